This is an optimization exercise on Yosys and OpenROAD, whose aim is small area, not a production implementation.
Only simulation tests tie the RTL to the original design; equivalence was not proved.
Order is by start time. A run may have started before the one above it ended, and the first run may already hold edits.
Not every run is shown, and edits may drop behaviour that the tests do not exercise.
No activity file was given, so power comes from the tool's default toggle rates.

===== flow/run.sh =====
#!/bin/bash
# synth_recipe.tcl (not shown) runs the flow's synth.tcl, then flattens the netlist and writes it again
# the make line also repeats each setting of config.mk as NAME=value (left out here)
make -C /OpenROAD-flow-scripts/flow DESIGN_CONFIG=/design/flow/config.mk WORK_HOME=/design/flow/orfs CLKGATE_MAP_FILE= SYNTH_SCRIPT=/design/flow/synth_recipe.tcl finish

===== flow/design.v =====
module CIPU(
    input clk,
    input rst,
    input [7:0] people_thing_in,
    input ready_fifo,
    input ready_lifo,
    input [7:0] thing_in,
    input [3:0] thing_num,
    output reg valid_fifo,
    output reg valid_lifo,
    output reg valid_fifo2,
    output reg [7:0] people_thing_out,
    output reg [7:0] thing_out,
    output reg done_thing,
    output reg done_fifo,
    output reg done_lifo,
    output reg done_fifo2
);
reg [2:0] state, next_state;
parameter IDLE = 3'd0,
          READ = 3'd1,
          FIFO_OUT = 3'd2,
          LIFO_OUT = 3'd3,
          FINISH = 3'd4;
reg [7:0] passenger_fifo[0:15];
reg [7:0] baggage_lifo[0:15];
reg [4:0] fifo_head, fifo_tail, lifo_top, lifo_tail;
reg [3:0] thing_num_buf;
reg done_flag, read_done_flag, flag;
always @(posedge clk or posedge rst) begin
    if (rst) state <= IDLE;
    else state <= next_state;
end
always @(*) begin
    if (rst) next_state = IDLE;
    else begin
        case (state)
            IDLE:
                if (ready_fifo) next_state = READ;
                else next_state = IDLE;
            READ:
                if (done_lifo) next_state = FIFO_OUT;
                else next_state = READ;
            FIFO_OUT:
                if (fifo_tail < fifo_head ) next_state = LIFO_OUT;
                else next_state = FIFO_OUT;
            LIFO_OUT:
                if (done_fifo2) next_state = FINISH;
                else next_state = LIFO_OUT;
            FINISH:
                next_state = FINISH;
            default:
                next_state = IDLE;
        endcase
    end
end
always @(posedge clk or posedge rst) begin
    if (rst) begin
        fifo_head <= 0;
        fifo_tail <= 0;
        lifo_top <= 0;
        lifo_tail <= 0;
        valid_fifo <= 0;
        done_fifo <= 0;
        valid_lifo <= 0;
        valid_fifo2 <= 0;
        done_thing <= 0;
        thing_num_buf <= 0;
        done_flag <= 1;
        read_done_flag <= 0;
        flag <= 0;
        done_lifo <= 0;
        done_fifo2 <= 0;
    end else begin
        case (state)
            READ: begin
                if (people_thing_in >= "A" && people_thing_in <= "Z") begin
                    passenger_fifo[fifo_tail] <= people_thing_in;
                    fifo_tail <= fifo_tail + 1;
                end 
                if (thing_in != ";" && thing_in != "$") begin
                    if (lifo_top < 15) begin   
                        lifo_top <= lifo_top + 1;
                        baggage_lifo[lifo_top] <= thing_in;
                    end
                end
                else if (thing_in == ";" && thing_num_buf == 0 && !valid_lifo && !done_thing) begin
                    if(thing_num)
                        thing_num_buf <= thing_num; 
                    else if(flag == 0)
                    begin
                        flag <= 1;
                    end
                end
                else if (thing_in == "$" ) begin
                    read_done_flag <= 1;
                    done_lifo <= 1;
                end
                if (thing_num_buf > 0) begin
                    thing_out <= baggage_lifo[lifo_top -1];
                    lifo_top <= lifo_top - 1;
                    thing_num_buf <= thing_num_buf - 1;  
                    valid_lifo <= 1;  
                    done_flag <= 0;
                end 
                else if(flag)begin
                    thing_out <= "0";
                    valid_lifo <= 1;
                    done_flag <= 0;
                    flag <= 0;
                end
                else if(thing_num_buf == 0 && !done_flag) begin
                    valid_lifo <= 0;
                    done_thing <= 1;
                    done_flag <= 1;
                end
                else begin
                    valid_lifo <= 0;
                    done_thing <= 0;
                end
            end
            FIFO_OUT: begin
                if (fifo_head < fifo_tail) begin
                    people_thing_out <= passenger_fifo[fifo_head];
                    valid_fifo <= 1;
                    done_fifo <= 0;
                end
                else if (fifo_head == fifo_tail)begin
                    valid_fifo <= 0;
                    done_fifo <= 1;
                end
                fifo_head <= fifo_head + 1;
            end
            LIFO_OUT:
            begin
                if (lifo_top > lifo_tail) begin
                    thing_out <= baggage_lifo[lifo_tail];
                    lifo_tail <= lifo_tail + 1;
                    valid_fifo2 <= 1;  
                end 
                else  begin
                    valid_fifo2 <= 0;
                    done_fifo2 <= 1;
                end
            end
            FINISH: begin
            end
        endcase
    end
end
endmodule

===== flow/constraint.sdc =====
create_clock -name core_clock -period 5.0 [get_ports {clk}]
set_input_delay 1.0000 -clock core_clock [delete_from_list [all_inputs] [get_ports {clk}]]
set_output_delay 1.0000 -clock core_clock [all_outputs]
set_load 0.01 [all_outputs]

===== flow/config.mk =====
export PLATFORM = sky130hd
export DESIGN_NAME = CIPU
export DESIGN_NICKNAME = CIPU
export VERILOG_FILES = /design/flow/design.v
export SDC_FILE = /design/flow/constraint.sdc
export NUM_CORES = 4
export LEC_CHECK = 0
export CAP_MARGIN = 20
export CORE_MARGIN = 2
export CORE_UTILIZATION = 40
export SLEW_MARGIN = 20

==> results.txt, run 1 <==
outcome=complete, no violations; post-synth top area cell=edfxtp_1; worst path cell trace=buf_4 > inv_1 > ha_2 > buf_4 > nor2b_1 > nand2_1 > a21boi_0 > a31o_2 > a221o_1 > a221oi_1 > a31oi_1; clk buf depth=3; drt total wl=roughly 47000 microns; CP top delay family=compound AO/OA/AOI/OAI gates; gr usage total=around 24%; Crit. End Element=flip-flop; post-synthesis xor/xnor area fraction=1.38%; WHS Path Cells=1; dpl hpwl=31200 microns; mapped cell area=0.0147 sq mm; PostCTS Resize Cnt=0; worst min-delay path class=reg2reg; RR Startpoint=lifo_top[1]; # hold bufs at CTS=0; Final Skew=around 24 ps; Overflow after GRT=0; utilization after layout=between 40% and 50%; Worst Hold Launch=lifo_tail[4]; drt wl/cell=26.8 microns; Seq/Total Area, Yosys=61.6%; TritonCTS clock tree=built; upper clock frequency limit=roughly 270 MHz; Levels on crit path=11; DRT Pass-1 Iters=8; # clock sinks=308; Iter 0 DRT Violations=1593; Compound-Gate Fraction of Synth Area=16.2%; Die Area=0.0384 sq mm; Synth Area in Simple Gates=a little under an eighth; Die X=196 microns; Mean Syn Cell Area=between 10 and 15 sq um; Yosys cell types=80; clock-pin slew on the worst setup and hold paths=60 ps; placed insts=1688; number of routed nets with antenna violations=0; Max Slew Vio Count=0; Critical R2R Capture=thing_out[4]; hold endpoint=lifo_tail[4]; Req. time, crit path=around 5300 ps; largest family of logic cells by synthesized area=compound AO/OA/AOI/OAI gates; Critical path buffers and inverters=3; area share of the leading cell type in the synthesized netlist=55.5%; Area contributors post-synth=edfxtp_1, dfrtp_1, a22oi_1, ha_1, nand2_1; Core Area=between 0.03 and 0.04 sq mm; Final GP Congestion=~0.99; initial antenna violation count=3; crit-path max FO=20; Initial Util=40.4%; overall power consumption=9.71 mW; setup TNS=0 ps; synthesized flop and latch total=308; Post-CTS Setup Inserts=0; layout cells sized above 1=14.7%; PortBufs=45; die height=between 150 and 200 microns; Worst R2R Setup Slack=between 1000 and 1500 ps; P per Cell Area=564 mW/mm^2; asr flop ratio synth=11.7%; Post-Synthesis Cells=1157; CP max stage delay=500 ps; row count=70; Most used DFF post-synth=edfxtp_1; WS Path Type=reg2reg; Final period util=75.5%; CP arrival=~4000 ps; P&R area growth vs syn=16.8%; H-tree depth=2; Min Clock Period, post-route=3770 ps; fillcell total=3237; Skew-Pair Late Insertion Delay=550 ps; setup violators final=0; Reg area=0.00907 sq mm; Post-Layout Inst Area=0.0172 sq mm; Worst path slowest cell=ha_2; via count=11200; Vias/cell=6.36; mux share of post-synthesis cell area=under 10%; Worst-Margin Slew=986 ps; Worst slew margin=between 30 and 40%; vias in the first global route=10800; wire length of the first global-routing pass=69600 microns; Post-synth EDFFs=272; Lkg Pwr=5.80 nW; setup repair after global routing missed its margin=no; multi-input logic area=approximately 0.0052 sq mm; clk root buf=clkbuf_16; Hold Vio Cnt, Final=0; Adder-Cell Fraction of Synth Area=2.46%; TritonCTS Buffers=35; final cell count without fillers=1753; Layout Nets=1310; max-cap violations=0; r2r worst-path depth=11; most used cell, CP=buf_4; I/O Pins=between 40 and 50; Max VDD drop=0.230 mV; Syn. warnings=3; type of origin of the critical path=flip-flop; pin count of the biggest net entering global routing=37; DR DRC count=0; placed cell area=0.0161 sq mm
[worst reg2reg max path, cell delays in order, from the launching register on]
cell and delay (ps):
dfrtp_1 370, buf_4 200, inv_1 120, ha_2 500, buf_4 370, nor2b_1 440, nand2_1 170, a21boi_0 350
a31o_2 260, a221o_1 170, a221oi_1 40, a31oi_1 500
[cells by family (layout without fill, tap and decap cells)]
kind of cell    count (synthesis)  after routing
compound gates                324            324
xor+xnor                       19             19
fa+ha+maj                      29             29
buf+inv                        98            223
flops                         308            308
mux                            48             48
other cells                     0              3
simple gates                  331            331
[sequential cells by signal (all words and copies together) (netlist names), 3 cells and up]
name / flops
baggage_lifo: 128
fifo_head: 5
fifo_tail: 5
lifo_tail: 5
lifo_top: 5
passenger_fifo: 128
people_thing_out: 8
state: 3
thing_num_buf: 4
thing_out: 8
[layout by cell type, fill, tap and decap left out, types with 7 or more instances in the layout]
cell type,Yosys,layout
edfxtp_1,272,272
buf_4,3,92
nand2_1,86,86
nor2_1,74,74
a22oi_1,57,57
nand3_1,47,47
clkdlybuf4s50_1,0,45
o21ai_0,43,43
a21oi_1,38,38
clkbuf_16,0,35
dfrtp_1,35,34
ha_1,29,28
a222oi_1,25,25
mux2i_1,25,25
a22o_1,23,23
inv_1,22,22
nor3_1,21,21
a31oi_1,21,21
a221oi_1,19,19
nand4_1,18,18
a32oi_1,18,18
nor2b_1,14,14
xnor2_1,14,14
mux2_2,14,14
nand2b_1,12,12
and3_1,12,12
clkbuf_1,41,12
o22ai_1,9,9
and2_1,8,8
mux4_2,8,8
a211oi_1,7,7
[cells in the mapped netlist, types with 4 or more instances]
master     number
a21o_1          5
dfrtp_1        35
nand4_1        18
mux2i_1        25
a221oi_1       19
or4_1           4
nand3_1        47
buf_6           7
o211ai_1        5
nor4_1          4
a31o_2          5
a31oi_1        21
and3_1         12
nand2b_1       12
a311oi_1        4
o21ai_1         5
o21a_1          5
clkbuf_1       41
a22o_1         23
a222oi_1       25
mux4_2          8
a211oi_1        7
nor2b_1        14
edfxtp_1      272
a22oi_1        57
a21oi_1        38
o2111ai_1       4
buf_1          11
and2_1          8
inv_1          22
xnor2_1        14
o21ai_0        43
o22ai_1         9
nor3_1         21
nand2_1        86
nor2_1         74
a32oi_1        18
mux2_2         14
or3_1           5
ha_1           29
buf_2          12
[report_power, final]
part	leakage [nW]	internal, mW	total, mW	switching, mW
Sequential	2.89	3.00	3.19	0.189
Combinational	2.39	1.44	4.06	2.62
Clock	0.524	1.43	2.47	1.04
[per-layer routing]
metal	vias up	share of wire (%)	track usage, %	routed length, microns
met1	5421	40	34.1	19000
met4	2	5.5	11.7	2560
li1	4822	-	-	-
met5	-	0.053	0	25
met2	725	43	35.7	20100
met3	182	11	6.33	5340
[through the flow]
step | setup slack, ps | hold WS (ps)
2_1_floorplan | 2070 | 445
4_1_cts | 1310 | 480
3_3_place_gp | 887 | 465
6_report | 1230 | 475
3_5_place_dp | 877 | 468
5_1_grt | 1110 | 496
[layout make-up]
| type | count | area share [%] |
|---|---|---|
| Antenna cell | 3 | 0.0436 |
| Clock buffer | 48 | 5.43 |
| Clock inverter | 14 | 0.938 |
| Inverter | 24 | 0.524 |
| Multi-Input combinational cell | 751 | 30.3 |
| Sequential cell | 308 | 52.7 |
| Tap cell | 468 | 3.40 |
| Timing Repair Buffer | 137 | 6.63 |
[worst max path at each step]
stage                     slack, ps        start                    to
after global placement          890  thing_in[5]   baggage_lifo[11][7]
after floorplan                2070          rst  passenger_fifo[0][0]
after detailed placement        880  thing_in[5]   baggage_lifo[11][7]
after global routing           1110  lifo_top[1]          thing_out[4]
final                          1230  lifo_top[1]          thing_out[4]
after CTS                      1310  lifo_top[1]          thing_out[4]
==> run 2: changes to the inputs <==
==> flow/design.v (replaced) <==
module CIPU(
    input clk,
    input rst,
    input [7:0] people_thing_in,
    input ready_fifo,
    input ready_lifo,
    input [7:0] thing_in,
    input [3:0] thing_num,
    output reg valid_fifo,
    output reg valid_lifo,
    output reg valid_fifo2,
    output [7:0] people_thing_out,
    output reg [7:0] thing_out,
    output reg done_thing,
    output reg done_fifo,
    output reg done_lifo,
    output reg done_fifo2
);
reg [1:0] st;
wire s_read = (st == 2'b01);
wire s_fout = (st == 2'b10);
wire s_lout = (st == 2'b11);
reg [4:0] pq [0:15];
reg [4:0] qi;           
reg [4:0] pout;
assign people_thing_out = {3'b010, pout};
reg [7:0] stk [0:14];
reg [3:0] top;
reg [3:0] cnt;
reg       zflag;
wire letter  = s_read && (people_thing_in[7:5] == 3'b010) && (people_thing_in[4:0] != 5'd0) &&
               (people_thing_in[4:0] <= 5'd26);
wire is_semi = (thing_in == 8'h3B);
wire is_end  = (thing_in == 8'h24);
wire push    = s_read && !is_semi && !is_end && (top != 4'd15);
wire load    = is_semi && (cnt == 4'd0) && !valid_lifo && !done_thing;
wire popping = (cnt != 4'd0);
wire [3:0] topm1 = top - 4'd1;
wire [3:0] raddr = s_lout ? qi[3:0] : topm1;
wire lout_go = (top != 4'd0);
wire q_more  = !qi[4];
integer i;
always @(posedge clk) begin
    if (letter) begin
        pq[0] <= people_thing_in[4:0];
        for (i = 1; i < 16; i = i + 1) pq[i] <= pq[i-1];
    end
    if (push) stk[top] <= thing_in;
    pout <= pq[qi[3:0]];
    thing_out <= (s_read && !popping) ? 8'h30 : stk[raddr];
end
always @(posedge clk or posedge rst) begin
    if (rst) begin
        st <= 2'b00;
        qi <= 5'h1f;
        top <= 4'd0;
        cnt <= 4'd0;
        zflag <= 1'b0;
        valid_fifo <= 1'b0;
        valid_lifo <= 1'b0;
        valid_fifo2 <= 1'b0;
        done_thing <= 1'b0;
        done_fifo <= 1'b0;
        done_lifo <= 1'b0;
        done_fifo2 <= 1'b0;
    end else begin
        case (st)
            2'b00: if (ready_fifo) st <= 2'b01;
            2'b01: begin
                if (done_lifo) st <= 2'b10;
                if (letter) qi <= qi + 5'd1;
                if (push) top <= top + 4'd1;
                if (load && thing_num != 4'd0) cnt <= thing_num;
                if (is_end) done_lifo <= 1'b1;
                if (popping) begin
                    top <= topm1;
                    cnt <= cnt - 4'd1;
                end
                zflag <= !zflag && load && (thing_num == 4'd0);
                valid_lifo <= popping || zflag;
                done_thing <= !popping && !zflag && valid_lifo;
            end
            2'b10: begin
                if (done_fifo) begin
                    st <= 2'b11;
                    qi <= qi + 5'd1;
                end else begin
                    valid_fifo <= q_more;
                    done_fifo <= !q_more;
                    if (q_more) qi <= qi - 5'd1;
                end
            end
            2'b11: begin
                valid_fifo2 <= lout_go;
                done_fifo2 <= !lout_go;
                if (lout_go) begin
                    top <= topm1;
                    qi <= qi + 5'd1;
                end
            end
        endcase
    end
end
endmodule
==> results.txt, run 2 <==
outcome=complete, no violations (unchanged); mapped cell area=0.0101 sq mm (was 0.0147 sq mm); # clock sinks=236 (was 308); layout cells sized above 1=10.8% (was 14.7%); Hold Vio Cnt, Final=0 (unchanged); Yosys cell types=83 (was 80); Worst R2R Setup Slack=1760 ps (was 1230 ps); Die X=163 microns (was 196 microns); worst path cell trace=clkinv_1 > ha_1 > a22o_1 > a211oi_1 > o22ai_1 > a221oi_1 > a21oi_1 (was buf_4 > inv_1 > ha_2 > buf_4 > nor2b_1 > nand2_1 > a21boi_0 > a31o_2 > a221o_1 > a221oi_1 > a31oi_1); CP max stage delay=870 ps (was 500 ps); H-tree depth=1 (was 2); Vias/cell=5.75 (was 6.36); drt total wl=23200 microns (was 47000 microns); Iter 0 DRT Violations=621 (was 1593); hold endpoint=pq[10][4] (was lifo_tail[4]); synthesized flop and latch total=236 (was 308); Critical R2R Capture=pout[4] (was thing_out[4]); worst setup margin=1760 ps (was 1230 ps); flip-flop count of the largest register after layout=120; Min Clock Period, post-route=3240 ps (was 3770 ps); drt wl/cell=20.9 microns (was 26.8 microns); Fin Hold WS=443 ps (was 475 ps); Skew-Pair Late Insertion Delay=530 ps (was 550 ps); max-cap violations=0 (unchanged); PortBufs=42 (was 45); Final GP Congestion=0.808 (was 0.994); multi-input logic area=0.00304 sq mm (was 0.00522 sq mm); Crit. End Element=flip-flop (unchanged); met3 WL post-DR=1450 microns (was 5340 microns); setup TNS=0 ps (unchanged); clk buf depth=3 (unchanged); met2 WL post-DR=11400 microns (was 20100 microns); initial antenna violation count=0 (was 3); RR Startpoint=qi[0] (was lifo_top[1]); Core Area=0.0250 sq mm (was 0.0364 sq mm); DRT Pass-1 Iters=5 (was 8); dpl hpwl=14800 microns (was 31200 microns); Max VDD drop=0.297 mV (was 0.230 mV); Largest regs=stk: 120 flops, pq: 80 flops, thing_out: 8 flops (was baggage_lifo: 128 flops, passenger_fifo: 128 flops); via count=6380 (was 11200); n_diodes=0 (was 3); r2r worst-path depth=7 (was 11); Post-synth EDFFs=200 (was 272); Initial Util=40.5% (was 40.4%); DR DRC count=0 (unchanged); WHS Path Cells=0 (was 1); Worst path slowest cell=dfstp_2 (was ha_2); row count=58 (was 70); Die Area=0.0266 sq mm (was 0.0384 sq mm); clock-pin slew on the worst setup and hold paths=60 ps (about the same); overall power consumption=7.59 mW (was 9.71 mW); Post-Synthesis Cells=718 (was 1157); Most used DFF post-synth=edfxtp_1 (unchanged); wire length of the first global-routing pass=36700 microns (was 69600 microns); Final period util=64.7% (was 75.5%); die height=163 microns (was 196 microns); Lkg Pwr=3.89 nW (was 5.80 nW); Syn. warnings=2 (was 3); I/O Pins=47 (unchanged); Final Skew=16.6 ps (was 24.0 ps); type of origin of the critical path=flip-flop (unchanged); gr usage total=17.7% (was 24.5%); Req. time, crit path=5400 ps (was 5270 ps); most frequent cell after synthesis=edfxtp_1 (unchanged); number of routed nets with antenna violations=0 (unchanged); Worst Hold Launch=pq[9][4] (was lifo_tail[4]); asr flop ratio synth=9.75% (was 11.7%); Worst-Margin Slew=1080 ps (was 986 ps); Mean Syn Cell Area=14.1 sq um (was 12.7 sq um); # hold bufs at CTS=0 (unchanged); TritonCTS Buffers=25 (was 35); most frequent cells in the layout=edfxtp_1, nand2_1, nor2_1 (was edfxtp_1, buf_4, nand2_1); upper clock frequency limit=309 MHz (was 265 MHz); clk root buf=clkbuf_16 (unchanged); P&R area growth vs syn=15.1% (was 16.8%); Layout Nets=802 (was 1310); leading cell type in the layout, fill and taps excluded=edfxtp_1 (unchanged); crit-path max FO=27 (was 20); P per Cell Area=650 mW/mm^2 (was 564 mW/mm^2); Reg with most FFs=stk; Max Slew Vio Count=0 (unchanged); pin count of the biggest net entering global routing=81 (was 37); Overflow after GRT=0 (unchanged); vias in the first global route=6468 (was 10800); Area contributors post-synth=edfxtp_1, dfrtp_1, mux4_2, dfxtp_1, ha_1 (was edfxtp_1, dfrtp_1, a22oi_1, ha_1, nand2_1); synth cell count leaders=edfxtp_1, nand2_1, nor2_1 (unchanged); TritonCTS clock tree=built (unchanged); setup violators final=0 (unchanged); CP arrival=3630 ps (was 4050 ps); PostCTS Resize Cnt=0 (unchanged); WS Path Type=reg2reg (unchanged); Reg area=0.00685 sq mm (was 0.00907 sq mm); fillcell total=2203 (was 3237); post-synth top area cell=edfxtp_1 (unchanged); Top Metal Used=met4 (was met5); M1 WL=9680 microns (was 19000 microns); area share of the leading cell type in the synthesized netlist=59.2% (was 55.5%); Worst slew margin=27.8% (was 33.3%); setup repair after global routing missed its margin=no (unchanged); Post-CTS Setup Inserts=0 (unchanged); dpl ws=1230 ps (was 877 ps); worst min-delay path class=reg2reg (unchanged); Seq/Total Area, Yosys=67.5% (was 61.6%)
## run 2: cell types whose count changed in the layout (fill, tap and decap cells not counted), moves of 22 or more
cell / before / now
edfxtp_1: 272 / 200
a22oi_1: 57 / 11
nor2_1: 74 / 44
buf_4: 92 / 15
nand3_1: 47 / 17
nand2_1: 86 / 45
mux2i_1: 25 / 3
## run 2: per-layer routing
metal,global-route usage [%],up-vias
li1,-,2893
met1,23.4,3206
met2,29.7,244
met3,2.87,37
met4,6.15,0
met5,0,-
## run 2: cell type report
type	count	share of cell area [%]
Clock buffer	39	6.16
Clock inverter	7	0.525
Inverter	16	0.515
Multi-Input combinational cell	425	26.0
Sequential cell	236	58.7
Tap cell	330	3.54
Timing Repair Buffer	57	4.57
## run 2: kinds of logic after synthesis
kind of cell               count (synthesis)  share of synthesized area (%)
other                                      2                         0.0741
muxes                                     21                           3.85
AOI/OAI and AO/OA                        169                           11.9
and+or+nand+nor                          209                           11.3
buffers and inverters                     58                           2.73
DFF                                      236                           67.5
adders and majority gates                 17                           2.10
xor gates and xnor gates                   6                          0.518
## run 2: worst max-delay path by stage
stage	start	to	slack [ps]	cells after the start
3_5_place_dp	thing_in[4]	stk[10][2]	1230	6
3_3_place_gp	thing_in[4]	stk[10][2]	1320	6
4_1_cts	st[0]	thing_out[4]	1740	6
6_report	qi[0]	pout[4]	1760	7
5_1_grt	st[0]	thing_out[4]	1530	6
2_1_floorplan	people_thing_in[7]	pq[0][0]	150	2
## run 2: per-stage QoR
| stage | area [sq um] | std cells | util (%) |
|---|---|---|---|
| final | 11700 | 1110 | 46.6 |
| after global routing | 11700 | 1110 | 46.6 |
| after CTS | 11700 | 1110 | 46.6 |
| after detailed placement | 10900 | 1064 | 43.5 |
| after global placement | 10900 | 1064 | 43.5 |
| after floorplan | 10100 | 719 | - |
## run 2: power breakdown
group          switching [mW]  internal (mW)  total, mW
clock network           0.726           1.04       1.76
logic                    1.84           1.27       3.10
registers               0.265           2.46       2.72
total                    2.83           4.76       7.59
## run 2: worst max-delay path: cells and delay by family, from the launching register on
family	cells	cell delay, ps
AO/OA/AOI/OAI	5	1060
flip-flops	1	870
adder cells (fa/ha/maj)	1	680
buffers and inverters	1	490
==> run 3: changes to the inputs <==
==> flow/flow/run.sh (new file) <==
#!/bin/bash
# Standard ORFS layout with smaller port buffers, smaller clock buffers and no CTS dummy loads.
set -euo pipefail
export BUFFER_PORTS_ARGS="-buffer_cell sky130_fd_sc_hd__buf_1"
export CTS_ARGS="-sink_clustering_enable -repair_clock_nets -dont_use_dummy_load -buf_list {sky130_fd_sc_hd__clkbuf_2 sky130_fd_sc_hd__clkbuf_4}"
bash standard.sh > standard.log 2>&1
==> flow/standard.sh (new file) <==
#!/bin/bash
# synth_recipe.tcl (not shown) runs the flow's synth.tcl, then flattens the netlist and writes it again
# the make line also repeats each setting of config.mk as NAME=value (left out here)
make -C /OpenROAD-flow-scripts/flow DESIGN_CONFIG=/design/flow/config.mk WORK_HOME=/design/flow/orfs CLKGATE_MAP_FILE= SYNTH_SCRIPT=/design/flow/synth_recipe.tcl "${@:-finish}"
removed: flow/run.sh
==> results.txt, run 3 <==
vias in the first global route=6398 (was 6468); fillcell total=2293 (was 2203); drt total wl=22800 microns (was 23200 microns); max-cap violations=0 (unchanged); P per Cell Area=621 mW/mm^2 (was 650 mW/mm^2); setup TNS=0 ps (unchanged); worst path cell trace=clkinv_1 > ha_1 > a22o_1 > a211oi_1 > o22ai_1 > a221oi_1 > a21oi_1 (unchanged); TritonCTS clock tree=built (unchanged); NetSw=2.74 mW (was 2.83 mW); Worst path slowest cell=dfstp_2 (unchanged); clk root buf=clkbuf_4 (was clkbuf_16); layout cells sized above 1=15.2% (was 10.8%); upper clock frequency limit=297 MHz (was 309 MHz); TritonCTS Buffers=61 (was 25); Crit. End Element=flip-flop (unchanged); Final Skew=152 ps (was 16.6 ps); asr flop ratio synth=9.75% (unchanged); gr usage total=17.3% (was 17.7%); Worst-Margin Slew=976 ps (was 1080 ps); Max Slew Vio Count=0 (unchanged); P&R area growth vs syn=9.94% (was 15.1%); Die X=163 microns (unchanged); Area contributors post-synth=edfxtp_1, dfrtp_1, mux4_2, dfxtp_1, ha_1 (unchanged); Mean Syn Cell Area=14.1 sq um (unchanged); dpl hpwl=14300 microns (was 14800 microns); busiest layer in global routing=met2 (unchanged); met3 usage in global routing=4.29% (was 2.87%); CP max stage delay=890 ps (was 870 ps); WHS Path Cells=0 (unchanged); PortBufs=42 (unchanged); most frequent cell after synthesis=edfxtp_1 (unchanged); Lkg Pwr=3.70 nW (was 3.89 nW); flip-flop count of the largest register after layout=120 (unchanged); Reg power frac=39.4% (was 35.9%); mapped cell area=0.0101 sq mm (unchanged); Final period util=67.4% (was 64.7%); Initial Util=40.5% (unchanged); Yosys cell types=83 (unchanged); Seq/Total Area, Yosys=67.5% (unchanged); WS Path Type=reg2reg (unchanged); Largest regs=stk: 120 flops, pq: 80 flops, thing_out: 8 flops (unchanged); initial antenna violation count=1 (was 0); Most used DFF post-synth=edfxtp_1 (unchanged); area share of the leading cell type in the synthesized netlist=59.2% (unchanged); Min Clock Period, post-route=3370 ps (was 3240 ps); met2 GRT Util=27.7% (was 29.7%); I/O Pins=47 (unchanged); placed cell area=0.0107 sq mm (was 0.0109 sq mm); synth cell count leaders=edfxtp_1, nand2_1, nor2_1 (unchanged); Layout Nets=841 (was 802); Worst slew margin=34.9% (was 27.8%); Die Area=0.0266 sq mm (unchanged); Comb power frac=43.2% (was 40.9%); post-synth top area cell=edfxtp_1 (unchanged); Int Power=4.18 mW (was 4.76 mW); # hold bufs at CTS=0 (unchanged); PostCTS Resize Cnt=0 (unchanged); Overflow after GRT=0 (unchanged); Skew-Pair Late Insertion Delay=730 ps (was 530 ps); synthesized flop and latch total=236 (unchanged); Req. time, crit path=5460 ps (was 5400 ps); worst min-delay path class=reg2reg (unchanged); r2r worst-path depth=7 (unchanged); pin count of the biggest net entering global routing=81 (unchanged); wire length of the first global-routing pass=35600 microns (was 36700 microns); Post-Synthesis Cells=718 (unchanged); Final GP Congestion=0.820 (was 0.808); clock-pin slew on the worst setup and hold paths=60 ps (about the same); Reg with most FFs=stk (unchanged); Hold Vio Cnt, Final=0 (unchanged); leading cell type in the layout, fill and taps excluded=edfxtp_1 (unchanged); DR DRC count=0 (unchanged); clk buf depth=3 (unchanged); Clk pwr share=17.4% (was 23.2%); type of origin of the critical path=flip-flop (unchanged); DRT Pass-1 Iters=5 (unchanged); Post-synth EDFFs=200 (unchanged); crit-path max FO=27 (unchanged); row count=58 (unchanged); Net Sw Frac=39.6% (was 37.3%); drt wl/cell=20.2 microns (was 20.9 microns); # clock sinks=236 (unchanged); Post-CTS Setup Inserts=0 (unchanged); Iter 0 DRT Violations=571 (was 621); setup repair after global routing missed its margin=no (unchanged); Vias/cell=5.67 (was 5.75); Syn. warnings=2 (unchanged); die height=163 microns (unchanged); CP arrival=3830 ps (was 3630 ps); Core Area=0.0250 sq mm (unchanged); setup violators final=0 (unchanged); Max VDD drop=0.275 mV (was 0.297 mV); via count=6405 (was 6380); most frequent cells in the layout=edfxtp_1, clkbuf_4, nand2_1 (was edfxtp_1, nand2_1, nor2_1); met1 usage=22.8% (was 23.4%); H-tree depth=2 (was 1); outcome=complete, no violations (unchanged); Post-Layout Inst Area=0.0111 sq mm (was 0.0117 sq mm); number of routed nets with antenna violations=0 (unchanged)
[run 3: layer usage]
metal  vias to the layer above  routed length, microns
met2                       222                   10800
met5                         -                       0
li1                       2981                       -
met3                        53                    1430
met4                         0                     604
met1                      3149                    9950
[run 3: path summary, 6_finish.rpt]
| kind | slack [ps] | endpoint | startpoint |
|---|---|---|---|
| max | 1630 | pout[4] | qi[0] |
| min | 390 | pq[12][1] | pq[11][1] |
| max reg2reg | 1630 | pout[4] | qi[0] |
| min reg2reg | 390 | pq[12][1] | pq[11][1] |
| max in group asynchronous | 3920 | top[0] | rst |
| min in group asynchronous | 490 | cnt[0] | rst |
[run 3: cell type report]
cell class,instances,area [sq um],area share (%)
antenna,1,2.50,0.0224
clock buffer,61,458,4.11
sequential,236,6850,61.4
timing repair buffer,60,293,2.63
tap,330,413,3.70
inverter,16,60.1,0.539
multi-input combinational,425,3080,27.6
[run 3: per-stage QoR]
stage	hold slack (ps)	worst slack (ps)	util [%]	instances	power (mW)
after global placement	428	1590	42.7	1067	5.73
after CTS	334	1640	44.5	1128	6.97
after floorplan	426	146	-	719	4.90
after global routing	380	1390	44.5	1129	7.39
final	393	1630	44.5	1129	6.92
after detailed placement	435	1510	42.7	1067	5.75
[run 3: logic make-up after synthesis]
logic type / synth area share, %
other: 0.0741
muxes: 3.85
and+or+nand+nor: 11.3
buffers and inverters: 2.73
adders and majority gates: 2.10
AOI/OAI and AO/OA: 11.9
xor gates and xnor gates: 0.518
DFF: 67.5
[run 3: power groups by stage]
| stage | clock, mW | combinational [mW] | sequential (mW) |
|---|---|---|---|
| final | 1.20 | 2.99 | 2.73 |
| after global routing | 1.35 | 3.28 | 2.76 |
| after floorplan | 0 | 2.25 | 2.65 |
| after CTS | 1.25 | 2.99 | 2.73 |
| after global placement | 0 | 2.97 | 2.76 |
| after detailed placement | 0 | 2.98 | 2.77 |
[run 3: worst max-delay path: cells and delay by family (launching register included)]
family / cells / cell delay (ps)
fa+ha+maj: 1 / 700
buf+inv: 1 / 510
compound gates: 5 / 1080
flops: 1 / 890
==> run 4: changes to the inputs <==
==> flow/flow/run.sh (replaced) <==
#!/bin/bash
# Standard ORFS layout, with the combinational logic of the standard synthesis
# re-mapped for area (registers untouched), small port buffers, and a clock tree
# of small clock buffers without dummy loads.
set -euo pipefail
export RDIR=$PWD/orfs/results/sky130hd/CIPU/base
export BUFFER_PORTS_ARGS="-buffer_cell sky130_fd_sc_hd__buf_1"
export CTS_ARGS="-sink_clustering_enable -repair_clock_nets -dont_use_dummy_load -buf_list {sky130_fd_sc_hd__clkbuf_4 sky130_fd_sc_hd__clkbuf_8} -sink_clustering_size 16 -sink_clustering_max_diameter 60"
export ABC_SCRIPT="+strash;&get,-n;&deepsyn,-T,90;&dch,-f;&nf,-R,1000;&put"
bash standard.sh synth > synth.log 2>&1
cp $RDIR/1_2_yosys.v $RDIR/1_2_yosys_std.v
if yosys -c flow/resynth.tcl > resynth.log 2>&1 && yosys -c flow/equiv.tcl > equiv.log 2>&1; then
  cp $RDIR/1_2_yosys_rs.v $RDIR/1_2_yosys.v
  rm -f $RDIR/1_synth.odb $RDIR/1_synth.sdc
  echo "using the re-mapped netlist" > resynth_used.log
else
  echo "re-mapping failed; using the standard netlist" > resynth_used.log
fi
bash standard.sh > standard.log 2>&1
==> flow/flow/equiv.tcl (new file) <==
# Prove the re-mapped netlist equal to the standard one, register for register.
set lib $::env(FLOW_HOME)/platforms/sky130hd/lib/sky130_fd_sc_hd__tt_025C_1v80.lib
set rdir $::env(RDIR)
set top $::env(FLOW_TOP)
yosys read_liberty -ignore_miss_func $lib
yosys read_verilog $rdir/1_2_yosys_std.v
yosys rename $top gold
yosys read_verilog $rdir/1_2_yosys_rs.v
yosys rename $top gate
yosys flatten gold gate
yosys async2sync
yosys opt_clean
yosys equiv_make gold gate eq
yosys hierarchy -top eq
yosys equiv_simple -undef
yosys equiv_induct -undef
yosys equiv_status -assert
==> flow/flow/resynth.tcl (new file) <==
# Re-map the combinational logic of the standard synthesis netlist for area.
# Every register cell of the standard synthesis is kept as it is (same instance,
# name and cell type); only the logic between them is re-synthesized.
set lib $::env(FLOW_HOME)/platforms/sky130hd/lib/sky130_fd_sc_hd__tt_025C_1v80.lib
set rdir $::env(RDIR)
set top $::env(FLOW_TOP)
yosys read_liberty -ignore_miss_func $lib
yosys read_verilog $rdir/1_2_yosys_std.v
yosys hierarchy -top $top
yosys blackbox *df* *dlx* *dlr* *dlclkp* *sdlclkp*
yosys flatten
yosys opt -purge
yosys abc -liberty $lib -dont_use sky130_fd_sc_hd__probe_p_8 -dont_use sky130_fd_sc_hd__probec_p_8 \
  -dont_use sky130_fd_sc_hd__lpflow_* -script $::env(ABC_SCRIPT)
yosys opt_clean -purge
yosys setundef -zero
yosys hilomap -singleton -hicell sky130_fd_sc_hd__conb_1 HI -locell sky130_fd_sc_hd__conb_1 LO
yosys splitnets
yosys opt_clean -purge
yosys rename -hide w:*.*
# left out here: hide names made inside functions
yosys tee -o $rdir/resynth_stat.txt stat -liberty $lib
yosys write_verilog -noattr -noexpr -nohex -nodec $rdir/1_2_yosys_rs.v
==> results.txt, run 4 <==
Worst-Margin Slew=999 ps (was 976 ps); DRT Pass-1 Iters=5 (unchanged); CP max stage delay=510 ps (was 890 ps); drt wl/cell=20.4 microns (was 20.2 microns); r2r worst-path depth=9 (was 7); Post-Layout Inst Area=0.00971 sq mm (was 0.0111 sq mm); setup TNS=0 ps (unchanged); CP arrival=4020 ps (was 3830 ps); Vias/cell=5.64 (was 5.67); Max VDD drop=0.282 mV (was 0.275 mV); Initial Util=40.5% (about the same); Critical path buffers and inverters=0 (was 1); PostCTS Resize Cnt=0 (unchanged); Worst slew margin=32.7% (was 34.9%); Critical R2R Capture=thing_out[6] (was pout[4]); gr usage total=16.3% (was 17.3%); I/O Pins=47 (unchanged); Syn. warnings=2 (unchanged); type of origin of the critical path=flip-flop (unchanged); Min Clock Period, post-route=3590 ps (was 3370 ps); PortBufs=42 (unchanged); Final Skew=60.6 ps (was 152 ps); setup violators final=0 (unchanged); Max Slew Vio Count=0 (unchanged); worst path cell trace=nand2b_1 > or2_0 > nor4_1 > o21ai_0 > o21ai_0 > nand3_1 > o221ai_1 > a31oi_1 > o31ai_1 (was clkinv_1 > ha_1 > a22o_1 > a211oi_1 > o22ai_1 > a221oi_1 > a21oi_1); Mean Syn Cell Area=15.3 sq um (was 14.1 sq um); Layout Nets=678 (was 841); n_diodes=0 (was 1); upper clock frequency limit=278 MHz (was 297 MHz); max-cap violations=0 (unchanged); clk root buf=clkbuf_8 (was clkbuf_4); outcome=complete, no violations (unchanged); worst min-delay path class=reg2reg (unchanged); crit-path max FO=12 (was 27); Post-Synthesis Cells=575 (was 718); clk buf depth=3 (unchanged); Req. time, crit path=5430 ps (was 5460 ps); P per Cell Area=563 mW/mm^2 (was 621 mW/mm^2); H-tree depth=1 (was 2); Lkg Pwr=3.04 nW (was 3.70 nW); crit path from=st[1] (was qi[0]); most frequent cells in the layout=edfxtp_1, o22ai_1, nor2_1 (was edfxtp_1, clkbuf_4, nand2_1); layout cells sized above 1=6.29% (was 15.2%); RR Startpoint=st[1] (was qi[0]); setup repair after global routing missed its margin=no (unchanged); initial antenna violation count=1 (unchanged); row count=54 (was 58); Skew-Pair Late Insertion Delay=550 ps (was 730 ps); # hold bufs at CTS=0 (unchanged); DR DRC count=0 (unchanged); most used cell, CP=o21ai_0; mapped cell area=0.00879 sq mm (was 0.0101 sq mm); Worst R2R Setup Slack=1410 ps (was 1630 ps); leading cell type in the layout, fill and taps excluded=edfxtp_1 (unchanged); TritonCTS clock tree=built (unchanged); number of routed nets with antenna violations=0 (unchanged); Post-CTS Setup Inserts=0 (unchanged); Die X=152 microns (was 163 microns); Crit. End Element=flip-flop (unchanged); drt total wl=19000 microns (was 22800 microns); WS Path Type=reg2reg (unchanged); wire length of the first global-routing pass=29900 microns (was 35600 microns); Levels on crit path=9 (was 7); clock-pin slew on the worst setup and hold paths=100 ps (was 60 ps); Final period util=71.8% (was 67.4%); Final GP Congestion=0.805 (was 0.820); placed cell area=0.00941 sq mm (was 0.0107 sq mm); TritonCTS Buffers=21 (was 61); via count=5256 (was 6405); flip-flop count of the largest register after layout=120 (unchanged); # clock sinks=236 (unchanged); Reg with most FFs=stk (unchanged); Core Area=0.0217 sq mm (was 0.0250 sq mm); Worst path slowest cell=nand3_1 (was dfstp_2); Die Area=0.0232 sq mm (was 0.0266 sq mm); die height=152 microns (was 163 microns); dpl hpwl=12300 microns (was 14300 microns); Iter 0 DRT Violations=540 (was 571); vias in the first global route=5330 (was 6398); CP top delay family=simple AND/OR/NAND/NOR gates (was compound AO/OA/AOI/OAI gates); CP Capture Point=thing_out[6] (was pout[4]); Hold Vio Cnt, Final=0 (unchanged); P&R area growth vs syn=10.4% (was 9.94%); Overflow after GRT=0 (unchanged); pin count of the biggest net entering global routing=57 (was 81); Largest regs=stk: 120 flops, pq: 80 flops, thing_out: 8 flops (unchanged)
[run 4: final cells by class]
type / instances / area, sq um
tap: 280 / 350
clock buffer: 21 / 289
fill: 1893 / 12000
sequential: 236 / 6850
inverter: 4 / 15.0
timing repair buffer: 55 / 255
multi-input combinational: 336 / 1950
[run 4: worst min path at each step]
stage	start	to	cells after the start
after floorplan	pq[9][2]	pq[10][2]	0
after global placement	pq[12][2]	pq[13][2]	0
after detailed placement	pq[12][2]	pq[13][2]	0
after CTS	pq[12][2]	pq[13][2]	0
after global routing	pq[12][2]	pq[13][2]	0
final	pq[12][2]	pq[13][2]	0
[run 4: metal layers]
metal	vias to the layer above	GRT usage, %	part of all wire (%)	routed length, microns
li1	2449	-	-	-
met1	2610	22.3	44	8280
met2	162	27.0	49	9260
met3	35	2.39	5.1	968
met4	0	5.07	2.6	503
met5	-	0	0	0
[run 4: per-stage QoR]
step	utilization [%]	hold WS [ps]	setup WS (ps)	power [mW]	cells
5_1_grt	44.8	426	1020	5.81	932
6_report	44.8	423	1410	5.46	932
3_3_place_gp	43.4	425	1290	4.50	911
4_1_cts	44.7	426	1370	5.48	932
3_5_place_dp	43.4	429	1160	4.54	911
2_1_floorplan	-	421	179	3.82	576
[run 4: report_power, final]
part | switching [mW] | internal (mW) | total [mW] | leakage, nW
clock | 0.576 | 0.375 | 0.951 | 0.151
sequential | 0.167 | 2.35 | 2.52 | 2.18
combinational | 1.33 | 0.666 | 2.00 | 0.708
total | 2.07 | 3.39 | 5.46 | 3.04
[run 4: worst register-to-register path, delay by kind of cell, from the launching register on]
kind	cells	cell delay [ps]
AOI/OAI and AO/OA	5	1320
and+or+nand+nor	4	1640
DFF	1	500
==> run 5: changes to the inputs <==
--- a/flow/flow/run.sh
+++ b/flow/flow/run.sh
@@ -5,7 +5,7 @@
 set -euo pipefail
 export RDIR=$PWD/orfs/results/sky130hd/CIPU/base
 export BUFFER_PORTS_ARGS="-buffer_cell sky130_fd_sc_hd__buf_1"
-export CTS_ARGS="-sink_clustering_enable -repair_clock_nets -dont_use_dummy_load -buf_list {sky130_fd_sc_hd__clkbuf_4 sky130_fd_sc_hd__clkbuf_8} -sink_clustering_size 16 -sink_clustering_max_diameter 60"
+export CTS_ARGS="-sink_clustering_enable -repair_clock_nets -dont_use_dummy_load -buf_list {sky130_fd_sc_hd__clkbuf_8} -sink_clustering_size 20 -sink_clustering_max_diameter 60"
 export ABC_SCRIPT="+strash;&get,-n;&deepsyn,-T,90;&dch,-f;&nf,-R,1000;&put"
 bash standard.sh synth > synth.log 2>&1
 cp $RDIR/1_2_yosys.v $RDIR/1_2_yosys_std.v
--- a/flow/config.mk
+++ b/flow/config.mk
@@ -8,4 +8,5 @@
 export CAP_MARGIN = 20
 export CORE_MARGIN = 2
 export CORE_UTILIZATION = 40
+export GPL_TIMING_DRIVEN = 0
 export SLEW_MARGIN = 20
==> results.txt, run 5 <==
Largest regs=stk: 120 flops, pq: 80 flops, thing_out: 8 flops (unchanged); leading cell type in the layout, fill and taps excluded=edfxtp_1 (unchanged); Skew-Pair Late Insertion Delay=540 ps (was 550 ps); Die Area=0.0232 sq mm (unchanged); PostCTS Resize Cnt=0 (unchanged); layout cells sized above 1=5.30% (was 6.29%); type of origin of the critical path=flip-flop (unchanged); upper clock frequency limit=274 MHz (was 278 MHz); Layout Nets=667 (was 678); Iter 0 DRT Violations=439 (was 540); flip-flop count of the largest register after layout=120 (unchanged); Max Slew Vio Count=0 (unchanged); Min Clock Period, post-route=3650 ps (was 3590 ps); drt wl/cell=20.7 microns (was 20.4 microns); Final Skew=99.8 ps (was 60.6 ps); P&R area growth vs syn=10.2% (was 10.4%); Hold Vio Cnt, Final=0 (unchanged); TritonCTS Buffers=19 (was 21); Post-Layout Inst Area=0.00969 sq mm (was 0.00971 sq mm); placed insts=902 (was 911); pin count of the biggest net entering global routing=28 (was 57); initial antenna violation count=0 (was 1); DRT Pass-1 Iters=5 (unchanged); worst min-delay path class=reg2reg (unchanged); Initial Util=40.5% (unchanged); clk buf depth=3 (unchanged); Syn. warnings=2 (unchanged); Reg with most FFs=stk (unchanged); gr usage total=16.1% (was 16.3%); Overflow after GRT=0 (unchanged); placed cell area=0.00943 sq mm (was 0.00941 sq mm); max-cap violations=0 (unchanged); # clock sinks=236 (unchanged); Max VDD drop=0.299 mV (was 0.282 mV); n_diodes=0 (unchanged); Reg area=0.00685 sq mm (unchanged); mapped cell area=0.00879 sq mm (unchanged); fillcell total=1888 (was 1893); setup repair after global routing missed its margin=no (unchanged); H-tree depth=1 (unchanged); Post-CTS Setup Inserts=0 (unchanged); wire length of the first global-routing pass=29900 microns (about the same); Worst-Margin Slew=1050 ps (was 999 ps); Final GP Congestion=0.801 (was 0.805); Final period util=73.1% (was 71.8%); Lkg Pwr=3.00 nW (was 3.04 nW); via count=5280 (was 5256); # hold bufs at CTS=0 (unchanged); setup violators final=0 (unchanged); CP arrival=4080 ps (was 4020 ps); DR DRC count=0 (unchanged); Core Area=0.0217 sq mm (unchanged); PortBufs=42 (unchanged); die height=152 microns (unchanged); row count=54 (unchanged); Post-Synthesis Cells=575 (unchanged); multi-input logic area=0.00197 sq mm (was 0.00195 sq mm); Req. time, crit path=5430 ps (about the same); final cell count without fillers=921 (was 932); clk root buf=clkbuf_8 (unchanged); Die X=152 microns (unchanged); I/O Pins=47 (unchanged); most frequent cells in the layout=edfxtp_1, o22ai_1, nor2_1 (unchanged); Vias/cell=5.73 (was 5.64); Crit. End Element=flip-flop (unchanged); outcome=complete, no violations (unchanged); Mean Syn Cell Area=15.3 sq um (unchanged); TritonCTS clock tree=built (unchanged); dpl hpwl=12400 microns (was 12300 microns); drt total wl=19100 microns (was 19000 microns); crit-path max FO=17 (was 12); WS Path Type=reg2reg (unchanged); Worst slew margin=29.5% (was 32.7%); number of routed nets with antenna violations=0 (unchanged); clock-pin slew on the worst setup and hold paths=120 ps (was 100 ps); P per Cell Area=559 mW/mm^2 (was 563 mW/mm^2); vias in the first global route=5293 (was 5330)
[run 5: critical path: stages (launching register included)]
cell and delay (ps):
dfrtp_1 550, nand2_1 280, o21ai_0 740, nand2_1 740, nor3_1 780, a221oi_1 260
o31ai_1 170
[run 5: final cells by class]
| class | count | share of cell area [%] |
|---|---|---|
| inverters | 4 | 0.155 |
| repair buffers | 46 | 2.53 |
| flip-flops and latches | 236 | 70.7 |
| well taps | 280 | 3.62 |
| clock buffers | 19 | 2.70 |
| multi-input cells | 336 | 20.3 |
[run 5: path summary, 6_finish.rpt]
check,slack (ps),cells past startpoint,startpoint,end
max in group asynchronous,4090,2,rst,top[3]
worst max-delay path,1350,6,st[1],thing_out[6]
worst min-delay path,430,0,pq[3][2],pq[4][2]
worst min register to register,430,0,pq[3][2],pq[4][2]
min in group asynchronous,470,2,rst,valid_fifo
worst max register to register,1350,6,st[1],thing_out[6]
[run 5: where the power goes]
part,switching [mW],internal (mW)
Combinational,1.34,0.641
Sequential,0.173,2.35
Clock,0.571,0.342
[run 5: metal layers]
layer | share of wire, % | global-route usage (%) | vias up
li1 | - | - | 2430
met1 | 44 | 21.8 | 2669
met3 | 4.5 | 2.42 | 34
met4 | 2.7 | 4.54 | 0
met5 | 0 | 0 | -
met2 | 49 | 27.3 | 147
[run 5: through the flow]
step	utilization (%)	setup WS [ps]	hold WS, ps	setup TNS (ps)	power (mW)
after CTS	44.7	1380	441	0	5.42
final	44.7	1350	431	0	5.42
after global routing	44.7	1010	449	0	5.74
after floorplan	-	179	421	0	3.82
after detailed placement	43.5	1130	433	0	4.53
after global placement	42.9	-1010	427	-4250	4.49
==> run 6: changes to the inputs <==
--- a/flow/design.v
+++ b/flow/design.v
@@ -20,7 +20,7 @@
 wire s_read = (st == 2'b01);
 wire s_fout = (st == 2'b10);
 wire s_lout = (st == 2'b11);
-reg [4:0] pq [0:15];
+reg [4:0] pq [0:14];
 reg [4:0] qi;           
 reg [4:0] pout;
 assign people_thing_out = {3'b010, pout};
@@ -37,16 +37,18 @@
 wire popping = (cnt != 4'd0);
 wire [3:0] topm1 = top - 4'd1;
 wire [3:0] raddr = s_lout ? qi[3:0] : topm1;
+wire [3:0] pq_ra = s_read ? (letter ? 4'd14 : 4'd15) : qi[3:0];
+wire [4:0] pq_rd = (pq_ra == 4'd15) ? pout : pq[pq_ra];
 wire lout_go = (top != 4'd0);
 wire q_more  = !qi[4];
 integer i;
 always @(posedge clk) begin
     if (letter) begin
         pq[0] <= people_thing_in[4:0];
-        for (i = 1; i < 16; i = i + 1) pq[i] <= pq[i-1];
+        for (i = 1; i < 15; i = i + 1) pq[i] <= pq[i-1];
     end
     if (push) stk[top] <= thing_in;
-    pout <= pq[qi[3:0]];
+    pout <= pq_rd;
     thing_out <= (s_read && !popping) ? 8'h30 : stk[raddr];
 end
 always @(posedge clk or posedge rst) begin
--- a/flow/flow/run.sh
+++ b/flow/flow/run.sh
@@ -5,8 +5,8 @@
 set -euo pipefail
 export RDIR=$PWD/orfs/results/sky130hd/CIPU/base
 export BUFFER_PORTS_ARGS="-buffer_cell sky130_fd_sc_hd__buf_1"
-export CTS_ARGS="-sink_clustering_enable -repair_clock_nets -dont_use_dummy_load -buf_list {sky130_fd_sc_hd__clkbuf_8} -sink_clustering_size 20 -sink_clustering_max_diameter 60"
-export ABC_SCRIPT="+strash;&get,-n;&deepsyn,-T,90;&dch,-f;&nf,-R,1000;&put"
+export CTS_ARGS="-sink_clustering_enable -repair_clock_nets -dont_use_dummy_load -buf_list {sky130_fd_sc_hd__clkbuf_4 sky130_fd_sc_hd__clkbuf_8} -sink_clustering_size 16 -sink_clustering_max_diameter 60"
+export ABC_SCRIPT="+strash;&get,-n;&deepsyn,-T,240;&dch,-f;&nf,-R,1000;&put"
 bash standard.sh synth > synth.log 2>&1
 cp $RDIR/1_2_yosys.v $RDIR/1_2_yosys_std.v
 if yosys -c flow/resynth.tcl > resynth.log 2>&1 && yosys -c flow/equiv.tcl > equiv.log 2>&1; then
==> results.txt, run 6 <==
Reg with most FFs=stk (unchanged); layout cells sized above 1=7.11% (was 5.30%); overall power consumption=5.26 mW (was 5.42 mW); setup violators final=0 (unchanged); Worst path slowest cell=a21oi_4 (was nor3_1); placed insts=874 (was 902); setup TNS=0 ps (unchanged); fillcell total=1875 (was 1888); initial antenna violation count=0 (unchanged); Die X=151 microns (was 152 microns); Skew-Pair Late Insertion Delay=530 ps (was 540 ps); Min Clock Period, post-route=3990 ps (was 3650 ps); PostCTS Resize Cnt=0 (unchanged); Critical path buffers and inverters=2 (was 0); max-cap violations=0 (unchanged); Worst-Margin Slew=984 ps (was 1050 ps); outcome=complete, no violations (unchanged); vias in the first global route=5221 (was 5293); die height=151 microns (was 152 microns); drt total wl=19800 microns (was 19100 microns); Largest regs=stk: 120 flops, pq: 75 flops, thing_out: 8 flops (was stk: 120 flops, pq: 80 flops, thing_out: 8 flops); worst path cell trace=nand2b_1 > nor4b_1 > o21ai_0 > a21oi_4 > buf_16 > buf_16 > or2_0 > nand2_1 > nand2_1 > a41oi_1 > nor2_1 > xor2_1 (was nand2_1 > o21ai_0 > nand2_1 > nor3_1 > a221oi_1 > o31ai_1); multi-input logic area=0.00191 sq mm (was 0.00197 sq mm); CP max stage delay=620 ps (was 780 ps); clock-pin slew on the worst setup and hold paths=100 ps (was 120 ps); Mean Syn Cell Area=15.7 sq um (was 15.3 sq um); most frequent cells in the layout=edfxtp_1, nand2_1, buf_1 (was edfxtp_1, o22ai_1, nor2_1); final cell count without fillers=894 (was 921); Vias/cell=5.94 (was 5.73); Initial Util=40.8% (was 40.5%); DRT Pass-1 Iters=5 (unchanged); H-tree depth=1 (unchanged); dpl ws=959 ps (was 1130 ps); setup repair after global routing missed its margin=no (unchanged); DR DRC count=0 (unchanged); clk buf depth=3 (unchanged); clk root buf=clkbuf_8 (unchanged); mapped cell area=0.00860 sq mm (was 0.00879 sq mm); P&R area growth vs syn=11.1% (was 10.2%); # clock sinks=231 (was 236); row count=53 (was 54); # hold bufs at CTS=0 (unchanged); I/O Pins=47 (unchanged); worst min-delay path class=reg2reg (unchanged); Worst slew margin=34.2% (was 29.5%); pin count of the biggest net entering global routing=26 (was 28); via count=5306 (was 5280); Iter 0 DRT Violations=506 (was 439); Layout Nets=645 (was 667); Post-Synthesis Cells=549 (was 575); TritonCTS Buffers=20 (was 19); TritonCTS clock tree=built (unchanged); Final Skew=52.7 ps (was 99.8 ps); Final period util=79.8% (was 73.1%); leading cell type in the layout, fill and taps excluded=edfxtp_1 (unchanged); Hold Vio Cnt, Final=0 (unchanged); drt wl/cell=22.2 microns (was 20.7 microns); placed cell area=0.00929 sq mm (was 0.00943 sq mm); Final GP Congestion=0.812 (was 0.801); Req. time, crit path=5460 ps (was 5430 ps); Core Area=0.0211 sq mm (was 0.0217 sq mm); crit-path max FO=25 (was 17); CP arrival=4450 ps (was 4080 ps); P per Cell Area=551 mW/mm^2 (was 559 mW/mm^2); worst setup margin=1010 ps (was 1350 ps); dpl hpwl=13100 microns (was 12400 microns); type of origin of the critical path=flip-flop (unchanged); number of routed nets with antenna violations=0 (unchanged); gr usage total=17.6% (was 16.1%); Worst R2R Setup Slack=1010 ps (was 1350 ps); Max Slew Vio Count=0 (unchanged); Lkg Pwr=3.03 nW (was 3.00 nW); Overflow after GRT=0 (unchanged); CP top delay family=simple AND/OR/NAND/NOR gates (unchanged); Die Area=0.0227 sq mm (was 0.0232 sq mm); Max VDD drop=0.235 mV (was 0.299 mV); n_diodes=0 (unchanged); flip-flop count of the largest register after layout=120 (unchanged); Syn. warnings=2 (unchanged); Reg area=0.00675 sq mm (was 0.00685 sq mm); PortBufs=42 (unchanged); Post-CTS Setup Inserts=0 (unchanged); Crit. End Element=flip-flop (unchanged); upper clock frequency limit=251 MHz (was 274 MHz); Post-Layout Inst Area=0.00956 sq mm (was 0.00969 sq mm); wire length of the first global-routing pass=30000 microns (was 29900 microns); WS Path Type=reg2reg (unchanged)
## run 6: per-stage QoR
step                util (%)  hold slack [ps]
floorplan                  -              425
global placement        43.2              430
detailed placement      44.0              435
CTS                     45.3              415
global route            45.3              434
finish                  45.3              422
## run 6: layer usage
layer | track usage, % | wire length [microns] | vias up
met3 | 2.67 | 1330 | 33
met2 | 27.8 | 9420 | 220
li1 | - | - | 2371
met1 | 25.3 | 8700 | 2682
met5 | 0 | 0 | -
met4 | 5.19 | 358 | 0
## run 6: cell type report
class	instances	area share (%)
multi-input cells	313	20.0
well taps	275	3.60
repair buffers	49	2.75
flip-flops and latches	231	70.6
inverters	6	0.236
clock buffers	20	2.88
## run 6: path summary, 6_finish.rpt
path / start / end / cells past startpoint
worst min-delay path: pq[4][3] / pq[5][3] / 0
max in group asynchronous: rst / qi[2] / 2
min in group asynchronous: rst / done_fifo2 / 2
worst max register to register: st[1] / qi[4] / 12
worst min register to register: pq[4][3] / pq[5][3] / 0
worst max-delay path: st[1] / qi[4] / 12
## run 6: power breakdown
group | switching [mW] | internal, mW | leakage, nW
registers | 0.171 | 2.34 | 2.14
logic | 1.23 | 0.600 | 0.743
clock network | 0.571 | 0.359 | 0.144
==> run 7: changes to the inputs <==
--- a/flow/design.v
+++ b/flow/design.v
@@ -26,8 +26,7 @@
 assign people_thing_out = {3'b010, pout};
 reg [7:0] stk [0:14];
 reg [3:0] top;
-reg [3:0] cnt;
-reg       zflag;
+reg [3:0] cnt;          
 wire letter  = s_read && (people_thing_in[7:5] == 3'b010) && (people_thing_in[4:0] != 5'd0) &&
                (people_thing_in[4:0] <= 5'd26);
 wire is_semi = (thing_in == 8'h3B);
@@ -39,6 +38,7 @@
 wire [3:0] raddr = s_lout ? qi[3:0] : topm1;
 wire [3:0] pq_ra = s_read ? (letter ? 4'd14 : 4'd15) : qi[3:0];
 wire [4:0] pq_rd = (pq_ra == 4'd15) ? pout : pq[pq_ra];
+wire num0    = (thing_num == 4'd0);    
 wire lout_go = (top != 4'd0);
 wire q_more  = !qi[4];
 integer i;
@@ -49,7 +49,7 @@
     end
     if (push) stk[top] <= thing_in;
     pout <= pq_rd;
-    thing_out <= (s_read && !popping) ? 8'h30 : stk[raddr];
+    thing_out <= (s_read && num0) ? 8'h30 : stk[raddr];
 end
 always @(posedge clk or posedge rst) begin
     if (rst) begin
@@ -57,7 +57,6 @@
         qi <= 5'h1f;
         top <= 4'd0;
         cnt <= 4'd0;
-        zflag <= 1'b0;
         valid_fifo <= 1'b0;
         valid_lifo <= 1'b0;
         valid_fifo2 <= 1'b0;
@@ -72,15 +71,14 @@
                 if (done_lifo) st <= 2'b10;
                 if (letter) qi <= qi + 5'd1;
                 if (push) top <= top + 4'd1;
-                if (load && thing_num != 4'd0) cnt <= thing_num;
+                if (load) cnt <= num0 ? 4'd1 : thing_num;
                 if (is_end) done_lifo <= 1'b1;
                 if (popping) begin
-                    top <= topm1;
+                    if (!num0) top <= topm1;
                     cnt <= cnt - 4'd1;
                 end
-                zflag <= !zflag && load && (thing_num == 4'd0);
-                valid_lifo <= popping || zflag;
-                done_thing <= !popping && !zflag && valid_lifo;
+                valid_lifo <= popping;
+                done_thing <= !popping && valid_lifo;
             end
             2'b10: begin
                 if (done_fifo) begin
--- a/flow/config.mk
+++ b/flow/config.mk
@@ -7,6 +7,7 @@
 export LEC_CHECK = 0
 export CAP_MARGIN = 20
 export CORE_MARGIN = 2
-export CORE_UTILIZATION = 40
+export CORE_UTILIZATION = 65
 export GPL_TIMING_DRIVEN = 0
+export PLACE_DENSITY = 0.75
 export SLEW_MARGIN = 20
==> results.txt, run 7 <==
outcome=complete, no violations (unchanged); Skew-Pair Late Insertion Delay=510 ps (was 530 ps); Worst path slowest cell=a21oi_1 (was a21oi_4); Max VDD drop=0.323 mV (was 0.235 mV); P&R area growth vs syn=8.31% (was 11.1%); H-tree depth=1 (unchanged); Final Skew=41.2 ps (was 52.7 ps); drt total wl=17800 microns (was 19800 microns); Hold Vio Cnt, Final=0 (unchanged); Post-CTS Setup Inserts=0 (unchanged); NetSw=1.93 mW (was 1.97 mW); crit-path max FO=47 (was 25); Reg power frac=47.3% (was 47.6%); Iter 0 DRT Violations=714 (was 506); most frequent cells in the layout=edfxtp_1, nor2_1, buf_1 (was edfxtp_1, nand2_1, buf_1); Overflow after GRT=0 (unchanged); Vias/cell=6.69 (was 5.94); leading cell type in the layout, fill and taps excluded=edfxtp_1 (unchanged); clk buf depth=3 (unchanged); number of routed nets with antenna violations=0 (unchanged); WS Path Type=in2reg (was reg2reg); P per Cell Area=558 mW/mm^2 (was 551 mW/mm^2); Final GP Congestion=0.848 (was 0.812); PortBufs=42 (unchanged); mapped cell area=0.00860 sq mm (about the same); TritonCTS Buffers=18 (was 20); Worst slew margin=34.2% (about the same); setup violators final=0 (unchanged); Post-Synthesis Cells=550 (was 549); placed insts=772 (was 874); Clk pwr share=16.8% (was 17.7%); r2r worst-path depth=9 (was 12); dpl hpwl=11600 microns (was 13100 microns); Die X=119 microns (was 151 microns); max-cap violations=0 (unchanged); die height=119 microns (was 151 microns); Layout Nets=640 (was 645); placed cell area=0.00905 sq mm (was 0.00929 sq mm); Lkg Pwr=2.94 nW (was 3.03 nW); flip-flop count of the largest register after layout=120 (unchanged); Min Clock Period, post-route=4360 ps (was 3990 ps); Req. time, crit path=5350 ps (was 5460 ps); wire length of the first global-routing pass=27500 microns (was 30000 microns); Int Power=3.26 mW (was 3.29 mW); n_diodes=0 (unchanged); Die Area=0.0142 sq mm (was 0.0227 sq mm); Mean Syn Cell Area=15.6 sq um (was 15.7 sq um); Crit. End Element=flip-flop (unchanged); final cell count without fillers=790 (was 894); CP top delay family=compound AO/OA/AOI/OAI gates (was simple AND/OR/NAND/NOR gates); drt wl/cell=22.5 microns (was 22.2 microns); layout cells sized above 1=5.70% (was 7.11%); I/O Pins=47 (unchanged); clk root buf=clkbuf_8 (unchanged); setup repair after global routing missed its margin=no (unchanged); Worst R2R Setup Slack=840 ps (was 1010 ps); TritonCTS clock tree=built (unchanged); Net Sw Frac=37.2% (was 37.4%); Final period util=87.3% (was 79.8%); # hold bufs at CTS=0 (unchanged); type of origin of the critical path=primary input (was flip-flop); worst path cell trace=buf_1 > or2_0 > or4_1 > nand3_1 > clkinv_2 > buf_12 > a21oi_1 > nand2_1 > o41ai_2 > a221o_1 (was nand2b_1 > nor4b_1 > o21ai_0 > a21oi_4 > buf_16 > buf_16 > or2_0 > nand2_1 > nand2_1 > a41oi_1 > nor2_1 > xor2_1); RR Startpoint=st[1] (unchanged); Initial Util=65.7% (was 40.8%); gr usage total=25.2% (was 17.6%); worst min-delay path class=reg2reg (unchanged); Comb power frac=35.9% (was 34.7%); vias in the first global route=5003 (was 5221); pin count of the biggest net entering global routing=48 (was 26); CP Capture Point=pout[2] (was qi[4]); Syn. warnings=2 (unchanged); PostCTS Resize Cnt=0 (unchanged); crit path from=people_thing_in[2] (was st[1]); DR DRC count=0 (unchanged); # clock sinks=230 (was 231); via count=5285 (was 5306); Largest regs=stk: 120 flops, pq: 75 flops, thing_out: 8 flops (unchanged); Post-Layout Inst Area=0.00931 sq mm (was 0.00956 sq mm); Worst-Margin Slew=987 ps (was 984 ps); clock-pin slew on the worst setup and hold paths=90 ps (was 100 ps); Reg with most FFs=stk (unchanged); Levels on crit path=10 (was 12); CP arrival=4710 ps (was 4450 ps); row count=42 (was 53); fillcell total=836 (was 1875); CP max stage delay=780 ps (was 620 ps); Max Slew Vio Count=0 (unchanged); Critical path buffers and inverters=3 (was 2); initial antenna violation count=0 (unchanged); Critical R2R Capture=pout[2] (was qi[4]); upper clock frequency limit=229 MHz (was 251 MHz); DRT Pass-1 Iters=6 (was 5); Core Area=0.0131 sq mm (was 0.0211 sq mm)
-- run 7: area by class of cell --
cell class              count  area (sq um)  share of cell area (%)
inverters                   6          23.8                   0.255
repair buffers             45           200                    2.15
clock buffers              18           248                    2.66
well taps                 176           220                    2.36
multi-input cells         315          1900                    20.4
flip-flops and latches    230          6720                    72.2
-- run 7: worst min path at each step --
stage	end	slack [ps]	from	cells after the start
after floorplan	pq[10][4]	420	pq[9][4]	0
final	pq[7][1]	460	pq[6][1]	0
after global placement	pq[11][2]	430	pq[10][2]	0
after global routing	pq[2][1]	470	pq[1][1]	0
after detailed placement	pq[7][1]	440	pq[6][1]	0
after CTS	pq[7][1]	450	pq[6][1]	0
-- run 7: layer usage --
layer	vias up	part of all wire [%]	global-route usage, %
met5	-	0	0
met4	0	1.4	5.95
met3	20	9.5	4.36
met2	293	45	36.9
met1	2619	44	40.6
li1	2353	-	-
-- run 7: stage by stage --
stage	hold slack, ps	utilization (%)	power [mW]	worst slack, ps	TNS, ps
5_1_grt	472	71.2	5.46	269	0
3_5_place_dp	435	69.2	4.32	61.7	0
2_1_floorplan	421	-	3.68	879	0
4_1_cts	454	71.1	5.16	551	0
6_report	455	71.2	5.19	636	0
3_3_place_gp	428	68.6	4.22	-204	-1620
-- run 7: power groups by stage --
stage | clock, mW | sequential (mW) | combinational (mW)
detailed placement | 0 | 2.49 | 1.82
floorplan | 0 | 2.49 | 1.19
global placement | 0 | 2.47 | 1.75
finish | 0.872 | 2.45 | 1.87
global route | 0.944 | 2.48 | 2.04
CTS | 0.875 | 2.45 | 1.84
==> run 8: changes to the inputs <==
==> flow/flow/run.sh (replaced) <==
#!/bin/bash
# Standard ORFS layout, with the combinational logic of the standard synthesis
# re-mapped for area (registers untouched), small port buffers, and a clock tree
# of small clock buffers without dummy loads.
set -euo pipefail
export RDIR=$PWD/orfs/results/sky130hd/CIPU/base
export BUFFER_PORTS_ARGS="-buffer_cell sky130_fd_sc_hd__buf_1"
export CTS_ARGS="-sink_clustering_enable -repair_clock_nets -dont_use_dummy_load -buf_list {sky130_fd_sc_hd__clkbuf_4 sky130_fd_sc_hd__clkbuf_8} -sink_clustering_size 16 -sink_clustering_max_diameter 60"
bash standard.sh synth > synth.log 2>&1
cp $RDIR/1_2_yosys.v $RDIR/1_2_yosys_std.v
# re-map with four random seeds of ABC's deep synthesis in parallel; keep the smallest
for s in 1 2 3 4; do
  RS_TAG=$s ABC_SCRIPT="+strash;&get,-n;&deepsyn,-S,$s,-T,${DEEPSYN_T:-150};&dch,-f;&nf,-R,1000;&put" \
    yosys -c flow/resynth.tcl > resynth_$s.log 2>&1 &
done
wait || true
best=""; barea=""
for s in 1 2 3 4; do
  f=$RDIR/resynth_stat_$s.txt
  [ -f $f ] || continue
  a=$(grep "Chip area" $f | awk '{print $NF}')
  if [ -z "$best" ] || awk "BEGIN{exit !($a < $barea)}"; then best=$s; barea=$a; fi
done
echo "best seed: ${best:-none} area ${barea:-none}" > resynth_used.log
if [ -n "$best" ]; then
  cp $RDIR/1_2_yosys_rs_$best.v $RDIR/1_2_yosys_rs.v
  if yosys -c flow/equiv.tcl > equiv.log 2>&1; then
    cp $RDIR/1_2_yosys_rs.v $RDIR/1_2_yosys.v
    rm -f $RDIR/1_synth.odb $RDIR/1_synth.sdc
    echo "using the re-mapped netlist" >> resynth_used.log
  else
    echo "equivalence failed; using the standard netlist" >> resynth_used.log
  fi
fi
bash standard.sh > standard.log 2>&1
--- a/flow/flow/resynth.tcl
+++ b/flow/flow/resynth.tcl
@@ -19,5 +19,5 @@
 yosys opt_clean -purge
 yosys rename -hide w:*.*
 # left out here: hide names made inside functions
-yosys tee -o $rdir/resynth_stat.txt stat -liberty $lib
-yosys write_verilog -noattr -noexpr -nohex -nodec $rdir/1_2_yosys_rs.v
+yosys tee -o $rdir/resynth_stat_$::env(RS_TAG).txt stat -liberty $lib
+yosys write_verilog -noattr -noexpr -nohex -nodec $rdir/1_2_yosys_rs_$::env(RS_TAG).v
--- a/flow/config.mk
+++ b/flow/config.mk
@@ -7,7 +7,7 @@
 export LEC_CHECK = 0
 export CAP_MARGIN = 20
 export CORE_MARGIN = 2
-export CORE_UTILIZATION = 65
+export CORE_UTILIZATION = 75
 export GPL_TIMING_DRIVEN = 0
-export PLACE_DENSITY = 0.75
+export PLACE_DENSITY = 0.85
 export SLEW_MARGIN = 20
==> results.txt, run 8 <==
Post-Layout Inst Area=0.00918 sq mm (was 0.00931 sq mm); Layout Nets=640 (unchanged); placed cell area=0.00893 sq mm (was 0.00905 sq mm); clock-pin slew on the worst setup and hold paths=100 ps (was 90 ps); via count=5368 (was 5285); Lkg Pwr=2.92 nW (was 2.94 nW); Critical R2R Capture=thing_out[6] (was pout[2]); drt wl/cell=24.8 microns (was 22.5 microns); clk buf depth=3 (unchanged); number of routed nets with antenna violations=0 (unchanged); Syn. warnings=2 (unchanged); r2r worst-path depth=9 (unchanged); Overflow after GRT=0 (unchanged); Post-CTS Setup Inserts=0 (unchanged); DR DRC count=0 (unchanged); Vias/cell=7.12 (was 6.69); PortBufs=42 (unchanged); Min Clock Period, post-route=3920 ps (was 4360 ps); max-cap violations=0 (unchanged); TritonCTS Buffers=18 (unchanged); Die Area=0.0123 sq mm (was 0.0142 sq mm); Die X=111 microns (was 119 microns); Worst R2R Setup Slack=1330 ps (was 840 ps); wire length of the first global-routing pass=28600 microns (was 27500 microns); Skew-Pair Late Insertion Delay=510 ps (about the same); gr usage total=30.3% (was 25.2%); pin count of the biggest net entering global routing=47 (was 48); outcome=complete, no violations (unchanged); # clock sinks=230 (unchanged); worst min-delay path class=reg2reg (unchanged); Worst Hold Launch=pq[0][0] (was pq[6][1]); clk root buf=clkbuf_8 (unchanged); Worst-Margin Slew=1060 ps (was 987 ps); Crit. End Element=flip-flop (unchanged); Final Skew=66.1 ps (was 41.2 ps); DRT Pass-1 Iters=5 (was 6); row count=38 (was 42); Iter 0 DRT Violations=958 (was 714); TritonCTS clock tree=built (unchanged); Max Slew Vio Count=0 (unchanged); Worst path slowest cell=nor2_1 (was a21oi_1); placed insts=736 (was 772); dpl hpwl=11900 microns (was 11600 microns); Critical path buffers and inverters=2 (was 3); Core Area=0.0110 sq mm (was 0.0131 sq mm); Final period util=78.5% (was 87.3%); final cell count without fillers=754 (was 790); initial antenna violation count=0 (unchanged); most frequent cells in the layout=edfxtp_1, nor2_1, nand2_1 (was edfxtp_1, nor2_1, buf_1); type of origin of the critical path=primary input (unchanged); worst path cell trace=buf_1 > or2_0 > or4_1 > nand3_1 > clkinv_2 > nor2_1 > nand2_1 > o41ai_1 > a221o_1 (was buf_1 > or2_0 > or4_1 > nand3_1 > clkinv_2 > buf_12 > a21oi_1 > nand2_1 > o41ai_2 > a221o_1); Largest regs=stk: 120 flops, pq: 75 flops, thing_out: 8 flops (unchanged); vias in the first global route=5317 (was 5003); Hold Vio Cnt, Final=0 (unchanged); P per Cell Area=599 mW/mm^2 (was 558 mW/mm^2); CP top delay family=simple AND/OR/NAND/NOR gates (was compound AO/OA/AOI/OAI gates); Initial Util=77.8% (was 65.7%); crit-path max FO=31 (was 47); setup repair after global routing missed its margin=no (unchanged); mapped cell area=0.00854 sq mm (was 0.00860 sq mm); PostCTS Resize Cnt=0 (unchanged); drt total wl=18700 microns (was 17800 microns); upper clock frequency limit=255 MHz (was 229 MHz); CP max stage delay=890 ps (was 780 ps); layout cells sized above 1=5.05% (was 5.70%); Reg with most FFs=stk (unchanged); n_diodes=0 (unchanged); Max VDD drop=0.462 mV (was 0.323 mV); flip-flop count of the largest register after layout=120 (unchanged); Req. time, crit path=5360 ps (was 5350 ps); I/O Pins=47 (unchanged); setup TNS=0 ps (unchanged); # hold bufs at CTS=0 (unchanged); leading cell type in the layout, fill and taps excluded=edfxtp_1 (unchanged); Worst slew margin=28.6% (was 34.2%); H-tree depth=1 (unchanged); RR Startpoint=top[1] (was st[1]); WS Path Type=in2reg (unchanged); P&R area growth vs syn=7.47% (was 8.31%); CP arrival=4280 ps (was 4710 ps); Final GP Congestion=0.871 (was 0.848); hold endpoint=pq[1][0] (was pq[7][1]); die height=111 microns (was 119 microns); Post-Synthesis Cells=551 (was 550); setup violators final=0 (unchanged); WHS Path Cells=0 (unchanged); Mean Syn Cell Area=15.5 sq um (was 15.6 sq um)
[run 8: stage by stage]
step	power (mW)	hold slack (ps)	utilization [%]	worst slack (ps)
5_1_grt	5.74	464	83.6	811
3_3_place_gp	4.44	431	80.9	16.0
2_1_floorplan	3.85	421	-	994
3_5_place_dp	4.58	434	81.4	557
6_report	5.50	442	83.6	1080
4_1_cts	5.43	457	83.6	1060
[run 8: how the worst max path moves through the flow]
stage / start / endpoint / cells past startpoint
floorplan: people_thing_in[0] / pout[0] / 7
global placement: people_thing_in[0] / pout[3] / 9
detailed placement: people_thing_in[0] / pout[1] / 9
CTS: people_thing_in[0] / pout[0] / 9
global route: people_thing_in[2] / pout[0] / 9
finish: people_thing_in[0] / pout[3] / 9
[run 8: power by group]
part	leakage (nW)	total, mW	switching [mW]	internal, mW
combinational	0.660	2.13	1.46	0.670
sequential	2.13	2.51	0.172	2.34
clock	0.129	0.859	0.534	0.325
total	2.92	5.50	2.17	3.33
[run 8: area by class of cell]
class	count	area, sq um
flip-flops and latches	230	6720
multi-input cells	318	1840
fillers	554	1800
clock buffers	18	248
repair buffers	44	185
well taps	140	175
inverters	4	16.3
[run 8: layer usage]
layer / share of wire, % / track usage (%) / wire [microns] / vias up
met5: 0 / 0 / 0 / -
met4: 3.1 / 11.3 / 588 / 0
met3: 13 / 7.16 / 2480 / 67
met2: 46 / 46.0 / 8670 / 412
met1: 37 / 44.2 / 6950 / 2566
li1: - / - / - / 2323
[run 8: worst register-to-register path, stage by stage (launching register included)]
cell and delay (ps):
dfrtp_1 650, xnor2_1 200, nor2_1 90, nand2_1 100, o21a_1 650, nand2_1 730
nor2_1 320, nor4_1 110, a2111oi_0 560, nand2_1 150
==> run 9: changes to the inputs <==
--- a/flow/flow/run.sh
+++ b/flow/flow/run.sh
@@ -5,7 +5,7 @@
 set -euo pipefail
 export RDIR=$PWD/orfs/results/sky130hd/CIPU/base
 export BUFFER_PORTS_ARGS="-buffer_cell sky130_fd_sc_hd__buf_1"
-export CTS_ARGS="-sink_clustering_enable -repair_clock_nets -dont_use_dummy_load -buf_list {sky130_fd_sc_hd__clkbuf_4 sky130_fd_sc_hd__clkbuf_8} -sink_clustering_size 16 -sink_clustering_max_diameter 60"
+export CTS_ARGS="-sink_clustering_enable -repair_clock_nets -dont_use_dummy_load -buf_list {sky130_fd_sc_hd__clkbuf_4} -sink_clustering_size 10 -sink_clustering_max_diameter 40"
 bash standard.sh synth > synth.log 2>&1
 cp $RDIR/1_2_yosys.v $RDIR/1_2_yosys_std.v
 # re-map with four random seeds of ABC's deep synthesis in parallel; keep the smallest
--- a/flow/config.mk
+++ b/flow/config.mk
@@ -5,9 +5,9 @@
 export SDC_FILE = /design/flow/constraint.sdc
 export NUM_CORES = 4
 export LEC_CHECK = 0
-export CAP_MARGIN = 20
+export CAP_MARGIN = 10
 export CORE_MARGIN = 2
 export CORE_UTILIZATION = 75
 export GPL_TIMING_DRIVEN = 0
 export PLACE_DENSITY = 0.85
-export SLEW_MARGIN = 20
+export SLEW_MARGIN = 10
==> results.txt, run 9 <==
worst setup margin=1030 ps (was 1080 ps); worst min-delay path class=in2async (was reg2reg); Largest regs=stk: 120 flops, pq: 75 flops, thing_out: 8 flops (unchanged); flip-flop count of the largest register after layout=120 (unchanged); I/O Pins=47 (unchanged); Vias/cell=7.13 (was 7.12); crit-path max FO=76 (was 31); Lkg Pwr=2.91 nW (was 2.92 nW); Worst slew margin=27.0% (was 28.6%); drt total wl=18300 microns (was 18700 microns); PortBufs=42 (unchanged); Die Area=0.0123 sq mm (unchanged); # clock sinks=230 (unchanged); Initial Util=77.8% (unchanged); initial antenna violation count=1 (was 0); Die X=111 microns (unchanged); fillcell total=570 (was 554); Post-CTS Setup Inserts=0 (unchanged); Max Slew Vio Count=0 (unchanged); upper clock frequency limit=252 MHz (was 255 MHz); H-tree depth=1 (unchanged); Final Skew=33.1 ps (was 66.1 ps); Final GP Congestion=0.871 (unchanged); clk buf depth=3 (unchanged); P per Cell Area=590 mW/mm^2 (was 599 mW/mm^2); Max VDD drop=0.425 mV (was 0.462 mV); drt wl/cell=24.0 microns (was 24.8 microns); Hold Vio Cnt, Final=0 (unchanged); row count=38 (unchanged); wire length of the first global-routing pass=27700 microns (was 28600 microns); dpl hpwl=11600 microns (was 11900 microns); Worst-Margin Slew=1080 ps (was 1060 ps); DR DRC count=0 (unchanged); Final period util=79.4% (was 78.5%); Min Clock Period, post-route=3970 ps (was 3920 ps); Worst R2R Setup Slack=1030 ps (was 1330 ps); setup violators final=0 (unchanged); number of routed nets with antenna violations=0 (unchanged); type of origin of the critical path=flip-flop (was primary input); leading cell type in the layout, fill and taps excluded=edfxtp_1 (unchanged); CP max stage delay=1040 ps (was 890 ps); max-cap violations=0 (unchanged); Core Area=0.0110 sq mm (unchanged); layout cells sized above 1=6.41% (was 5.05%); Critical R2R Capture=pout[0] (was thing_out[6]); most frequent cells in the layout=edfxtp_1, nor2_1, nand2_1 (unchanged); Crit. End Element=flip-flop (unchanged); # hold bufs at CTS=0 (unchanged); r2r worst-path depth=8 (was 9); worst path cell trace=clkinv_1 > nand2_1 > nor4b_1 > nand3_1 > inv_4 > nor2_1 > o41ai_1 > a221o_1 (was buf_1 > or2_0 > or4_1 > nand3_1 > clkinv_2 > nor2_1 > nand2_1 > o41ai_1 > a221o_1); setup repair after global routing missed its margin=no (unchanged); Iter 0 DRT Violations=995 (was 958); CP arrival=4460 ps (was 4280 ps); Reg with most FFs=stk (unchanged); vias in the first global route=5203 (was 5317); Worst path slowest cell=o41ai_1 (was nor2_1); Post-Synthesis Cells=551 (unchanged); P&R area growth vs syn=6.87% (was 7.47%); Skew-Pair Late Insertion Delay=620 ps (was 510 ps); gr usage total=29.4% (was 30.3%); Layout Nets=650 (was 640); RR Startpoint=st[1] (was top[1]); pin count of the biggest net entering global routing=77 (was 47); Mean Syn Cell Area=15.5 sq um (unchanged); TritonCTS clock tree=built (unchanged); mapped cell area=0.00854 sq mm (unchanged); via count=5458 (was 5368); Syn. warnings=2 (unchanged); Overflow after GRT=0 (unchanged); setup TNS=0 ps (unchanged); outcome=complete, no violations (unchanged); PostCTS Resize Cnt=0 (unchanged); clock-pin slew on the worst setup and hold paths=110 ps (was 100 ps); multi-input logic area=0.00183 sq mm (was 0.00184 sq mm); Reg area=0.00672 sq mm (unchanged); DRT Pass-1 Iters=7 (was 5); Req. time, crit path=5490 ps (was 5360 ps); clk root buf=clkbuf_4 (was clkbuf_8); TritonCTS Buffers=28 (was 18); die height=111 microns (unchanged); WS Path Type=reg2reg (was in2reg); dpl ws=-176 ps (was 557 ps)
## run 9: layer usage
layer | vias to the layer above | track usage (%) | wire length [microns]
met1 | 2588 | 43.7 | 6920
met3 | 58 | 7.82 | 2460
met5 | - | 0 | 0
met4 | 0 | 9.92 | 445
met2 | 454 | 43.6 | 8520
li1 | 2358 | - | -
## run 9: worst max path at each step
stage,startpoint,end,slack (ps),depth (start not counted)
finish,st[1],pout[0],1030,8
global route,st[1],pout[0],670,8
CTS,people_thing_in[0],pout[0],490,9
detailed placement,people_thing_in[0],pout[1],-180,9
global placement,people_thing_in[0],pout[3],20,9
floorplan,people_thing_in[0],pout[0],990,7
## run 9: power breakdown
group          total, mW  switching [mW]  internal, mW  leakage, nW
registers           2.51           0.170          2.34         2.13
clock network      0.792           0.535         0.257        0.129
logic               2.09            1.42         0.668        0.656
total               5.39            2.13          3.26         2.91
## run 9: worst max-delay path, delay by kind of cell, from the launching register on
family,cells,cell delay [ps]
and+or+nand+nor,4,1230
DFF,1,450
AOI/OAI and AO/OA,2,1350
buffers and inverters,2,820
## run 9: final cells by class
class / instances / area share, %
sequential: 230 / 73.6
multi-input combinational: 318 / 20.0
clock buffer: 28 / 2.30
tap: 140 / 1.92
timing repair buffer: 44 / 1.89
inverter: 4 / 0.192
antenna: 1 / 0.0274
## run 9: metrics by stage
step | total power, mW | hold slack (ps) | utilization (%) | area, sq um | instances
floorplan | 3.85 | 421 | - | 8550 | 552
global placement | 4.44 | 431 | 80.9 | 8880 | 734
detailed placement | 4.55 | 437 | 80.9 | 8890 | 735
CTS | 5.31 | 376 | 82.9 | 9100 | 763
global route | 5.64 | 391 | 83.1 | 9130 | 765
finish | 5.39 | 383 | 83.1 | 9130 | 765
==> run 10: changes to the inputs <==
--- a/flow/flow/run.sh
+++ b/flow/flow/run.sh
@@ -8,19 +8,32 @@
 export CTS_ARGS="-sink_clustering_enable -repair_clock_nets -dont_use_dummy_load -buf_list {sky130_fd_sc_hd__clkbuf_4} -sink_clustering_size 10 -sink_clustering_max_diameter 40"
 bash standard.sh synth > synth.log 2>&1
 cp $RDIR/1_2_yosys.v $RDIR/1_2_yosys_std.v
-# re-map with four random seeds of ABC's deep synthesis in parallel; keep the smallest
+# re-map with random seeds of ABC's deep synthesis, four at a time in parallel, in two
+# rounds (the second starts from the first round's smallest netlist); keep the smallest
+best=""; barea=""
+pick() {
+  for s in "$@"; do
+    f=$RDIR/resynth_stat_$s.txt
+    [ -f $f ] || continue
+    a=$(grep "Chip area" $f | awk '{print $NF}')
+    if [ -z "$best" ] || awk "BEGIN{exit !($a < $barea)}"; then best=$s; barea=$a; fi
+  done
+}
 for s in 1 2 3 4; do
-  RS_TAG=$s ABC_SCRIPT="+strash;&get,-n;&deepsyn,-S,$s,-T,${DEEPSYN_T:-150};&dch,-f;&nf,-R,1000;&put" \
+  RS_IN=$RDIR/1_2_yosys_std.v RS_TAG=$s ABC_SCRIPT="+strash;&get,-n;&deepsyn,-S,$s,-T,${DEEPSYN_T:-120};&dch,-f;&nf,-R,1000;&put" \
     yosys -c flow/resynth.tcl > resynth_$s.log 2>&1 &
 done
 wait || true
-best=""; barea=""
-for s in 1 2 3 4; do
-  f=$RDIR/resynth_stat_$s.txt
-  [ -f $f ] || continue
-  a=$(grep "Chip area" $f | awk '{print $NF}')
-  if [ -z "$best" ] || awk "BEGIN{exit !($a < $barea)}"; then best=$s; barea=$a; fi
-done
+pick 1 2 3 4
+if [ -n "$best" ]; then
+  r1=$best
+  for s in 5 6 7 8; do
+    RS_IN=$RDIR/1_2_yosys_rs_$r1.v RS_TAG=$s ABC_SCRIPT="+strash;&get,-n;&deepsyn,-S,$s,-T,${DEEPSYN_T:-120};&dch,-f;&nf,-R,1000;&put" \
+      yosys -c flow/resynth.tcl > resynth_$s.log 2>&1 &
+  done
+  wait || true
+  pick 5 6 7 8
+fi
 echo "best seed: ${best:-none} area ${barea:-none}" > resynth_used.log
 if [ -n "$best" ]; then
   cp $RDIR/1_2_yosys_rs_$best.v $RDIR/1_2_yosys_rs.v
--- a/flow/flow/resynth.tcl
+++ b/flow/flow/resynth.tcl
@@ -5,7 +5,7 @@
 set rdir $::env(RDIR)
 set top $::env(FLOW_TOP)
 yosys read_liberty -ignore_miss_func $lib
-yosys read_verilog $rdir/1_2_yosys_std.v
+yosys read_verilog $::env(RS_IN)
 yosys hierarchy -top $top
 yosys blackbox *df* *dlx* *dlr* *dlclkp* *sdlclkp*
 yosys flatten
--- a/flow/config.mk
+++ b/flow/config.mk
@@ -7,7 +7,7 @@
 export LEC_CHECK = 0
 export CAP_MARGIN = 10
 export CORE_MARGIN = 2
-export CORE_UTILIZATION = 75
+export CORE_UTILIZATION = 78
 export GPL_TIMING_DRIVEN = 0
-export PLACE_DENSITY = 0.85
+export PLACE_DENSITY = 0.87
 export SLEW_MARGIN = 10
==> results.txt, run 10 <==
Post-synth EDFFs=200; area share of the leading cell type in the synthesized netlist=between 60% and 70%; DRT Pass-1 Iters=5 (was 7); outcome=complete, no violations (unchanged); Die Area=0.0133 sq mm (was 0.0123 sq mm); number of routed nets with antenna violations=0 (unchanged); clock-pin slew on the worst setup and hold paths=100 ps (was 110 ps); flip-flop count of the largest register after layout=120 (unchanged); vias in the first global route=5764 (was 5203); via count=5792 (was 5458); asr flop ratio synth=9.57%; mapped cell area=0.00963 sq mm (was 0.00854 sq mm); Worst-Margin Slew=925 ps (was 1080 ps); Final period util=62.0% (was 79.4%); Final GP Congestion=0.869 (was 0.871); synth cell count leaders=edfxtp_1, mux2i_1, nor2_1; worst min-delay path class=reg2reg (was in2async); PortBufs=42 (unchanged); Post-CTS Setup Inserts=0 (unchanged); dpl ws=989 ps (was -176 ps); drt total wl=19900 microns (was 18300 microns); wire length of the first global-routing pass=30200 microns (was 27700 microns); Worst path slowest cell=nor2_1 (was o41ai_1); PostCTS Resize Cnt=0 (unchanged); pin count of the biggest net entering global routing=76 (was 77); most frequent cells in the layout=edfxtp_1, mux2i_1, buf_1 (was edfxtp_1, nor2_1, nand2_1); setup TNS=0 ps (unchanged); row count=40 (was 38); Layout Nets=739 (was 650); CP arrival=3360 ps (was 4460 ps); WS Path Type=in2reg (was reg2reg); dpl hpwl=13400 microns (was 11600 microns); P per Cell Area=619 mW/mm^2 (was 590 mW/mm^2); setup violators final=0 (unchanged); Die X=115 microns (was 111 microns); most frequent cell after synthesis=edfxtp_1; Max Slew Vio Count=0 (unchanged); worst path cell trace=buf_1 > or4b_1 > mux2i_1 > a21oi_1 > nand2_1 > nor2_1 (was clkinv_1 > nand2_1 > nor4b_1 > nand3_1 > inv_4 > nor2_1 > o41ai_1 > a221o_1); Hold Vio Cnt, Final=0 (unchanged); type of origin of the critical path=primary input (was flip-flop); max-cap violations=0 (unchanged); layout cells sized above 1=12.2% (was 6.41%); Iter 0 DRT Violations=557 (was 995); overall power consumption=6.32 mW (was 5.39 mW); Req. time, crit path=5260 ps (was 5490 ps); die height=115 microns (was 111 microns); I/O Pins=47 (unchanged); Mean Syn Cell Area=15.4 sq um (was 15.5 sq um); Yosys cell types=66; DR DRC count=0 (unchanged); setup repair after global routing missed its margin=no (unchanged); leading cell type in the layout, fill and taps excluded=edfxtp_1 (unchanged); gr usage total=30.7% (was 29.4%); Overflow after GRT=0 (unchanged); Core Area=0.0120 sq mm (was 0.0110 sq mm); clk root buf=clkbuf_4 (unchanged); H-tree depth=1 (unchanged); # clock sinks=230 (unchanged); Max VDD drop=0.439 mV (was 0.425 mV); Reg with most FFs=stk (unchanged); clk buf depth=3 (unchanged); Min Clock Period, post-route=3100 ps (was 3970 ps); TritonCTS clock tree=built (unchanged); upper clock frequency limit=322 MHz (was 252 MHz); # hold bufs at CTS=0 (unchanged); crit-path max FO=17 (was 76); Syn. warnings=2 (unchanged); Most used DFF post-synth=edfxtp_1; TritonCTS Buffers=29 (was 28); P&R area growth vs syn=6.08% (was 6.87%); drt wl/cell=23.5 microns (was 24.0 microns); CP max stage delay=730 ps (was 1040 ps); Post-Synthesis Cells=627 (was 551); Initial Util=80.2% (was 77.8%); Skew-Pair Late Insertion Delay=650 ps (was 620 ps); Seq/Total Area, Yosys=69.8%; Final Skew=50.3 ps (was 33.1 ps); synthesized flop and latch total=230; initial antenna violation count=0 (was 1); post-synth top area cell=edfxtp_1; Largest regs=stk: 120 flops, pq: 75 flops, thing_out: 8 flops (unchanged); Lkg Pwr=3.57 nW (was 2.91 nW); Vias/cell=6.85 (was 7.13); worst setup margin=1900 ps (was 1030 ps); n_diodes=0 (was 1); Worst slew margin=37.8% (was 27.0%); Area contributors post-synth=edfxtp_1, mux2i_1, dfrtp_1, mux4_2, ha_1; Crit. End Element=flip-flop (unchanged)
==> run 10: final cells by class <==
cell class | count | area, sq um
flip-flops and latches | 230 | 6720
multi-input cells | 351 | 2690
fillers | 603 | 1790
clock buffers | 29 | 218
well taps | 147 | 184
plain buffers | 30 | 180
repair buffers | 42 | 158
inverters | 17 | 66.3
==> run 10: worst paths after layout <==
kind,end,slack [ps],cells after the start,start
min in group asynchronous,st[0],490,2,rst
worst min-delay path,pq[12][0],430,0,pq[11][0]
worst max register to register,stk[13][4],2200,7,st[1]
worst max-delay path,stk[13][4],1900,6,thing_in[0]
worst min register to register,pq[12][0],430,0,pq[11][0]
max in group asynchronous,top[1],3950,2,rst
==> run 10: critical path, delay by kind of cell <==
| family | cells | cell delay [ps] |
|---|---|---|
| AND/OR/NAND/NOR | 3 | 1200 |
| multiplexers | 1 | 70 |
| AO/OA/AOI/OAI | 1 | 430 |
| buffers and inverters | 1 | 650 |
==> run 10: kinds of logic after synthesis <==
| group | share of synthesized area [%] |
|---|---|
| fa+ha+maj | 1.82 |
| buf+inv | 2.53 |
| mux | 9.86 |
| other cells | 0.0780 |
| compound gates | 7.75 |
| flops | 69.8 |
| xor+xnor | 0.818 |
| simple gates | 7.35 |
==> run 10: report_power, final <==
group,switching [mW],internal (mW)
clock,0.543,0.265
combinational,1.79,1.17
sequential,0.132,2.42
total,2.47,3.85
==> run 10: per-layer routing <==
layer  share of wire (%)  up-vias  wire (microns)  global-route usage (%)
met4                 5.2        0            1020                    15.4
met1                  37     2809            7280                    38.5
met3                 7.4       77            1470                    4.64
met5                   0        -               0                       0
li1                    -     2554               -                       -
met2                  51      352           10100                    53.0
==> run 10: stage by stage <==
stage          utilization [%]  cell area, sq um  instances  hold WS, ps
2_1_floorplan                -              9640        628          420
3_3_place_gp              83.1              9980        817          425
3_5_place_dp              83.2             10000        817          432
4_1_cts                   85.0             10200        846          432
5_1_grt                   85.1             10200        846          439
6_report                  85.1             10200        846          428
==> run 11: changes to the inputs <==
--- a/flow/flow/equiv.tcl
+++ b/flow/flow/equiv.tcl
@@ -8,6 +8,7 @@
 yosys read_verilog $rdir/1_2_yosys_rs.v
 yosys rename $top gate
 yosys flatten gold gate
+yosys rename -hide w:_*
 yosys async2sync
 yosys opt_clean
 yosys equiv_make gold gate eq
==> results.txt, run 11 <==
setup violators final=0 (unchanged); Initial Util=79.3% (was 80.2%); pin count of the biggest net entering global routing=28 (was 76); max-cap violations=0 (unchanged); Critical path buffers and inverters=1 (unchanged); clock-pin slew on the worst setup and hold paths=100 ps (about the same); Die X=109 microns (was 115 microns); Crit. End Element=flip-flop (unchanged); PostCTS Resize Cnt=0 (unchanged); drt wl/cell=24.2 microns (was 23.5 microns); Final GP Congestion=0.869 (about the same); Comb power frac=39.0% (was 46.9%); Min Clock Period, post-route=3760 ps (was 3100 ps); most frequent cells in the layout=edfxtp_1, nor2_1, buf_1 (was edfxtp_1, mux2i_1, buf_1); clk root buf=clkbuf_4 (unchanged); TritonCTS clock tree=built (unchanged); Reg power frac=46.4% (was 40.3%); crit-path max FO=20 (was 17); type of origin of the critical path=flip-flop (was primary input); RR Startpoint=st[1] (unchanged); Int Power=3.28 mW (was 3.85 mW); Final Skew=39.9 ps (was 50.3 ps); fillcell total=473 (was 603); Vias/cell=7.20 (was 6.85); CP arrival=4230 ps (was 3360 ps); Post-CTS Setup Inserts=0 (unchanged); drt total wl=18300 microns (was 19900 microns); Worst-Margin Slew=1180 ps (was 925 ps); CP top delay family=compound AO/OA/AOI/OAI gates (was simple AND/OR/NAND/NOR gates); layout cells sized above 1=6.63% (was 12.2%); NetSw=2.15 mW (was 2.47 mW); P per Cell Area=591 mW/mm^2 (was 619 mW/mm^2); Largest regs=stk: 120 flops, pq: 75 flops, thing_out: 8 flops (unchanged); utilization after layout=85.5% (was 85.1%); placed insts=729 (was 817); final cell count without fillers=758 (was 846); r2r worst-path depth=8 (was 7); Max VDD drop=0.462 mV (was 0.439 mV); setup repair after global routing missed its margin=no (unchanged); Worst path slowest cell=o41ai_1 (was nor2_1); gr usage total=32.5% (was 30.7%); row count=38 (was 40); TritonCTS Buffers=28 (was 29); Fin Hold WS=380 ps (was 428 ps); Lkg Pwr=2.93 nW (was 3.57 nW); outcome=complete, no violations (unchanged); Mean Syn Cell Area=15.7 sq um (was 15.4 sq um); Net Sw Frac=39.6% (was 39.0%); clk buf depth=3 (unchanged); # clock sinks=230 (unchanged); worst path cell trace=nand2b_1 > nor4b_1 > o21ai_0 > a21oi_4 > buf_16 > nor2_1 > o41ai_1 > a221o_1 (was buf_1 > or4b_1 > mux2i_1 > a21oi_1 > nand2_1 > nor2_1); PortBufs=42 (unchanged); WS Path Type=reg2reg (was in2reg); via count=5459 (was 5792); CP max stage delay=820 ps (was 730 ps); setup TNS=0 ps (unchanged); Req. time, crit path=5480 ps (was 5260 ps); Layout Nets=644 (was 739); Skew-Pair Late Insertion Delay=610 ps (was 650 ps); Worst slew margin=20.4% (was 37.8%); number of routed nets with antenna violations=0 (unchanged); Overflow after GRT=0 (unchanged); Post-Synthesis Cells=543 (was 627); Critical R2R Capture=pout[1] (was stk[13][4]); worst min-delay path class=in2async (was reg2reg); P&R area growth vs syn=7.75% (was 6.08%); Final period util=75.2% (was 62.0%); vias in the first global route=5280 (was 5764); upper clock frequency limit=266 MHz (was 322 MHz); Reg with most FFs=stk (unchanged); wire length of the first global-routing pass=28200 microns (was 30200 microns); # hold bufs at CTS=0 (unchanged); Syn. warnings=2 (unchanged); DRT Pass-1 Iters=7 (was 5); I/O Pins=47 (unchanged); Worst R2R Setup Slack=1240 ps (was 2200 ps); Hold Vio Cnt, Final=0 (unchanged); n_diodes=0 (unchanged); dpl ws=893 ps (was 989 ps); die height=109 microns (was 115 microns); Core Area=0.0107 sq mm (was 0.0120 sq mm); dpl hpwl=12300 microns (was 13400 microns); DR DRC count=0 (unchanged); Die Area=0.0118 sq mm (was 0.0133 sq mm); leading cell type in the layout, fill and taps excluded=edfxtp_1 (unchanged); H-tree depth=1 (unchanged); mapped cell area=0.00853 sq mm (was 0.00963 sq mm); initial antenna violation count=0 (unchanged); flip-flop count of the largest register after layout=120 (unchanged); Iter 0 DRT Violations=732 (was 557); Clk pwr share=14.7% (was 12.8%); Max Slew Vio Count=0 (unchanged); worst setup margin=1240 ps (was 1900 ps)
==> run 11: changes by cell type in the layout (fill, tap and decap cells not counted), moves of 9 or more <==
cell	delta
clkbuf_1	-11
mux4_2	-11
o22ai_1	+31
a222oi_1	+13
nor2_1	+9
inv_1	-16
a211oi_1	-10
a21oi_1	+18
nor3_1	+16
ha_1	-14
mux2i_1	-63
buf_4	-10
==> run 11: routing by layer <==
metal  GRT usage (%)  vias up  part of all wire, %  wire length (microns)
li1                -     2345                    -                      -
met1            43.1     2626                   36                   6590
met2            54.2      431                   50                   9210
met3            5.49       57                  9.8                   1800
met4            14.0        0                  3.9                    713
met5               0        -                    0                      0
==> run 11: cell type report <==
type                    count  area [sq um]  area share, %
flip-flops and latches    230          6720           73.2
multi-input cells         313          1830           19.9
repair buffers             46           245           2.67
clock buffers              28           210           2.29
well taps                 140           175           1.91
inverters                   1          3.75         0.0409
==> run 11: through the flow <==
stage,power (mW),cell area (sq um)
CTS,5.37,9170
detailed placement,4.60,8960
finish,5.43,9190
global placement,4.44,8870
floorplan,3.86,8540
global route,5.67,9190
==> run 11: worst max path at each step <==
stage	start	end	cells past startpoint
final	st[1]	pout[1]	8
after detailed placement	thing_in[1]	stk[1][6]	8
after CTS	st[1]	pout[1]	8
after global placement	people_thing_in[7]	pout[2]	8
after floorplan	people_thing_in[7]	pout[0]	7
after global routing	st[1]	pout[1]	8
==> run 11: worst reg2reg max path: cells and delay by family (launching register included) <==
kind	cells	cell delay, ps
buffers and inverters	1	240
DFF	1	500
and+or+nand+nor	3	980
AOI/OAI and AO/OA	4	1900
==> run 11: power groups by stage <==
stage               clock network, mW  logic, mW  registers, mW
CTS                             0.801       2.06           2.51
global route                    0.867       2.26           2.54
detailed placement                  0       2.05           2.55
global placement                    0       1.91           2.53
floorplan                           0       1.32           2.54
finish                          0.796       2.11           2.52
==> run 12: changes to the inputs <==
--- a/flow/config.mk
+++ b/flow/config.mk
@@ -7,7 +7,7 @@
 export LEC_CHECK = 0
 export CAP_MARGIN = 10
 export CORE_MARGIN = 2
-export CORE_UTILIZATION = 78
+export CORE_UTILIZATION = 75
 export GPL_TIMING_DRIVEN = 0
-export PLACE_DENSITY = 0.87
+export PLACE_DENSITY = 0.85
 export SLEW_MARGIN = 10
==> results.txt, run 12 <==
DR DRC count=0 (unchanged); P&R area growth vs syn=7.60% (was 7.75%); Final period util=81.9% (was 75.2%); dpl hpwl=12600 microns (was 12300 microns); Post-CTS Setup Inserts=0 (unchanged); Iter 0 DRT Violations=951 (was 732); met2 GRT Util=47.7% (was 54.2%); NetSw=2.16 mW (was 2.15 mW); leading cell type in the layout, fill and taps excluded=edfxtp_1 (unchanged); worst min-delay path class=in2async (unchanged); Worst R2R Setup Slack=900 ps (was 1240 ps); mapped cell area=0.00853 sq mm (unchanged); via count=5497 (was 5459); TritonCTS clock tree=built (unchanged); Initial Util=77.6% (was 79.3%); # clock sinks=230 (unchanged); Max VDD drop=0.412 mV (was 0.462 mV); initial antenna violation count=0 (unchanged); most used cell, CP=buf_16; PostCTS Resize Cnt=0 (unchanged); busiest layer in global routing=met2 (unchanged); Mean Syn Cell Area=15.7 sq um (unchanged); n_diodes=0 (unchanged); r2r worst-path depth=9 (was 8); Critical R2R Capture=pout[0] (was pout[1]); clk root buf=clkbuf_4 (unchanged); die height=111 microns (was 109 microns); Die Area=0.0122 sq mm (was 0.0118 sq mm); Worst path slowest cell=o41ai_1 (unchanged); Comb power frac=39.1% (was 39.0%); Int Power=3.27 mW (was 3.28 mW); utilization after layout=83.5% (was 85.5%); Skew-Pair Late Insertion Delay=630 ps (was 610 ps); clock-pin slew on the worst setup and hold paths=100 ps (about the same); H-tree depth=1 (unchanged); Crit. End Element=flip-flop (unchanged); most frequent cells in the layout=edfxtp_1, nor2_1, buf_1 (unchanged); Critical path buffers and inverters=2 (was 1); Net Sw Frac=39.7% (was 39.6%); Largest regs=stk: 120 flops, pq: 75 flops, thing_out: 8 flops (unchanged); drt total wl=18800 microns (was 18300 microns); vias in the first global route=5333 (was 5280); Req. time, crit path=5500 ps (was 5480 ps); WS Path Type=reg2reg (unchanged); setup violators final=0 (unchanged); RR Startpoint=st[1] (unchanged); flip-flop count of the largest register after layout=120 (unchanged); Hold Vio Cnt, Final=0 (unchanged); Syn. warnings=2 (unchanged); worst path cell trace=nand2b_1 > nor4b_1 > o21ai_0 > a21oi_4 > buf_16 > buf_16 > nor2_1 > o41ai_1 > a221o_1 (was nand2b_1 > nor4b_1 > o21ai_0 > a21oi_4 > buf_16 > nor2_1 > o41ai_1 > a221o_1); Post-Synthesis Cells=543 (unchanged); fillcell total=550 (was 473); CP max stage delay=990 ps (was 820 ps); CP top delay family=compound AO/OA/AOI/OAI gates (unchanged); max-cap violations=0 (unchanged); met1 usage=46.3% (was 43.1%); Final Skew=43.5 ps (was 39.9 ps); crit-path max FO=21 (was 20); Core Area=0.0110 sq mm (was 0.0107 sq mm); gr usage total=30.8% (was 32.5%); I/O Pins=47 (unchanged); Worst-Margin Slew=1230 ps (was 1180 ps); Final GP Congestion=0.872 (was 0.869); met3 usage in global routing=6.09% (was 5.49%); Overflow after GRT=0 (unchanged); Lkg Pwr=2.93 nW (about the same); outcome=complete, no violations (unchanged); wire length of the first global-routing pass=29200 microns (was 28200 microns); Die X=111 microns (was 109 microns); P per Cell Area=592 mW/mm^2 (was 591 mW/mm^2); pin count of the biggest net entering global routing=32 (was 28); # hold bufs at CTS=0 (unchanged); type of origin of the critical path=flip-flop (unchanged); Min Clock Period, post-route=4100 ps (was 3760 ps); row count=38 (unchanged); setup repair after global routing missed its margin=no (unchanged); layout cells sized above 1=6.47% (was 6.63%); Layout Nets=644 (unchanged); upper clock frequency limit=244 MHz (was 266 MHz); DRT Pass-1 Iters=6 (was 7); Max Slew Vio Count=0 (unchanged); Vias/cell=7.25 (was 7.20); Reg with most FFs=stk (unchanged); Reg power frac=46.2% (was 46.4%); CP arrival=4590 ps (was 4230 ps); setup TNS=0 ps (unchanged); clk buf depth=3 (unchanged); number of routed nets with antenna violations=0 (unchanged); PortBufs=42 (unchanged); TritonCTS Buffers=28 (unchanged); drt wl/cell=24.7 microns (was 24.2 microns); Clk pwr share=14.7% (about the same); Worst slew margin=17.1% (was 20.4%)
[run 12: worst max-delay path by stage]
stage / from / end / slack (ps) / depth (start not counted)
after CTS: st[1] / pout[0] / 960 / 9
after global routing: st[1] / pout[1] / 600 / 9
after detailed placement: people_thing_in[7] / pout[0] / 800 / 9
after floorplan: people_thing_in[7] / pout[0] / 750 / 7
after global placement: people_thing_in[7] / pout[0] / -470 / 7
final: st[1] / pout[0] / 900 / 9
[run 12: final cells by class]
class | instances | area (sq um) | area share (%)
tap | 140 | 175 | 1.91
inverter | 1 | 3.75 | 0.0409
timing repair buffer | 46 | 238 | 2.59
sequential | 230 | 6720 | 73.3
multi-input combinational | 313 | 1820 | 19.9
clock buffer | 28 | 210 | 2.29
[run 12: through the flow]
stage	std cells	setup WS (ps)	hold WS [ps]	cell area [sq um]	power [mW]
floorplan	544	755	421	8540	3.86
global placement	726	-475	429	8870	4.46
detailed placement	729	799	436	8950	4.60
CTS	757	955	383	9160	5.36
global route	758	601	408	9170	5.67
finish	758	904	371	9170	5.43
[run 12: worst reg2reg max path: cells and delay by family, from the launching register on]
family                 cells  cell delay [ps]
AO/OA/AOI/OAI              4             2000
AND/OR/NAND/NOR            3             1080
buffers and inverters      2              400
flip-flops                 1              500
[run 12: power groups by stage]
| stage | registers (mW) | logic, mW | clock network [mW] |
|---|---|---|---|
| 2_1_floorplan | 2.54 | 1.32 | 0 |
| 3_3_place_gp | 2.53 | 1.94 | 0 |
| 3_5_place_dp | 2.54 | 2.06 | 0 |
| 4_1_cts | 2.50 | 2.07 | 0.791 |
| 5_1_grt | 2.53 | 2.28 | 0.861 |
| 6_report | 2.51 | 2.13 | 0.800 |
[run 12: layer usage]
metal / vias to the layer above / part of all wire, %
li1: 2359 / -
met5: - / 0
met1: 2627 / 38
met4: 0 / 2.2
met2: 460 / 48
met3: 51 / 12

port drivers added, routing unchanged:
Ports are ideal in the flow. The routed layouts listed here were re-timed in OpenROAD. Step 1, drivers: a clkbuf_16 drives clk and a buf_2 each remaining input, both assumed. Step 2 moves the port delays by t, midway between the first and last clock arrival at a register: inputs arrive t later, outputs are due t later. That takes back most of the time a late clock gives input paths. Three values: ideal ports, drivers, drivers and shift; two values: the first two.
run | t, ns | slack for setup (ns) | hold slack, ns | slew at the worst register clock pin (ns) | pins driven straight from the clock port
run 1 | 0.599 | 1.227 / 1.227 / 0.827 | 0.475 / 0.475 / 0.475 | 0.06 / 0.06 | 1
run 2 | 0.569 | 1.764 / 1.764 / 1.223 | 0.443 / 0.443 / 0.443 | 0.06 / 0.06 | 1
run 3 | 0.695 | 1.629 / 1.629 / 1.505 | 0.393 / 0.393 / 0.393 | 0.07 / 0.07 | 1
run 4 | 0.559 | 1.408 / 1.408 / 1.137 | 0.423 / 0.423 / 0.423 | 0.10 / 0.10 | 1
run 5 | 0.532 | 1.346 / 1.346 / 1.096 | 0.431 / 0.431 / 0.431 | 0.12 / 0.12 | 1
run 6 | 0.544 | 1.008 / 1.008 / 1.008 | 0.422 / 0.422 / 0.422 | 0.10 / 0.10 | 1
run 7 | 0.521 | 0.636 / 0.649 / 0.128 | 0.455 / 0.455 / 0.455 | 0.10 / 0.10 | 1
run 8 | 0.514 | 1.076 / 1.093 / 0.579 | 0.442 / 0.442 / 0.442 | 0.10 / 0.10 | 1
run 9 | 0.646 | 1.029 / 1.029 / 0.713 | 0.383 / 0.365 / 0.426 | 0.11 / 0.11 | 1
run 10 | 0.657 | 1.898 / 1.906 / 1.249 | 0.428 / 0.428 / 0.428 | 0.11 / 0.11 | 1
run 11 | 0.631 | 1.241 / 1.241 / 1.038 | 0.380 / 0.368 / 0.423 | 0.11 / 0.11 | 1
run 12 | 0.642 | 0.904 / 0.904 / 0.763 | 0.371 / 0.355 / 0.426 | 0.11 / 0.11 | 1
After both steps setup and hold are still met in every run listed. For run 10, which loses most, drivers alone change the setup slack by +0.008 ns; drivers and shift together by -0.649 ns.
